From an optimization exercise on the open Yosys and OpenROAD flow, aimed at small area; shortcuts taken in it are not production practice. Function was checked by simulation only, so behaviour that the tests miss may differ from the original. Runs are listed by start time; runs that overlapped did not see each other's results, and the first one shown may already differ from the original design. Not every run is shown, and edits may drop behaviour that the tests do not exercise. No activity file was given, so power comes from the tool's default toggle rates.

$ cat design/flow/config.mk
export PLATFORM = sky130hd
export DESIGN_NAME = arm
export DESIGN_NICKNAME = arm
export VERILOG_FILES = /design/flow/design.v
export SDC_FILE = /design/flow/constraint.sdc
export NUM_CORES = 4
export LEC_CHECK = 0
export CAP_MARGIN = 20
export CORE_MARGIN = 2
export CORE_UTILIZATION = 40
export PLACE_DENSITY = 0.6
export SLEW_MARGIN = 20
$ cat design/flow/constraint.sdc
create_clock -name core_clock -period 9.0 [get_ports {clk}]
set_input_delay 1.8000 -clock core_clock [delete_from_list [all_inputs] [get_ports {clk}]]
set_output_delay 1.8000 -clock core_clock [all_outputs]
set_load 0.01 [all_outputs]
$ cat design/flow/design.v
module mux_n #(parameter WIDTH = 8)
(	input logic [WIDTH-1:0] d0, d1,
	input logic s,
	output logic [WIDTH-1:0] y
);
	assign y = s ? d1 : d0;
endmodule
module mux3 #(parameter WIDTH = 8)
(
    input  logic [WIDTH-1:0] d0,    
    input  logic [WIDTH-1:0] d1,    
    input  logic [WIDTH-1:0] d2,    
    input  logic [1:0]       s,     
    output logic [WIDTH-1:0] y      
);
    always_comb begin
        case (s)
            2'b00: y = d0;        
            2'b01: y = d1;        
            2'b10: y = d2;        
            default: y = '0;      
        endcase
    end
endmodule
module adder #(parameter int WIDTH = 32) 
(
	input  logic [WIDTH-1:0] A,
	output logic [WIDTH-1:0] Y
);
	assign Y = A + WIDTH'(32'd4);  
endmodule
module flopenr #(parameter WIDTH = 8) 
                (input  logic             clk, reset, en, 
                 input  logic [WIDTH-1:0] d,  
                 output logic [WIDTH-1:0] q); 
  always_ff @(posedge clk, posedge reset) begin 
    if (reset)   q <= 0; 
    else if (en) q <= d; 
	end 
endmodule 
module alu #(parameter N = 32)
(
    input  logic [2:0]    aluControl,
    input  logic [N-1:0]  SrcA,
    input  logic [N-1:0]  SrcB,
    output logic [N-1:0]  aluResult,
    output logic [3:0]    aluFlags
);
    logic [N:0] add_wide;
    logic [N:0] sub_wide;
    always_comb begin
        case (aluControl)
            3'b000:   aluResult = SrcA + SrcB;    
            3'b001:   aluResult = SrcA - SrcB;    
            3'b010:   aluResult = SrcA & SrcB;    
            3'b011:   aluResult = SrcA | SrcB;    
            3'b100:   aluResult = SrcB;           
            default:  aluResult = SrcA + SrcB;    
        endcase
        add_wide = {1'b0, SrcA} + {1'b0, SrcB};
        sub_wide = {1'b0, SrcA} + {1'b0, ~SrcB} + {{N{1'b0}}, 1'b1};  
        aluFlags[3] = aluResult[N-1];              
        aluFlags[2] = (aluResult == '0);           
        case (aluControl)
            3'b000: begin
                aluFlags[1] = add_wide[N];    
                aluFlags[0] = (~(SrcA[N-1] ^ SrcB[N-1])) &
                               (SrcA[N-1] ^ aluResult[N-1]);   
            end
            3'b001: begin
                aluFlags[1] = sub_wide[N];    
                aluFlags[0] = (SrcA[N-1] ^ SrcB[N-1]) &
                               (SrcA[N-1] ^ aluResult[N-1]);   
            end
            default: begin
                aluFlags[1] = 1'b0;
                aluFlags[0] = 1'b0;
            end
        endcase
    end
endmodule
module extimm 
(
    input  logic [23:0]  Instr,
    input  logic [1:0]   ImmSrc,
    output logic [31:0]  ExtImm
);
    always_comb
        case (ImmSrc)
            2'b00: ExtImm = {24'b0, Instr[7:0]};
            2'b01: ExtImm = {20'b0, Instr[11:0]};
            2'b10: ExtImm = {{6{Instr[23]}}, Instr[23:0], 2'b00};
            default: ExtImm = 32'b0;
        endcase
endmodule
module condcheck 
(
    input  logic [3:0]  Cond,
    input  logic [3:0]  Flags,
    output logic        CondEx
);
    logic neg, zero, carry, overflow, ge;
    assign {neg, zero, carry, overflow} = Flags;
    assign ge = (neg == overflow);
    always_comb begin
        case (Cond)
            4'b0000: CondEx = zero;                   
            4'b0001: CondEx = ~zero;                  
            4'b0010: CondEx = carry;                  
            4'b0011: CondEx = ~carry;                 
            4'b0100: CondEx = neg;                    
            4'b0101: CondEx = ~neg;                   
            4'b0110: CondEx = overflow;               
            4'b0111: CondEx = ~overflow;              
            4'b1000: CondEx = carry & ~zero;          
            4'b1001: CondEx = ~(carry & ~zero);       
            4'b1010: CondEx = ge;                     
            4'b1011: CondEx = ~ge;                    
            4'b1100: CondEx = ~zero & ge;             
            4'b1101: CondEx = ~(~zero & ge);          
            4'b1110: CondEx = 1'b1;                   
            default: CondEx = 1'b0;                   
        endcase
    end
endmodule
module control_unit (
	input  logic [3:0] Cond,
	input  logic [1:0] Op,
	input  logic [5:0] Funct,
	input  logic [3:0] Rd,
	output logic MemtoReg,
	output logic MemWrite,
	output logic [2:0] ALUControl,
	output logic ALUSrc,
	output logic [1:0] ImmSrc,
	output logic RegWrite,
	output logic [1:0] RegSrc
);
	always_comb begin
		MemtoReg   = 1'b0;
		MemWrite   = 1'b0;
		RegWrite   = 1'b0;
		ALUSrc     = 1'b0;
		ImmSrc     = 2'b00;
		RegSrc     = 2'b00;
		ALUControl = 3'b000;  
		case (Op)
			2'b00: begin  
				RegWrite = 1'b1;
				MemtoReg = 1'b0;
				MemWrite = 1'b0;
				RegSrc   = 2'b00;
				if (Funct[5] == 1'b0) begin
					ALUSrc = 1'b0;
					ImmSrc = 2'b00;  
				end else begin
					ALUSrc = 1'b1;
					ImmSrc = 2'b00;  
				end
				case (Funct[4:1])
					4'b0010: ALUControl = 3'b001;  
					4'b0000: ALUControl = 3'b010;  
					4'b1100: ALUControl = 3'b011;  
					4'b1101: ALUControl = 3'b100;  
					default: ALUControl = 3'b000;  
				endcase
			end
			2'b01: begin  
				ALUSrc = 1'b1;      
				ImmSrc = 2'b01;     
				RegSrc = 2'b00;
				if (Funct[0] == 1'b0) begin  
					MemWrite = 1'b1;
					RegWrite = 1'b0;
					MemtoReg = 1'b0;  
					RegSrc    = 2'b10;  
				end else begin  
					MemWrite = 1'b0;
					RegWrite = 1'b1;
					MemtoReg = 1'b1;
				end
			end
			default: begin
			end
		endcase
	end
endmodule
module hazardunit
(
    input  logic [3:0]  destRegE,       
    input  logic        loadE,          
    input  logic [3:0]  rsE,            
    input  logic [3:0]  rtE,            
    input  logic [3:0]  rsD,            
    input  logic [3:0]  rtD,            
    input  logic        writeM,         
    input  logic [3:0]  rdM,            
    input  logic        writeW,         
    input  logic [3:0]  rdW,            
    input  logic        branch_M,
    output logic        stall,          
    output logic        flush,          
    output logic [1:0]  forwardA,       
    output logic [1:0]  forwardB        
);
    always_comb begin
        forwardA = 2'b00;
        forwardB = 2'b00;
        if (writeM && (rdM != 4'd15) && (rdM == rsE))
            forwardA = 2'b01;
        else if (writeW && (rdW != 4'd15) && (rdW == rsE))
            forwardA = 2'b10;
        if (writeM && (rdM != 4'd15) && (rdM == rtE))
            forwardB = 2'b01;
        else if (writeW && (rdW != 4'd15) && (rdW == rtE))
            forwardB = 2'b10;
    end
    always_comb begin
    stall = 0;
        flush = 0;
        if (loadE && ((destRegE == rsD) || (destRegE == rtD))) begin
            stall = 1;  
        end
        if (branch_M) begin
            flush = 1;  
        end
    end
endmodule
module reg_file 
(
	input  logic        CLK,
	input  logic        WE3,          
	input  logic [3:0]  RA1,          
	input  logic [3:0]  RA2,          
	input  logic [3:0]  WA3,          
	input  logic [31:0] WD3,          
	input  logic [31:0] R15,          
	output logic [31:0] RD1,          
	output logic [31:0] RD2           
);
	logic [31:0] rf[14:0];
	always_ff @(posedge CLK) begin
		if (WE3 && WA3 != 4'b1111) begin  
			rf[WA3] <= WD3;
		end
	end
	assign RD1 =
		(RA1 == 4'b1111)                           ? R15  :
		(WE3 && (WA3 == RA1) && (WA3 != 4'b1111))  ? WD3  :
		                                             rf[RA1];
	assign RD2 =
		(RA2 == 4'b1111)                           ? R15  :
		(WE3 && (WA3 == RA2) && (WA3 != 4'b1111))  ? WD3  :
		                                             rf[RA2];
endmodule
module IF_register (
	input  logic [31:0] instF,
	input  logic        stall,
	input  logic        flushD,
	input  logic        clk,
	output logic [31:0] instD
);
	always_ff @(posedge clk) begin
		if (flushD) instD <= 32'h0000_0000;  
		else if (!stall) instD <= instF;     
	end
endmodule
module D_register (
    input   logic       clk,
    input   logic       flushE,
    input   logic       stallD,
    input   logic       MemtoRegD,
    input   logic       MemWriteD,
    input   logic       ALUSrcD,
    input   logic       RegWriteD,
    input   logic [2:0] ALUControlD,
    input   logic       BranchD,
    input   logic [1:0] FlagWriteD,
    input   logic       CondTrueD,
    input   logic [3:0] RA1D,
    input   logic [3:0] RA2D,
    input   logic [3:0] WA3D,
    input   logic [31:0] RD1D,
    input   logic [31:0] RD2D,
    input   logic [31:0] ExtImmD,
    output  logic       MemtoRegE,
    output  logic       MemWriteE,
    output  logic       ALUSrcE,
    output  logic       RegWriteE,
    output  logic [2:0] ALUControlE,
    output  logic       BranchE,
    output  logic [1:0] FlagWriteE,
    output  logic       CondTrueE,
    output  logic [3:0] RA1E,
    output  logic [3:0] RA2E,
    output  logic [3:0] WA3E,
    output  logic [31:0] RD1E,
    output  logic [31:0] RD2E,
    output  logic [31:0] ExtImmE
);
    always_ff @(posedge clk) begin
        if (flushE) begin
            MemtoRegE   <= 1'b0;  
            MemWriteE   <= 1'b0;  
            ALUSrcE     <= 1'b0;  
            RegWriteE   <= 1'b0;
            ALUControlE <= 3'b000;  
            BranchE     <= 1'b0;
            FlagWriteE  <= 2'b00;  
            CondTrueE   <= 1'b0;
            RA1E        <= 4'b0;  
            RA2E        <= 4'b0;  
            WA3E        <= 4'b0;  
            RD1E        <= 32'h0;  
            RD2E        <= 32'h0;  
            ExtImmE     <= 32'h0;
        end else if (!stallD) begin
            MemtoRegE   <= MemtoRegD;
            MemWriteE   <= MemWriteD & CondTrueD;  
            ALUSrcE     <= ALUSrcD;  
            RegWriteE   <= RegWriteD & CondTrueD;
            ALUControlE <= ALUControlD;  
            BranchE     <= BranchD;
            FlagWriteE  <= FlagWriteD;  
            CondTrueE   <= CondTrueD;
            RA1E        <= RA1D;  
            RA2E        <= RA2D;  
            WA3E        <= WA3D;
            RD1E        <= RD1D;   
            RD2E        <= RD2D;  
            ExtImmE     <= ExtImmD;  
        end
    end
endmodule
module E_register (
	input  logic        clk,
	input  logic        flushE,    
	input  logic        MemtoRegE,
	input  logic        MemWriteE,
	input  logic        RegWriteE,
	input  logic        PCSrcE,
	input  logic [31:0] ALUResultE,
	input  logic [31:0] WriteDataE,
	input  logic [3:0]  WA3E,
	output logic        MemtoRegM,
	output logic        MemWriteM,
	output logic        RegWriteM,
	output logic        PCSrcM,
	output logic [31:0] ALUResultM,
	output logic [31:0] WriteDataM,
	output logic [3:0]  WA3M
);
	always_ff @(posedge clk) begin
		if (flushE) begin
			MemtoRegM  <= 1'b0;
			MemWriteM  <= 1'b0;
			RegWriteM  <= 1'b0;
			PCSrcM     <= 1'b0;
			ALUResultM <= 32'h0;
			WriteDataM <= 32'h0;
			WA3M       <= 4'h0;
		end else begin
			MemtoRegM  <= MemtoRegE;
			MemWriteM  <= MemWriteE;
			RegWriteM  <= RegWriteE;
			PCSrcM     <= PCSrcE;
			ALUResultM <= ALUResultE;
			WriteDataM <= WriteDataE;
			WA3M       <= WA3E;
		end
	end
endmodule
module WB_register 
(
    input  logic        clk,
    input  logic        PCSrcM,
    input  logic        RegWriteM,
    input  logic        MemtoRegM,
    input  logic [31:0] ReadDataM,
    input  logic [31:0] ALUOutM,
    input  logic [3:0]  WA3M,
    output logic        PCSrcW,
    output logic        RegWriteW,
    output logic        MemtoRegW,
    output logic [31:0] ReadDataW,
    output logic [31:0] ALUOutW,
    output logic [3:0]  WA3W
);
    always_ff @(posedge clk) begin
        PCSrcW     <= PCSrcM;
        RegWriteW  <= RegWriteM;
        MemtoRegW  <= MemtoRegM;
        ReadDataW  <= ReadDataM;
        ALUOutW    <= ALUOutM;
        WA3W       <= WA3M;
    end
endmodule
module datapath( 
	input  logic        clk, 
	input  logic        reset,
	input  logic [1:0]  RegSrc,
	input  logic        RegWrite,
	input  logic        MemWrite,
	input  logic [1:0]  ImmSrc,
	input  logic        ALUSrc,
	input  logic [2:0]  ALUControl,
	input  logic        MemtoReg,
	input  logic        Branch,           
	input  logic [1:0]  FlagWrite,        
	output logic [31:0] PC,
	output logic [3:0]  ALUFlagsE,
	input  logic [31:0] InstrF,           
	output logic [31:0] InstrD,           
	output logic [31:0] ALUResult, 
	output logic [31:0] WriteData,
	input  logic [31:0] ReadData,
	output logic        MemWriteEOut
);
	logic [31:0] PCNext, PCPlus4, PCPlus8;
	logic [31:0] ExtImmD, SrcA, SrcB, Result;
	logic [31:0] WriteDataD;              
	logic [3:0]  RA1, RA2;                
	logic        PCSrcM_clean;
	logic        stallF_clean;
	logic        flushD_clean;
	always_comb begin
		if (reset) begin
			PCSrcM_clean = 1'b0;
			stallF_clean = 1'b0;
			flushD_clean = 1'b1;
		end 
		else begin
			PCSrcM_clean = PCSrcM;
			stallF_clean = stallF;
			flushD_clean = flushD;
		end
	end
	mux_n #(32) pcmux 
	(
		.d0(PCPlus4),
		.d1(ALUResultM),
		.s(PCSrcM_clean),
		.y(PCNext)
	);
	flopenr #(32) pcreg 
	(
		.clk(clk),
		.reset(reset),
		.en(~stallF_clean),
		.d(PCNext),
		.q(PC)
	);
	adder pcadd1
	(
		.A(PC),
		.Y(PCPlus4)
	);
	adder pcadd2(
		.A(PCPlus4),
		.Y(PCPlus8)
	);
	logic [31:0] PCPlus8E;
	assign PCPlus8E = PCPlus4E + 32'd4;
	IF_register u_fetch_dff
	(
		.instF(InstrF),
		.stall(stallF_clean),
		.flushD(flushD_clean),
		.clk(clk),
		.instD(InstrD)
	);
	mux_n #(4) ra1mux 
	(
		.d0(InstrD[19:16]),
		.d1(4'b1111),
		.s(RegSrc[0]),
		.y(RA1)
	);
	mux_n #(4) ra2mux 
	(
		.d0(InstrD[3:0]),
		.d1(InstrD[15:12]),
		.s(RegSrc[1]),
		.y(RA2)
	);
	logic       RegWriteW_clean;
	logic [3:0] WA3W_clean;
	assign RegWriteW_clean = RegWriteW | LinkW;
	assign WA3W_clean      = LinkW ? 4'd14 : WA3W;    
	logic LinkD, LinkE, LinkM, LinkW;
	reg_file rf 
	(
		.CLK(clk),
	    .WE3(RegWriteW_clean),
		.RA1(RA1),
		.RA2(RA2),
	    .WA3(WA3W_clean),
        .WD3(Result),
		.R15(PCPlus8),
		.RD1(SrcA),
		.RD2(WriteDataD)
	);
	extimm Extend
	(
		.Instr(InstrD[23:0]),
		.ImmSrc(ImmSrc),
		.ExtImm(ExtImmD)
	);
    logic        stallF, stallD, flushE, flushM;
    logic [1:0]  forwardA, forwardB;
	logic [31:0] ALUResultE_int;
	logic [31:0] srcA_fwd, srcB_fwd;
	always_comb begin
		srcA_fwd = (forwardA == 2'b01) ? ALUResultM :
		           (forwardA == 2'b10) ? Result     :
		                                 RD1E;
		srcB_fwd = (forwardB == 2'b01) ? ALUResultM :
		           (forwardB == 2'b10) ? Result     :
		                                 RD2E;
	end
	mux_n #(32) srcbmux 
	(
		.d0(srcB_fwd),
		.d1(ExtImmE),
		.s(ALUSrcE),
		.y(SrcB)
	);
	logic [31:0] SrcA_ALU;
	assign SrcA_ALU = BranchE ? PCPlus8E : srcA_fwd;
	alu #(32) alu_inst 
	(
		.aluControl(ALUControlE),
		.SrcA(SrcA_ALU),
		.SrcB(SrcB),
		.aluResult(ALUResultE_int),
		.aluFlags(ALUFlagsE)
	);
	logic        MemtoRegE, MemWriteE, ALUSrcE, RegWriteE;
	logic [2:0]  ALUControlE;
	logic        BranchE;
	logic [1:0]  FlagWriteE;
	logic        CondTrueE;
	logic [31:0] RD1E, RD2E, ExtImmE;
	logic [3:0]  RA1E, RA2E, WA3E;
	logic [3:0] Register_flags;      
	logic [3:0] Cond_flags;          
	logic       CondTrueD;           
	always_comb begin
		Cond_flags = Register_flags;
		if (FlagWriteE) 
			Cond_flags = ALUFlagsE;  
	end
	condcheck u_condcheck
	(
		.Cond(InstrD[31:28]),
		.Flags(Cond_flags),
		.CondEx(CondTrueD)
	);
	D_register u_decode_dff 
	(
		.clk(clk),
		.flushE(flushE),
		.stallD(stallD),
		.MemtoRegD(MemtoReg),
		.MemWriteD(MemWrite),
		.ALUSrcD(ALUSrc),
		.RegWriteD(RegWrite),
		.ALUControlD(ALUControl),
		.BranchD(Branch),
		.FlagWriteD(FlagWrite),
		.CondTrueD(CondTrueD),
		.RA1D(RA1),
		.RA2D(RA2),
		.RD1D(SrcA),
		.RD2D(WriteDataD),
		.ExtImmD(ExtImmD),
		.WA3D(InstrD[15:12]),
		.MemtoRegE(MemtoRegE),
		.MemWriteE(MemWriteE),
		.ALUSrcE(ALUSrcE),
		.RegWriteE(RegWriteE),
		.ALUControlE(ALUControlE),
		.BranchE(BranchE),
		.FlagWriteE(FlagWriteE),
		.CondTrueE(CondTrueE),
		.RA1E(RA1E),
		.RA2E(RA2E),
		.RD1E(RD1E),
		.RD2E(RD2E),
		.ExtImmE(ExtImmE),
		.WA3E(WA3E)
	);
	logic [3:0] WA3W;
	logic        MemtoRegM, MemWriteM, RegWriteM, PCSrcM;
	logic [31:0] ALUResultM, WriteDataM;
	logic [3:0]  WA3M;
	logic        PCSrcW, RegWriteW, MemtoRegW;
	logic [31:0] ReadDataW, ALUOutW;
	always_ff @(posedge clk or posedge reset) begin
		if (reset)
			Register_flags <= 4'h0;
		else if (FlagWriteE)
			Register_flags <= ALUFlagsE;
	end
	logic PCSrcE;
	assign PCSrcE = BranchE & CondTrueE;
	E_register u_execute_dff 
	(
		.clk(clk),
		.flushE(flushM),
	    .MemtoRegE(MemtoRegE),
	    .MemWriteE(MemWriteE),
	    .RegWriteE(RegWriteE),
	    .PCSrcE(PCSrcE),
	    .ALUResultE(ALUResultE_int),
	    .WriteDataE(srcB_fwd),
	    .WA3E(WA3E),
	    .MemtoRegM(MemtoRegM),
	    .MemWriteM(MemWriteM),
	    .RegWriteM(RegWriteM),
	    .PCSrcM(PCSrcM),
	    .ALUResultM(ALUResultM),
	    .WriteDataM(WriteDataM),
	    .WA3M(WA3M)
    );
	logic haz_stall, haz_flush;
	hazardunit hz
	(
		.destRegE(WA3E),
		.loadE(MemtoRegE),
		.rsE(RA1E),
		.rtE(RA2E),
		.rsD(RA1),
		.rtD(RA2),
		.writeM(RegWriteM),
		.rdM(WA3M),
		.writeW(RegWriteW_clean),
		.rdW(WA3W_clean),
		.branch_M(PCSrcM),
		.stall(haz_stall),
		.flush(haz_flush),
		.forwardA(forwardA),
		.forwardB(forwardB)
	);
	assign stallF = haz_stall;
	assign stallD = 1'b0;
	assign flushE = haz_flush | haz_stall | reset;    
	assign flushM = haz_flush | reset;                
	logic  flushD;
	assign flushD = haz_flush;
	assign MemWriteEOut = MemWriteM;
	assign WriteData = WriteDataM;
	assign ALUResult = ALUResultM;
    WB_register u_write_dff 
	(
	    .clk(clk),
	    .PCSrcM(PCSrcM),
	    .RegWriteM(RegWriteM),
	    .MemtoRegM(MemtoRegM),
	    .ReadDataM(ReadData),
	    .ALUOutM(ALUResultM),
	    .WA3M(WA3M),
	    .PCSrcW(PCSrcW),
	    .RegWriteW(RegWriteW),
	    .MemtoRegW(MemtoRegW),
	    .ReadDataW(ReadDataW),
	    .ALUOutW(ALUOutW),
	    .WA3W(WA3W)
    );
	assign LinkD = (InstrD[27:25] == 3'b101) && InstrD[24];
	logic [31:0] PCPlus4D, PCPlus4E, PCPlus4M, PCPlus4W;
	always_ff @(posedge clk or posedge reset) begin
		if (reset) begin
			LinkE    <= 1'b0;
			LinkM    <= 1'b0;
			LinkW    <= 1'b0;
			PCPlus4D <= 32'h0;
			PCPlus4E <= 32'h0;
			PCPlus4M <= 32'h0;
			PCPlus4W <= 32'h0;
		end 
		else begin
			PCPlus4D <= PCPlus4;
			LinkE    <= LinkD;
			PCPlus4E <= PCPlus4D;
			LinkM    <= LinkE;
			PCPlus4M <= PCPlus4E;
			LinkW    <= LinkM;
			PCPlus4W <= PCPlus4M;
		end
	end
	logic [1:0] WB_select;
	always_comb 
		WB_select = LinkW ? 2'b10 : {1'b0, MemtoRegW};
	mux3 #(32) ry_mux 
	(
		.d0(ALUOutW),
		.d1(ReadDataW),
		.d2(PCPlus4W),
		.s(WB_select),
		.y(Result)
	);
endmodule
module arm(
    input  logic        clk,
    input  logic        reset,
    output logic [31:0] PC,
    input  logic [31:0] InstrF,
    output logic        MemWrite,
    output logic [31:0] ALUResult,
    output logic [31:0] WriteData,
    input  logic [31:0] ReadData
);
    logic        RegWrite, ALUSrc, MemtoReg;
    logic [1:0]  RegSrc, ImmSrc;
    logic [2:0]  ALUControl;
    logic        MemWriteD;
    logic        BranchD;
    logic [1:0]  FlagWriteD;
    logic [31:0] InstrD;
    logic [3:0]  ALUFlagsE;
    logic [1:0] Op;          
    logic [5:0] Funct;       
    assign Op    = InstrD[27:26];
    assign Funct = {InstrD[25], InstrD[24:21], InstrD[20]};
    control_unit cu(
        .Cond   (InstrD[31:28]),
        .Op     (Op),
        .Funct  (Funct),
        .Rd     (InstrD[15:12]),
        .MemtoReg(MemtoReg),
        .MemWrite(MemWriteD),
        .ALUControl(ALUControl),
        .ALUSrc (ALUSrc),
        .ImmSrc (ImmSrc),
        .RegWrite(RegWrite),
        .RegSrc (RegSrc)
    );
    always_comb BranchD = (InstrD[27:25] == 3'b101);
    always_comb begin
        FlagWriteD = 2'b00;
        if (Op == 2'b00) begin  
            case (Funct[4:1])
                4'b0010: FlagWriteD = 2'b11;  
                4'b0100: FlagWriteD = 2'b11;  
                default: FlagWriteD = 2'b00;  
            endcase
        end
    end
    logic        ALUSrc_clean;
    logic [1:0]  ImmSrc_clean;
    logic [2:0]  ALUControl_clean;
    always_comb begin
        ALUSrc_clean     = ALUSrc;
        ImmSrc_clean     = ImmSrc;
        ALUControl_clean = ALUControl;
        if (BranchD) begin
            ALUSrc_clean    = 1'b1;      
            ImmSrc_clean    = 2'b10;     
            ALUControl_clean = 3'b000;    
        end
    end
    datapath dp(
        .clk(clk),
        .reset(reset),
        .RegSrc(RegSrc),
        .RegWrite(RegWrite),
        .MemWrite(MemWriteD),
        .ImmSrc(ImmSrc_clean),
        .ALUSrc(ALUSrc_clean),
        .ALUControl(ALUControl_clean),
        .MemtoReg(MemtoReg),
        .Branch(BranchD),
        .FlagWrite(FlagWriteD),
        .PC(PC),
        .InstrF(InstrF),
        .InstrD(InstrD),
        .ALUResult(ALUResult),
        .WriteData(WriteData),
        .ReadData(ReadData),
        .MemWriteEOut(MemWrite),
        .ALUFlagsE(ALUFlagsE)
    );
endmodule
$ cat design/flow/run.sh
#!/bin/bash
# synth_recipe.tcl (not shown) runs the flow's synth.tcl, then flattens the netlist and writes it again
# the make line also repeats each setting of config.mk as NAME=value (left out here)
make -C /OpenROAD-flow-scripts/flow DESIGN_CONFIG=/design/flow/config.mk WORK_HOME=/design/flow/orfs CLKGATE_MAP_FILE= SYNTH_SCRIPT=/design/flow/synth_recipe.tcl finish
==> results.cfg, run 1 <==
[status]
status = timing/DRC/antenna clean

[synthesis]
synth_commonest_cells = nand2_1, edfxtp_1, nor2_1, dfxtp_1, clkbuf_1
yosysSeqAreaShare_pct = 50.83
ys_warn_count = 14
syn_area_um2 = 47840
avgSynthCellArea_um2 = 10.33
synth_edf_count = 480
synthCells = 4630
synth_top_cell_by_area = edfxtp_1
async_flop_share_pct = 17.90
synth_top_area_share_pct = 30.13
synthFlopType = edfxtp_1
synth_area_leaders = edfxtp_1, dfxtp_1, dfrtp_1
yosysMostFrequentCell = nand2_1
synth_cell_type_count = 103
ys_ff_latch = 933

[global_routing]
use_met3_pct = 5.905
gr-usage-met2_pct = 46.23
grt_first_pass_wirelength_mm = 269.1
gr-total-overflow = 0
met1_usage_pct = 41.00
top_usage_layer = met2
grt_usage_pct = 30.54
grt_max_degree = 148
antenna_found_initial = 9
first_global_vias = 36590

[timing]
min_period_ps = 8156
worst_pin_slew_ps = 1175
slew_violations = 0
fin_skew_ps = 60.71
setup_viol = 0
maxSlewHeadroom_pct = 21.06
setup_tns_ps = 0
finalHoldViolCount = 0
fin_ws_ps = 844.1
rsz0062_at_grt = no
period_share_pct = 90.62
clock.fmax_mhz = 122.6

[clocking]
cts_setup_buffers = 0
insertion_delay_ps = 720
h-tree-depth = 3
clk_pin_slew_ps = 60
cts-buffers-inserted = 99
clock-sinks = 933
cts-root-buf = clkbuf_16
clockBufferDepth = 3
tritoncts = yes

[run]
cap_violations = 0

[critical_path]
cp-end-kind = flip-flop
r2r_start = dp.u_write_dff.WA3W[3]
crit_path_start = dp.u_write_dff.WA3W[3]
r2r_cells = 25
crit_path_start_kind = flip-flop
worst-path-max-fanout = 23
critical_path_arrival_ps = 8730
critical_path_required_ps = 9580
r2r_setup_slack_ps = 840
crit_end = dp.u_decode_dff.MemWriteE
path_class = reg2reg
r2r_end = dp.u_decode_dff.MemWriteE

[floorplan]
start_util_pct = 40.41
die_w_um = 349.8
die-area_um2 = 122400
coreArea_um2 = 118400
rows = 126
die_h_um = 349.8
io_pins = 163

[pwr]
power.total_uw = 13130
power_density_nw_per_um2 = 238.2
ir_drop_v = 0.0001471
p_int_uw = 8601
leakage_uw = 0.02106
p_clk_share_pct = 32.4
power_frac_comb_pct = 26.1
power_switching_uw = 4525
p_seq_share_pct = 41.5
switching_share_pct = 34.47

[route]
drtPass1Iterations = 6
via_per_inst = 6.025
wl_per_cell_um = 29.40
vias = 38710
postRouteAntennaNets = 0
drt_iter0_drc = 4732
drt_wl_total_mm = 188.9
drc = 0

[cells_and_area]
fin_cells = 6425
nets = 4934
drive_gt1_share_pct = 11.13
syn_to_final_growth_pct = 15.19

[place]
routabilityCongestion = 1.035
place_inst = 6231
dpl.hpwl_mm = 129.8
place_ws_ps = 1012
port_buffers = 162

[min_path]
hp-class = reg2reg
## flip-flops by register name, summed over array words and instances (netlist names), 3 cells and up
| name | count |
|---|---|
| dp.u_write_dff.ReadDataW | 32 |
| dp.pcreg.q | 32 |
| dp.u_execute_dff.ALUResultM | 32 |
| dp.rf.rf | 480 |
| dp.u_fetch_dff.instD | 32 |
| dp.PCPlus4D | 32 |
| dp.PCPlus4M | 32 |
| dp.u_write_dff.WA3W | 4 |
| dp.u_decode_dff.RA2E | 4 |
| dp.u_decode_dff.ExtImmE | 26 |
| dp.PCPlus4E | 32 |
| dp.u_execute_dff.WriteDataM | 32 |
| dp.u_decode_dff.RA1E | 4 |
| dp.PCPlus4W | 32 |
| dp.u_decode_dff.RD2E | 32 |
| dp.u_decode_dff.WA3E | 4 |
| dp.u_decode_dff.RD1E | 32 |
| dp.u_execute_dff.WA3M | 4 |
| dp.u_write_dff.ALUOutW | 32 |
| dp.u_decode_dff.ALUControlE | 3 |
| dp.Register_flags | 4 |
## worst min path at each step
| stage | start | endpoint | depth (start not counted) |
|---|---|---|---|
| after detailed placement | dp.PCPlus4D[19] | dp.PCPlus4E[19] | 0 |
| after global placement | dp.PCPlus4D[31] | dp.PCPlus4E[31] | 0 |
| final | dp.PCPlus4D[12] | dp.PCPlus4E[12] | 0 |
| after CTS | dp.PCPlus4M[1] | dp.PCPlus4W[1] | 0 |
| after floorplan | dp.u_execute_dff.MemtoRegM | dp.u_write_dff.MemtoRegW | 0 |
| after global routing | dp.PCPlus4M[1] | dp.PCPlus4W[1] | 0 |
## stage by stage
step	hold WS [ps]	cell area [µm²]	util (%)
final	320.4	55110	46.54
after CTS	318.3	55070	46.51
after floorplan	309.6	47840	-
after detailed placement	334.7	51680	43.65
after global placement	331.4	51670	43.64
after global routing	322.1	55090	46.53
## layer usage
metal | vias to the layer above | part of all wire (%)
li1 | 17170 | -
met1 | 19150 | 41
met2 | 1954 | 44
met3 | 433 | 9.0
met4 | 10 | 6.6
met5 | - | 0.028
## critical path, stage by stage, from the launching register on
cell and delay, ps:
dfxtp_1 550, or2_0 340, or4_1 430, nand3_1 490, buf_4 370, a21boi_0 190
o21ai_0 200, o21ai_0 220, mux2i_1 420, inv_1 170, o31ai_1 300, xnor2_1 100
ha_1 430, a21oi_1 290, o21ai_0 250, nor4_1 560, o21ai_0 330, o22ai_1 260
mux2i_1 220, a221oi_1 140, nor4_1 540, a41oi_1 340, a31oi_2 300, o211ai_1 180
nor4_4 320, a21oi_1 100
## repair_timing
item | 4_1_cts | 5_1_grt
setup endpoints to repair | 0 | 3
gates resized for setup | 0 | 1
hold buffers | 0 | 0
## cells by family after synthesis
kind of cell,synth area share (%)
AND/OR/NAND/NOR,15.79
flip-flops,50.83
AO/OA/AOI/OAI,13.16
adder cells (fa/ha/maj),3.573
multiplexers,10.08
buffers and inverters,3.685
XOR/XNOR,2.874
## final cells by class
class / instances / area, µm²
Clock inverter: 59 / 651.9
Sequential cell: 933 / 24340
Tap cell: 1600 / 2002
Inverter: 130 / 493.0
Fill cell: 10960 / 63290
Timing Repair Buffer: 323 / 2843
Multi-Input combinational cell: 3245 / 22020
Clock buffer: 127 / 2738
Antenna cell: 8 / 20.02
## cells in the final DEF (no fill, tap or decap), drive strengths merged, types with 10 or more instances in the layout
master	instances
or2	10
o31ai	18
buf	161
nor3	67
inv	134
o21bai	12
xor2	52
nor2b	21
and3	90
dfxtp	286
a21o	21
a211oi	132
o211ai	27
o22ai	17
ha	135
clkinv	41
nand2	724
nand3	193
a21oi	246
dfrtp	167
mux4	115
nand2b	22
clkbuf	127
a311oi	100
nor4	37
o221ai	15
or4	20
mux2i	209
o21ai	195
nor2	362
o21a	10
nand4	40
and2	34
a31oi	54
edfxtp	480
mux2	12
or3	18
clkdlybuf4s50	162
xnor2	105
## power groups by stage
stage | logic (µW) | clock network, µW | registers [µW]
after CTS | 3320 | 4290 | 5430
after global routing | 3600 | 4470 | 5470
final | 3420 | 4250 | 5450
after floorplan | 1810 | 0 | 5340
after detailed placement | 3300 | 0 | 5520
after global placement | 3310 | 0 | 5510
==> run 2: changes to the inputs <==
==> design/flow/design.v (replaced) <==
module arm(
    input  logic        clk,
    input  logic        reset,
    output logic [31:0] PC,
    input  logic [31:0] InstrF,
    output logic        MemWrite,
    output logic [31:0] ALUResult,
    output logic [31:0] WriteData,
    input  logic [31:0] ReadData
);
    logic [31:2] pc_q;
    logic [31:2] pc_plus4;
    logic        stall;            
    logic        PCSrcM;           
    logic [31:0] ResM;             
    assign pc_plus4 = pc_q + 30'd1;
    always_ff @(posedge clk or posedge reset) begin
        if (reset)       pc_q <= '0;
        else if (!stall) pc_q <= PCSrcM ? ResM[31:2] : pc_plus4;
    end
    assign PC = {pc_q, 2'b00};
    logic [31:0] InstrD;
    always_ff @(posedge clk) begin
        if (!stall) InstrD <= InstrF;
        if (reset | PCSrcM) InstrD[27:26] <= 2'b11;
    end
    logic [31:0] InstrE;
    logic        validE;
    logic       d_store;
    logic [3:0] ra2_d;
    logic       loadE;
    assign d_store = (InstrD[27:26] == 2'b01) & ~InstrD[20];
    assign ra2_d   = d_store ? InstrD[15:12] : InstrD[3:0];
    assign loadE   = validE & (InstrE[27:26] == 2'b01) & InstrE[20];
    assign stall   = loadE & ((InstrE[15:12] == InstrD[19:16]) |
                              (InstrE[15:12] == ra2_d));
    logic        stalled_last;
    logic [31:2] link_d;
    always_ff @(posedge clk) stalled_last <= stall;
    assign link_d = stalled_last ? pc_plus4 : pc_q;
    logic [31:2] link_e;
    always_ff @(posedge clk) begin
        InstrE <= InstrD;
        link_e <= link_d;
        if (reset) InstrE[27:26] <= 2'b11;
    end
    always_ff @(posedge clk or posedge reset) begin
        if (reset) validE <= 1'b0;
        else       validE <= ~(stall | PCSrcM);
    end
    logic [3:0] flags;             
    logic       e_dp, e_mem, e_load, e_store, e_br, e_link;
    logic [3:0] opc;
    assign e_dp    = (InstrE[27:26] == 2'b00);
    assign e_mem   = (InstrE[27:26] == 2'b01);
    assign e_load  = e_mem & InstrE[20];
    assign e_store = e_mem & ~InstrE[20];
    assign e_br    = (InstrE[27:25] == 3'b101);
    assign e_link  = e_br & InstrE[24];
    assign opc     = InstrE[24:21];
    logic n_f, z_f, c_f, v_f, ge, cond_ok;
    assign {n_f, z_f, c_f, v_f} = flags;
    assign ge = (n_f == v_f);
    always_comb begin
        case (InstrE[31:28])
            4'b0000: cond_ok = z_f;
            4'b0001: cond_ok = ~z_f;
            4'b0010: cond_ok = c_f;
            4'b0011: cond_ok = ~c_f;
            4'b0100: cond_ok = n_f;
            4'b0101: cond_ok = ~n_f;
            4'b0110: cond_ok = v_f;
            4'b0111: cond_ok = ~v_f;
            4'b1000: cond_ok = c_f & ~z_f;
            4'b1001: cond_ok = ~(c_f & ~z_f);
            4'b1010: cond_ok = ge;
            4'b1011: cond_ok = ~ge;
            4'b1100: cond_ok = ~z_f & ge;
            4'b1101: cond_ok = ~(~z_f & ge);
            4'b1110: cond_ok = 1'b1;
            default: cond_ok = 1'b0;
        endcase
    end
    logic exec_e;
    assign exec_e = validE & cond_ok;
    logic is_sub, is_and, is_orr, is_mov, flag_we;
    assign is_sub  = e_dp & (opc == 4'b0010);
    assign is_and  = e_dp & (opc == 4'b0000);
    assign is_orr  = e_dp & (opc == 4'b1100);
    assign is_mov  = e_dp & (opc == 4'b1101);
    assign flag_we = validE & e_dp & ((opc == 4'b0010) | (opc == 4'b0100));
    logic        RegWriteM, MemWriteM, LinkM, MemtoRegM;
    logic [3:0]  WA3M;
    logic [31:0] WriteDataM;
    logic        we_m;
    logic [3:0]  wa_m;
    logic [31:0] wd_m;
    assign we_m = (RegWriteM | LinkM) & (wa_m != 4'd15);
    assign wa_m = LinkM ? 4'd14 : WA3M;
    assign wd_m = MemtoRegM ? ReadData : (LinkM ? WriteDataM : ResM);
    logic [31:0] rf [0:14];
    always_ff @(posedge clk) begin
        if (we_m) rf[wa_m] <= wd_m;
    end
    logic [3:0] ra1, ra2;
    assign ra1 = InstrE[19:16];
    assign ra2 = e_store ? InstrE[15:12] : InstrE[3:0];
    logic byp1, byp2;
    assign byp1 = RegWriteM & (WA3M == ra1) & (WA3M != 4'd15);
    assign byp2 = RegWriteM & (WA3M == ra2) & (WA3M != 4'd15);
    logic [31:0] rd1, rd2;
    always_comb begin
        if (e_br)                     rd1 = {link_e, 2'b00};
        else if (ra1 == 4'd15)        rd1 = {pc_plus4, 2'b00};
        else if (byp1)                rd1 = ResM;
        else                          rd1 = rf[ra1];
        if (e_link)                   rd2 = {link_e, 2'b00};
        else if (ra2 == 4'd15)        rd2 = {pc_plus4, 2'b00};
        else if (byp2)                rd2 = ResM;
        else                          rd2 = rf[ra2];
    end
    logic        use_imm;
    logic [31:0] imm, srcb, srcb_x, alu_out;
    logic [32:0] sum;
    logic        cin;
    assign use_imm = e_br | e_mem | (e_dp & InstrE[25]);
    assign imm = e_br  ? {{6{InstrE[23]}}, InstrE[23:0], 2'b11} :
                 e_mem ? {20'b0, InstrE[11:0]} :
                         {24'b0, InstrE[7:0]};
    assign srcb   = use_imm ? imm : rd2;
    assign srcb_x = is_sub ? ~srcb : srcb;
    assign cin    = is_sub | e_br;      
    assign sum    = {1'b0, rd1} + {1'b0, srcb_x} + {32'b0, cin};
    always_comb begin
        if (is_and)      alu_out = rd1 & srcb;
        else if (is_orr) alu_out = rd1 | srcb;
        else if (is_mov) alu_out = srcb;
        else             alu_out = sum[31:0];
    end
    always_ff @(posedge clk or posedge reset) begin
        if (reset)        flags <= 4'b0;
        else if (flag_we) flags <= {sum[31], sum[31:0] == 32'b0, sum[32],
                                    (rd1[31] == srcb_x[31]) & (rd1[31] ^ sum[31])};
    end
    always_ff @(posedge clk or posedge reset) begin
        if (reset) begin
            RegWriteM <= 1'b0;
            MemWriteM <= 1'b0;
            PCSrcM    <= 1'b0;
            LinkM     <= 1'b0;
        end else begin
            RegWriteM <= exec_e & (e_dp | e_load) & ~PCSrcM;
            MemWriteM <= exec_e & e_store & ~PCSrcM;
            PCSrcM    <= exec_e & e_br & ~PCSrcM;
            LinkM     <= e_link;
        end
    end
    always_ff @(posedge clk) begin
        ResM       <= alu_out;
        WriteDataM <= rd2;
        WA3M       <= InstrE[15:12];
        MemtoRegM  <= e_load;
    end
    assign MemWrite  = MemWriteM;
    assign ALUResult = ResM;
    assign WriteData = WriteDataM;
endmodule
==> results.cfg, run 2 <==
[cells_and_area]
syn_to_final_growth_pct = 16.61
fin_cells = 4102
drive_gt1_share_pct = 17.52
mostFrequentLayoutCells = edfxtp_1, nand2_1, mux4_2, o21ai_0, clkdlybuf4s50_1
largest_reg_flops = 480
stdcell_area_um2 = 40680
nets = 2983
top_register = rf
layout_commonest_cell = edfxtp_1
nFillCells = 7512

[critical_path]
cp_cell_sequence = nor3b_4, buf_6, mux2_2, nand2_1, a21oi_2, buf_4, o21ai_0, o22ai_1, a22oi_1, and3_1, a21oi_1, ha_1, o21a_1, a2111oi_2, a21boi_2, or4_1, a21oi_1, a211oi_1, xnor2_1, nor4_1, nand4_1, o41ai_2
critical_path_arrival_ps = 8390
r2r_start = InstrE[26]
r2r_setup_slack_ps = 1160
critPathMaxStageDelay_ps = 650
r2r_end = flags[2]
crit_path_start_kind = flip-flop
critical_path_required_ps = 9550
crit_slowest_cell = dfxtp_1
cp-end-kind = flip-flop
r2r_cells = 22
crit_end = flags[2]
cp_common_cell = a21oi_1
path_class = reg2reg
worst-path-max-fanout = 15
crit_path_start = InstrE[26]

[synthesis]
syn_area_um2 = 34890
avgSynthCellArea_um2 = 12.77
synthCells = 2733
synth_cell_type_count = 87
yosysMostFrequentCell = edfxtp_1
ys_ff_latch = 683
async_flop_share_pct = 5.710
synth_area_leaders = edfxtp_1, mux4_2, dfxtp_1
synth_top_cell_by_area = edfxtp_1
yosysSeqAreaShare_pct = 54.38
synth_commonest_cells = edfxtp_1, nand2_1, mux4_2, o21ai_0, nor2_1
synth_edf_count = 510
synth_top_area_share_pct = 43.90
synthFlopType = edfxtp_1
ys_warn_count = 1

[floorplan]
start_util_pct = 40.28
rows = 108
die-area_um2 = 89600
die_w_um = 299.3
io_pins = 163
coreArea_um2 = 86620
die_h_um = 299.3

[global_routing]
gr-total-overflow = 0
grt_usage_pct = 28.95
first_global_vias = 25480
grt_first_pass_wirelength_mm = 185.8
grt_max_degree = 75
antenna_found_initial = 2

[route]
via_per_inst = 6.346
postRouteAntennaNets = 0
vias = 26030
drt_wl_total_mm = 131.4
drtPass1Iterations = 6
wl_per_cell_um = 32.04
drt_iter0_drc = 3159
drc = 0

[clocking]
cts_resized = 0
cts-root-buf = clkbuf_16
insertion_delay_ps = 660
h-tree-depth = 3
clock-sinks = 683
cts_setup_buffers = 0
tritoncts = yes
clk_pin_slew_ps = 70
cts-buffers-inserted = 75
cts_hold_buf = 0
clockBufferDepth = 3

[timing]
period_share_pct = 87.15
worst_pin_slew_ps = 1195
fin_skew_ps = 42.07
setup_viol = 0
min_period_ps = 7844
slew_violations = 0
setup_tns_ps = 0
rsz0062_at_grt = no
clock.fmax_mhz = 127.5
maxSlewHeadroom_pct = 19.49
finalHoldViolCount = 0

[min_path]
hp-class = reg2reg

[run]
cap_violations = 0

[pwr]
leakage_uw = 0.01390
ir_drop_v = 0.0001307
power_density_nw_per_um2 = 258.1

[place]
dpl_cell_area_um2 = 38030
port_buffers = 160
routabilityCongestion = 1.013
dpl.hpwl_mm = 90.61
place_inst = 3960

[status]
status = timing/DRC/antenna clean
## run 2: cell types whose count changed after synthesis, sizes merged, moves of 104 or more
cell	previous run	this run
dfxtp	286	134
nand3	193	46
nor2	362	161
a21oi	246	121
clkbuf	269	122
dfrtp	167	39
nand2	724	358
a211oi	132	28
mux4	115	221
## run 2: area by class of cell
cell class	count	area (µm²)	area share [%]
diodes	2	5.005	0.01230
clock buffers	91	1957	4.810
clock inverters	48	680.7	1.673
inverters	36	135.1	0.3322
multi-input cells	1818	15000	36.87
flip-flops and latches	683	18990	46.67
well taps	1155	1445	3.552
repair buffers	269	2472	6.077
## run 2: worst min-delay path by stage
stage                     slack, ps       start         end  cells after the start
after floorplan                 320  InstrD[10]  InstrE[10]                      0
final                           340  InstrD[21]  InstrE[21]                      0
after global routing            350  InstrD[21]  InstrE[21]                      0
after global placement          330  InstrD[21]  InstrE[21]                      0
after CTS                       340  InstrD[21]  InstrE[21]                      0
after detailed placement        330  InstrD[21]  InstrE[21]                      0
## run 2: worst max-delay path: cells and delay by family, from the launching register on
family / cells / cell delay, ps
fa+ha+maj: 1 / 330
xor+xnor: 1 / 190
simple gates: 6 / 2060
flops: 1 / 650
mux: 1 / 480
compound gates: 11 / 3350
buf+inv: 2 / 660
## run 2: per-layer routing
metal,vias up,GRT usage (%),wire length (µm)
li1,10850,-,-
met1,13200,38.84,50590
met2,1652,45.75,60740
met3,326,5.008,12660
met4,2,14.14,7432
met5,-,0,11
## run 2: through the flow
step / util (%) / total power (µW) / setup slack [ps] / hold WS [ps]
2_1_floorplan: - / 5716 / 3201 / 323.3
5_1_grt: 46.96 / 10810 / 934.2 / 348.6
6_report: 46.97 / 10500 / 1156 / 340.0
3_5_place_dp: 43.90 / 7172 / 932.9 / 326.9
4_1_cts: 46.94 / 10450 / 947.4 / 341.1
3_3_place_gp: 43.86 / 7136 / 1138 / 326.9
## run 2: report_power, final
| part | leakage, µW | internal (µW) | switching (µW) |
|---|---|---|---|
| registers | 0.00625 | 3960 | 591 |
| logic | 0.00639 | 1070 | 1580 |
| clock network | 0.00126 | 1930 | 1370 |
| total | 0.0139 | 6960 | 3540 |
## run 2: cells by family (layout without fill, tap and decap cells)
logic type               Yosys count  after routing  share of synthesized area, %
AO/OA/AOI/OAI                    599            599                         10.96
buffers and inverters            233            444                         3.073
flip-flops                       683            683                         54.38
multiplexers                     364            364                         18.57
AND/OR/NAND/NOR                  695            695                         8.625
XOR/XNOR                         124            124                         3.113
other                              1              4                       0.01075
adder cells (fa/ha/maj)           34             34                         1.262
==> run 3: changes to the inputs <==
--- a/design/flow/design.v
+++ b/design/flow/design.v
@@ -1,3 +1,16 @@
+module rdport (
+    input  logic [479:0] regs,      
+    input  logic [14:0]  sel,       
+    input  logic         sel_a, sel_b, sel_c,
+    input  logic [31:0]  a, b, c,
+    output logic [31:0]  rd
+);
+    always_comb begin
+        rd = ({32{sel_a}} & a) | ({32{sel_b}} & b) | ({32{sel_c}} & c);
+        for (int i = 0; i < 15; i++)
+            rd = rd | ({32{sel[i]}} & regs[32*i +: 32]);
+    end
+endmodule
 module arm(
     input  logic        clk,
     input  logic        reset,
@@ -108,17 +121,28 @@
     logic byp1, byp2;
     assign byp1 = RegWriteM & (WA3M == ra1) & (WA3M != 4'd15);
     assign byp2 = RegWriteM & (WA3M == ra2) & (WA3M != 4'd15);
+    logic        l1, p1, b1, l2, p2, b2;
+    logic [14:0] s1, s2;
+    assign l1 = e_br;
+    assign p1 = ~e_br & (ra1 == 4'd15);
+    assign b1 = ~e_br & byp1;
+    assign l2 = e_link;
+    assign p2 = ~e_link & (ra2 == 4'd15);
+    assign b2 = ~e_link & byp2;
+    always_comb begin
+        for (int i = 0; i < 15; i++) begin
+            s1[i] = ~e_br & ~byp1 & (ra1 == 4'(i));
+            s2[i] = ~e_link & ~byp2 & (ra2 == 4'(i));
+        end
+    end
+    logic [479:0] regs;
+    always_comb
+        for (int i = 0; i < 15; i++) regs[32*i +: 32] = rf[i];
     logic [31:0] rd1, rd2;
-    always_comb begin
-        if (e_br)                     rd1 = {link_e, 2'b00};
-        else if (ra1 == 4'd15)        rd1 = {pc_plus4, 2'b00};
-        else if (byp1)                rd1 = ResM;
-        else                          rd1 = rf[ra1];
-        if (e_link)                   rd2 = {link_e, 2'b00};
-        else if (ra2 == 4'd15)        rd2 = {pc_plus4, 2'b00};
-        else if (byp2)                rd2 = ResM;
-        else                          rd2 = rf[ra2];
-    end
+    rdport port1 (.regs(regs), .sel(s1), .sel_a(l1), .sel_b(p1), .sel_c(b1),
+                  .a({link_e, 2'b00}), .b({pc_plus4, 2'b00}), .c(ResM), .rd(rd1));
+    rdport port2 (.regs(regs), .sel(s2), .sel_a(l2), .sel_b(p2), .sel_c(b2),
+                  .a({link_e, 2'b00}), .b({pc_plus4, 2'b00}), .c(ResM), .rd(rd2));
     logic        use_imm;
     logic [31:0] imm, srcb, srcb_x, alu_out;
     logic [32:0] sum;
--- a/design/flow/config.mk
+++ b/design/flow/config.mk
@@ -8,5 +8,8 @@
 export CAP_MARGIN = 20
 export CORE_MARGIN = 2
 export CORE_UTILIZATION = 40
+export CTS_BUF_LIST = sky130_fd_sc_hd__clkbuf_4 sky130_fd_sc_hd__clkbuf_8
 export PLACE_DENSITY = 0.6
 export SLEW_MARGIN = 20
+export SYNTH_HIERARCHICAL = 1
+export SYNTH_MINIMUM_KEEP_SIZE = 0
==> results.cfg, run 3 <==
[clocking]
clock-sinks = 683
cts_resized = 0
cts-buffers-inserted = 111
clk_pin_slew_ps = 60
clockBufferDepth = 3
h-tree-depth = 3
insertion_delay_ps = 760
cts_hold_buf = 0
cts-root-buf = clkbuf_8
cts_setup_buffers = 0
tritoncts = yes

[timing]
setup_viol = 0
setup_tns_ps = 0
finalHoldViolCount = 0
clock.fmax_mhz = 122.7
maxSlewHeadroom_pct = 26.30
worst_pin_slew_ps = 1104
hold_slack_ps = 341.5
min_period_ps = 8149
slew_violations = 0
period_share_pct = 90.54
rsz0062_at_grt = no
fin_skew_ps = 68.21

[cells_and_area]
top_register = rf
nFillCells = 7191
syn_to_final_growth_pct = 16.67
layout_commonest_cell = edfxtp_1
mostFrequentLayoutCells = edfxtp_1, a22oi_1, a22o_1, a221oi_1, clkdlybuf4s50_1
drive_gt1_share_pct = 13.81
largest_reg_flops = 480
nets = 2978

[synthesis]
synthFlopType = edfxtp_1
synth_commonest_cells = edfxtp_1, a22oi_1, a22o_1, a221oi_1, o21ai_0
synth_top_area_share_pct = 47.01
avgSynthCellArea_um2 = 12.11
async_flop_share_pct = 5.710
synth_cell_type_count = 79
ys_ff_latch = 683
synth_top_cell_by_area = edfxtp_1
ys_warn_count = 8
synthCells = 2690
syn_area_um2 = 32570
synth_area_leaders = edfxtp_1, dfxtp_1, a22o_1
synth_edf_count = 510
yosysSeqAreaShare_pct = 58.24
yosysMostFrequentCell = edfxtp_1

[min_path]
holdPathStages = 0
hp-class = reg2reg
min-delay-start = InstrD[9]
whs_endpoint = InstrE[9]

[critical_path]
r2r_end = ResM[28]
r2r_start = InstrE[26]
cp-end-kind = flip-flop
crit_path_start_kind = flip-flop
r2r_setup_slack_ps = 850
critical_path_arrival_ps = 8790
critical_path_required_ps = 9640
critPathMaxStageDelay_ps = 700
r2r_cells = 28
crit_slowest_cell = o311ai_0
worst-path-max-fanout = 18
path_class = reg2reg

[place]
dpl.hpwl_mm = 86.67
routabilityCongestion = 0.9581
port_buffers = 160

[pwr]
leakage_uw = 0.01268
power_frac_comb_pct = 25.7
p_seq_share_pct = 45.8
ir_drop_v = 0.0001195
switching_share_pct = 35.18
p_int_uw = 6442
power_density_nw_per_um2 = 261.5
power_switching_uw = 3497
p_clk_share_pct = 28.6

[route]
drt_iter0_drc = 3211
drt_wl_total_mm = 130.0
vias = 26740
drc = 0
postRouteAntennaNets = 0
wl_per_cell_um = 32.18
drtPass1Iterations = 8
via_per_inst = 6.620

[global_routing]
first_global_vias = 25560
grt_first_pass_wirelength_mm = 182.3
grt_usage_pct = 30.28
grt_max_degree = 76
gr-total-overflow = 0
antenna_found_initial = 5

[floorplan]
rows = 104
die_h_um = 289.4
die-area_um2 = 83740
die_w_um = 289.4
coreArea_um2 = 80550
io_pins = 163
start_util_pct = 40.44

[status]
status = timing/DRC/antenna clean

[run]
cap_violations = 0
run 3: cell types whose count changed in the layout (fill, tap and decap cells not counted), sizes merged, moves of 36 or more:
cell,delta
nand4,+75
a22oi,+180
xor2,+39
mux2i,-69
a221oi,+182
clkbuf,+64
and3,+66
nand2,-210
a21oi,-38
mux4,-221
xnor2,-38
a22o,+187
o22ai,-36
run 3: through the flow:
stage / setup slack, ps / instance area, µm² / total power (µW) / cells / util, %
finish: 851.3 / 38000 / 9939 / 4039 / 47.18
global route: 340.6 / 38000 / 10250 / 4037 / 47.18
CTS: 969.1 / 37990 / 9879 / 4035 / 47.16
detailed placement: 973.3 / 35660 / 7055 / 3824 / 44.27
global placement: 1108 / 35650 / 7025 / 3824 / 44.26
floorplan: 2709 / 32610 / 5586 / 2699 / -
run 3: cell type report:
cell class | count | area [µm²] | area share, %
Multi-Input combinational cell | 1784 | 12800 | 33.69
Inverter | 24 | 90.09 | 0.2370
Timing Repair Buffer | 274 | 2474 | 6.509
Clock buffer | 155 | 1908 | 5.021
Antenna cell | 3 | 7.507 | 0.01975
Tap cell | 1060 | 1326 | 3.490
Clock inverter | 56 | 417.9 | 1.100
Sequential cell | 683 | 18980 | 49.93
run 3: critical path, delay by kind of cell (launching register included):
family | cells | cell delay (ps)
compound gates | 10 | 3200
xor+xnor | 1 | 140
fa+ha+maj | 1 | 250
buf+inv | 3 | 660
flops | 1 | 560
mux | 3 | 940
simple gates | 10 | 2310
run 3: cells by family after synthesis:
kind of cell / after synthesis / synth area share [%]
AOI/OAI and AO/OA: 965 / 22.43
other: 1 / 0.01151
and+or+nand+nor: 582 / 8.996
DFF: 683 / 58.24
xor gates and xnor gates: 125 / 3.361
muxes: 68 / 2.116
adders and majority gates: 34 / 1.352
buffers and inverters: 232 / 3.488
run 3: metal layers:
layer | vias to the layer above | track usage (%) | share of wire (%)
li1 | 11250 | - | -
met1 | 13390 | 40.63 | 40
met2 | 1779 | 47.34 | 45
met3 | 313 | 7.780 | 12
met4 | 2 | 11.04 | 3.6
met5 | - | 0 | 0.0092
run 3: worst max path at each step:
stage	cells after the start	slack, ps	to	startpoint
after floorplan	27	2710	flags[2]	InstrE[27]
after global placement	27	1110	ResM[28]	InstrE[26]
after detailed placement	27	970	ResM[28]	InstrE[26]
after CTS	27	970	ResM[28]	InstrE[26]
after global routing	28	340	ResM[28]	InstrE[26]
final	28	850	ResM[28]	InstrE[26]
run 3: per-module statistics from Yosys (local to each module, per instance):
module	area [µm²]	cells inside	flops+latches	copies in the design
arm	26200	1878	683	1
rdport	3189	406	0	2
run 3: power groups by stage:
stage               combinational, µW  clock, µW  sequential, µW
floorplan                        1270          0            4320
global placement                 2450          0            4580
detailed placement               2480          0            4580
CTS                              2490       2870            4520
global route                     2700       3000            4560
finish                           2550       2840            4550
==> run 4: changes to the inputs <==
==> design/flow/config.mk (replaced) <==
export PLATFORM = sky130hd
export DESIGN_NAME = arm
export DESIGN_NICKNAME = arm
export VERILOG_FILES = /design/flow/design.v
export SDC_FILE = /design/flow/constraint.sdc
export NUM_CORES = 4
export LEC_CHECK = 0
export CAP_MARGIN = 20
export CORE_MARGIN = 2
export CORE_UTILIZATION = 60
export CTS_BUF_LIST = sky130_fd_sc_hd__clkbuf_2 sky130_fd_sc_hd__clkbuf_4
export CTS_CLUSTER_SIZE = 30
export PLACE_DENSITY = 0.7
export SLEW_MARGIN = 20
export SYNTH_HIERARCHICAL = 1
export SYNTH_MINIMUM_KEEP_SIZE = 0
==> results.cfg, run 4 <==
[status]
status = timing/DRC/antenna clean

[critical_path]
path_class = reg2reg
cp-end-kind = flip-flop
worst-path-max-fanout = 17
critical_path_required_ps = 9980
cp_common_cell = nand4_1
crit_path_start_kind = flip-flop
critical_path_arrival_ps = 9070
crit_slowest_cell = nor2_2
critPathMaxStageDelay_ps = 980

[clocking]
cts_hold_buf = 0
insertion_delay_ps = 1080
h-tree-depth = 4
clock-sinks = 683
cts_resized = 0
cts-root-buf = clkbuf_4
cts_setup_buffers = 0
clk_pin_slew_ps = 70
tritoncts = yes
clockBufferDepth = 3
cts-buffers-inserted = 172

[cells_and_area]
stdcell_area_um2 = 37640
mostFrequentLayoutCells = edfxtp_1, clkbuf_4, a22oi_1, a22o_1, a221oi_1
largest_reg_flops = 480
drive_gt1_share_pct = 16.74
top_register = rf
nets = 3051
syn_to_final_growth_pct = 15.56
layout_commonest_cell = edfxtp_1
nFillCells = 3917
post-route-util_pct = 70.09

[pwr]
p_int_uw = 6406
ir_drop_v = 0.0001793
leakage_uw = 0.01290
p_clk_share_pct = 28.6
power_switching_uw = 3446
p_seq_share_pct = 46.1
power_density_nw_per_um2 = 261.7
power_frac_comb_pct = 25.3
switching_share_pct = 34.98

[min_path]
hp-class = reg2reg

[route]
drtPass1Iterations = 7
wl_per_cell_um = 32.65
drc = 0
vias = 28160
drt_iter0_drc = 4826
postRouteAntennaNets = 0
drt_wl_total_mm = 124.2
via_per_inst = 7.403

[place]
routabilityCongestion = 1.018
port_buffers = 160
dpl.hpwl_mm = 81.49
dpl_cell_area_um2 = 35230

[synthesis]
synth_edf_count = 510
synth_commonest_cells = edfxtp_1, a22oi_1, a22o_1, a221oi_1, o21ai_0
synth_top_area_share_pct = 47.01
avgSynthCellArea_um2 = 12.11
synth_top_cell_by_area = edfxtp_1
ys_warn_count = 8
synth_cell_type_count = 79
yosysSeqAreaShare_pct = 58.24
yosysMostFrequentCell = edfxtp_1
synthCells = 2690
synthFlopType = edfxtp_1
syn_area_um2 = 32570
ys_ff_latch = 683
async_flop_share_pct = 5.710
synth_area_leaders = edfxtp_1, dfxtp_1, a22o_1

[global_routing]
antenna_found_initial = 4
gr-total-overflow = 0
grt_first_pass_wirelength_mm = 176.0
grt_usage_pct = 43.62
grt_max_degree = 77
first_global_vias = 26680

[timing]
setup_tns_ps = 0
period_share_pct = 89.96
worst_pin_slew_ps = 1267
fin_skew_ps = 70.16
setup_viol = 0
clock.fmax_mhz = 123.5
finalHoldViolCount = 0
min_period_ps = 8096
rsz0062_at_grt = no
slew_violations = 0
maxSlewHeadroom_pct = 15.04

[floorplan]
die_h_um = 237.0
die-area_um2 = 56170
start_util_pct = 60.65
coreArea_um2 = 53710
die_w_um = 237.0
io_pins = 163
rows = 85

[run]
cap_violations = 0
[run 4: worst max-delay path: cells and delay by family (launching register included)]
family,cells,cell delay [ps]
XOR/XNOR,1,230
AO/OA/AOI/OAI,10,2190
buffers and inverters,2,360
multiplexers,2,690
AND/OR/NAND/NOR,12,3620
flip-flops,1,570
adder cells (fa/ha/maj),1,380
[run 4: final timing paths]
path                       slack [ps]        end  cells past startpoint  startpoint
max                               900   flags[2]                     28  InstrE[26]
min                               350  InstrE[4]                      0   InstrD[4]
max reg2reg                       900   flags[2]                     28  InstrE[26]
min reg2reg                       350  InstrE[4]                      0   InstrD[4]
max in group asynchronous        6880   pc_q[28]                      3       reset
min in group asynchronous        1140  MemWriteM                      2       reset
[run 4: cells by family after synthesis]
family / share of synthesized area (%)
simple gates: 8.996
fa+ha+maj: 1.352
other cells: 0.01151
flops: 58.24
xor+xnor: 3.361
compound gates: 22.43
mux: 2.116
buf+inv: 3.488
[run 4: metrics by stage]
step	worst slack, ps	power, µW	hold slack, ps	instances
2_1_floorplan	2709	5586	323.3	2699
3_3_place_gp	1375	6887	329.3	3472
3_5_place_dp	1167	6942	329.7	3472
4_1_cts	1152	9713	347.6	3796
5_1_grt	409.3	10160	349.7	3802
6_report	904.0	9852	345.7	3804
[run 4: power by group through the flow]
stage	clock network (µW)	logic [µW]	registers [µW]
after floorplan	0	1270	4320
after global placement	0	2340	4550
after detailed placement	0	2390	4560
after CTS	2820	2400	4490
after global routing	3000	2620	4540
final	2820	2490	4540
[run 4: Yosys stat by module, one instance, submodules excluded]
module	copies in the design	flip-flops and latches	cell area [µm²]	cells inside
rdport	2	0	3189	406
arm	1	683	26200	1878
[run 4: layout make-up]
class	count	area (µm²)	area share, %
well taps	696	870.8	2.313
diodes	7	17.52	0.04653
flip-flops and latches	683	18980	50.42
clock buffers	264	1982	5.265
inverters	24	90.09	0.2393
clock inverters	60	397.9	1.057
multi-input cells	1784	12760	33.89
repair buffers	286	2551	6.777
[run 4: layer usage]
layer  routed length (µm)  GRT usage (%)
met3                20660          15.35
met2                52860          63.17
met4                 6405          21.63
met5                   12              0
met1                44250          58.54
==> run 5: changes to the inputs <==
--- a/design/flow/design.v
+++ b/design/flow/design.v
@@ -1,12 +1,12 @@
 module rdport (
     input  logic [479:0] regs,      
     input  logic [14:0]  sel,       
-    input  logic         sel_a, sel_b, sel_c,
-    input  logic [31:0]  a, b, c,
+    input  logic         sel_b, sel_c,
+    input  logic [31:0]  b, c,
     output logic [31:0]  rd
 );
     always_comb begin
-        rd = ({32{sel_a}} & a) | ({32{sel_b}} & b) | ({32{sel_c}} & c);
+        rd = ({32{sel_b}} & b) | ({32{sel_c}} & c);
         for (int i = 0; i < 15; i++)
             rd = rd | ({32{sel[i]}} & regs[32*i +: 32]);
     end
@@ -121,32 +121,32 @@
     logic byp1, byp2;
     assign byp1 = RegWriteM & (WA3M == ra1) & (WA3M != 4'd15);
     assign byp2 = RegWriteM & (WA3M == ra2) & (WA3M != 4'd15);
-    logic        l1, p1, b1, l2, p2, b2;
+    logic [31:0] pcv;
+    assign pcv = e_br ? {link_e, 2'b00} : {pc_plus4, 2'b00};
+    logic        p1, b1, p2, b2;
     logic [14:0] s1, s2;
-    assign l1 = e_br;
-    assign p1 = ~e_br & (ra1 == 4'd15);
-    assign b1 = ~e_br & byp1;
-    assign l2 = e_link;
-    assign p2 = ~e_link & (ra2 == 4'd15);
-    assign b2 = ~e_link & byp2;
+    assign p1 = e_br | (~is_mov & (ra1 == 4'd15));
+    assign b1 = ~e_br & ~is_mov & byp1 & (ra1 != 4'd15);
+    assign p2 = e_br | (ra2 == 4'd15);
+    assign b2 = ~e_br & byp2 & (ra2 != 4'd15);
     always_comb begin
         for (int i = 0; i < 15; i++) begin
-            s1[i] = ~e_br & ~byp1 & (ra1 == 4'(i));
-            s2[i] = ~e_link & ~byp2 & (ra2 == 4'(i));
+            s1[i] = ~e_br & ~is_mov & ~byp1 & (ra1 == 4'(i));
+            s2[i] = ~e_br & ~byp2 & (ra2 == 4'(i));
         end
     end
     logic [479:0] regs;
     always_comb
         for (int i = 0; i < 15; i++) regs[32*i +: 32] = rf[i];
     logic [31:0] rd1, rd2;
-    rdport port1 (.regs(regs), .sel(s1), .sel_a(l1), .sel_b(p1), .sel_c(b1),
-                  .a({link_e, 2'b00}), .b({pc_plus4, 2'b00}), .c(ResM), .rd(rd1));
-    rdport port2 (.regs(regs), .sel(s2), .sel_a(l2), .sel_b(p2), .sel_c(b2),
-                  .a({link_e, 2'b00}), .b({pc_plus4, 2'b00}), .c(ResM), .rd(rd2));
+    rdport port1 (.regs(regs), .sel(s1), .sel_b(p1), .sel_c(b1),
+                  .b(pcv), .c(ResM), .rd(rd1));
+    rdport port2 (.regs(regs), .sel(s2), .sel_b(p2), .sel_c(b2),
+                  .b(pcv), .c(ResM), .rd(rd2));
     logic        use_imm;
     logic [31:0] imm, srcb, srcb_x, alu_out;
-    logic [32:0] sum;
-    logic        cin;
+    logic [31:0] g0, p0, gk, pk, cy, sum;
+    logic        cin, cout, logic_op;
     assign use_imm = e_br | e_mem | (e_dp & InstrE[25]);
     assign imm = e_br  ? {{6{InstrE[23]}}, InstrE[23:0], 2'b11} :
                  e_mem ? {20'b0, InstrE[11:0]} :
@@ -154,16 +154,33 @@
     assign srcb   = use_imm ? imm : rd2;
     assign srcb_x = is_sub ? ~srcb : srcb;
     assign cin    = is_sub | e_br;      
-    assign sum    = {1'b0, rd1} + {1'b0, srcb_x} + {32'b0, cin};
-    always_comb begin
-        if (is_and)      alu_out = rd1 & srcb;
-        else if (is_orr) alu_out = rd1 | srcb;
-        else if (is_mov) alu_out = srcb;
-        else             alu_out = sum[31:0];
-    end
+    assign g0 = rd1 & srcb_x;
+    assign p0 = rd1 ^ srcb_x;
+    always_comb begin
+        gk = g0;
+        pk = p0;
+        gk[0] = g0[0] | (p0[0] & cin);
+        for (int l = 0; l < 5; l++)
+            for (int i = 0; i < 32; i++)
+                if ((i + 1) % (2 << l) == 0) begin
+                    gk[i] = gk[i] | (pk[i] & gk[i - (1 << l)]);
+                    pk[i] = pk[i] & pk[i - (1 << l)];
+                end
+        for (int l = 3; l >= 0; l--)
+            for (int i = 0; i < 32; i++)
+                if ((i + 1) % (2 << l) == (1 << l) && i >= (2 << l)) begin
+                    gk[i] = gk[i] | (pk[i] & gk[i - (1 << l)]);
+                    pk[i] = pk[i] & pk[i - (1 << l)];
+                end
+    end
+    assign cy   = {gk[30:0], cin};
+    assign cout = gk[31];
+    assign sum  = p0 ^ cy;
+    assign logic_op = is_and | is_orr;
+    assign alu_out  = logic_op ? (g0 | ({32{is_orr}} & p0)) : sum;
     always_ff @(posedge clk or posedge reset) begin
         if (reset)        flags <= 4'b0;
-        else if (flag_we) flags <= {sum[31], sum[31:0] == 32'b0, sum[32],
+        else if (flag_we) flags <= {sum[31], sum == 32'b0, cout,
                                     (rd1[31] == srcb_x[31]) & (rd1[31] ^ sum[31])};
     end
     always_ff @(posedge clk or posedge reset) begin
==> design/flow/config.mk (replaced) <==
export PLATFORM = sky130hd
export DESIGN_NAME = arm
export DESIGN_NICKNAME = arm
export VERILOG_FILES = /design/flow/design.v
export SDC_FILE = /design/flow/constraint.sdc
export NUM_CORES = 4
export LEC_CHECK = 0
export CAP_MARGIN = 20
export CORE_MARGIN = 2
export CORE_UTILIZATION = 40
export CTS_BUF_LIST = sky130_fd_sc_hd__clkbuf_4 sky130_fd_sc_hd__clkbuf_8
export PLACE_DENSITY = 0.6
export SLEW_MARGIN = 20
export SYNTH_HIERARCHICAL = 1
export SYNTH_MINIMUM_KEEP_SIZE = 0
==> results.cfg, run 5 <==
[route]
drc = 0
postRouteAntennaNets = 0
drtPass1Iterations = 9
via_per_inst = 6.396
drt_iter0_drc = 3425
wl_per_cell_um = 31.18
vias = 25120
drt_wl_total_mm = 122.4

[floorplan]
die-area_um2 = 81360
start_util_pct = 40.25
coreArea_um2 = 78610
rows = 103
io_pins = 163
die_h_um = 285.2
die_w_um = 285.2

[critical_path]
crit_end = flags[2]
crit_path_start_kind = flip-flop
r2r_setup_slack_ps = 880
critical_path_required_ps = 9670
path_class = reg2reg
critPathMaxStageDelay_ps = 810
cp_common_cell = o21ai_0
critical_path_arrival_ps = 8790
r2r_start = InstrE[27]
cp-end-kind = flip-flop
r2r_end = flags[2]
r2r_cells = 34
worst-path-max-fanout = 15
crit_path_start = InstrE[27]
crit_slowest_cell = nor2_2

[clocking]
clock-sinks = 683
cts-buffers-inserted = 111
cts_resized = 0
cts_hold_buf = 0
insertion_delay_ps = 750
cts_setup_buffers = 0
tritoncts = yes
clockBufferDepth = 3
cts-root-buf = clkbuf_8
h-tree-depth = 3
clk_pin_slew_ps = 60

[global_routing]
grt_max_degree = 86
antenna_found_initial = 7
grt_usage_pct = 29.33
grt_first_pass_wirelength_mm = 172.4
gr-total-overflow = 0
gr-usage-met2_pct = 46.07
use_met3_pct = 10.06
first_global_vias = 24910
top_usage_layer = met2
met1_usage_pct = 37.15

[place]
place_ws_ps = 1145
routabilityCongestion = 0.9951
dpl.hpwl_mm = 79.30
port_buffers = 160
place_inst = 3715

[min_path]
hp-class = reg2reg

[cells_and_area]
syn_to_final_growth_pct = 17.63
layout_commonest_cell = edfxtp_1
fin_cells = 3927
nets = 2894
mostFrequentLayoutCells = edfxtp_1, a22oi_1, nand2_1, clkdlybuf4s50_1, dfxtp_1
top_register = rf
nFillCells = 7062
drive_gt1_share_pct = 14.16
largest_reg_flops = 480

[pwr]
ir_drop_v = 0.0001005
leakage_uw = 0.01271
power_density_nw_per_um2 = 262.7

[timing]
min_period_ps = 8117
worst_pin_slew_ps = 1301
rsz0062_at_grt = no
clock.fmax_mhz = 123.2
slew_violations = 0
period_share_pct = 90.19
setup_viol = 0
setup_tns_ps = 0
fin_ws_ps = 882.9
finalHoldViolCount = 0
maxSlewHeadroom_pct = 12.34
fin_skew_ps = 33.93

[synthesis]
yosysMostFrequentCell = edfxtp_1
avgSynthCellArea_um2 = 12.31
yosysSeqAreaShare_pct = 59.97
syn_area_um2 = 31640
async_flop_share_pct = 5.710
synth_top_area_share_pct = 48.40
synth_cell_type_count = 69
synthCells = 2571
synth_area_leaders = edfxtp_1, dfxtp_1, a22oi_1
synth_edf_count = 510
ys_warn_count = 8
synthFlopType = edfxtp_1
synth_commonest_cells = edfxtp_1, a22oi_1, nand2_1, dfxtp_1, o21ai_0
synth_top_cell_by_area = edfxtp_1
ys_ff_latch = 683

[run]
cap_violations = 0

[status]
status = timing/DRC/antenna clean
run 5: cell types whose count changed in the layout (fill, tap and decap cells not counted), sizes merged, moves of 59 or more:
cell / previous run / this run
a221oi: 192 / 133
a222oi: 5 / 64
a22o: 196 / 68
a22oi: 218 / 283
clkbuf: 264 / 166
nand2: 148 / 224
nand3: 26 / 89
nand4: 91 / 13
run 5: critical path: cells and delay by family (launching register included):
kind	cells	cell delay, ps
simple gates	13	3340
mux	2	540
flops	1	340
buf+inv	3	590
compound gates	12	2010
fa+ha+maj	2	940
xor+xnor	2	220
run 5: per-module statistics from Yosys (local to each module, per instance):
module  area [µm²]  flip-flops and latches  times used
rdport        2942                       0           2
arm          25760                     683           1
run 5: how the worst min path moves through the flow:
stage / from / endpoint / slack [ps] / cells after the start
finish: InstrD[7] / InstrE[7] / 340 / 0
floorplan: InstrD[10] / InstrE[10] / 320 / 0
detailed placement: InstrD[30] / InstrE[30] / 330 / 0
CTS: InstrD[7] / InstrE[7] / 340 / 0
global placement: InstrD[24] / InstrE[24] / 330 / 0
global route: InstrD[29] / InstrE[29] / 350 / 0
run 5: kinds of logic after synthesis:
family,share of synthesized area [%]
AO/OA/AOI/OAI,19.80
flip-flops,59.97
AND/OR/NAND/NOR,9.286
buffers and inverters,3.547
XOR/XNOR,3.350
multiplexers,1.653
adder cells (fa/ha/maj),2.381
other,0.01185
run 5: layer usage:
layer,vias to the layer above,routed length [µm]
li1,10650,-
met1,12500,46340
met2,1631,55700
met3,338,15490
met4,6,4848
met5,-,46
run 5: per-stage QoR:
stage	util, %	hold WS (ps)	power, µW	area [µm²]
finish	47.34	338.4	9778	37220
global route	47.34	348.7	10130	37210
CTS	47.33	343.3	9743	37210
detailed placement	44.30	326.9	6870	34830
global placement	44.30	328.8	6821	34820
floorplan	-	323.3	5445	31660
run 5: final cells by class:
type	instances	area [µm²]	share of cell area, %
Sequential cell	683	18980	50.99
Multi-Input combinational cell	1656	11860	31.86
Timing Repair Buffer	283	2522	6.778
Clock buffer	166	2009	5.399
Tap cell	1050	1314	3.530
Clock inverter	44	370.4	0.9952
Inverter	43	161.4	0.4337
Antenna cell	2	5.005	0.01345
run 5: report_power, final:
part | internal [µW] | switching [µW] | total, µW
logic | 955 | 1540 | 2490
registers | 3950 | 441 | 4400
clock network | 1600 | 1290 | 2890
==> run 6: changes to the inputs <==
==> design/flow/flow/run.sh (new file) <==
#!/bin/bash
# Own layout flow: the standard layout (standard.sh, standard synthesis
# included) with two changes: the port buffers are the smallest buffer
# cell, and clock tree synthesis inserts no dummy loads.
set -euo pipefail
export BUFFER_PORTS_ARGS="-buffer_cell sky130_fd_sc_hd__buf_1"
export CTS_ARGS="-sink_clustering_enable -repair_clock_nets -dont_use_dummy_load -buf_list sky130_fd_sc_hd__clkbuf_8"
bash standard.sh finish > standard_flow.log 2>&1
==> design/flow/standard.sh (new file) <==
#!/bin/bash
# synth_recipe.tcl (not shown) runs the flow's synth.tcl, then flattens the netlist and writes it again
# the make line also repeats each setting of config.mk as NAME=value (left out here)
make -C /OpenROAD-flow-scripts/flow DESIGN_CONFIG=/design/flow/config.mk WORK_HOME=/design/flow/orfs CLKGATE_MAP_FILE= SYNTH_SCRIPT=/design/flow/synth_recipe.tcl "${@:-finish}"
removed: design/flow/run.sh
==> results.cfg, run 6 <==
[cells_and_area]
largest_reg_flops = 480
nets = 2889
post-route-util_pct = 45.03
drive_gt1_share_pct = 11.76
layout_commonest_cell = edfxtp_1
syn_to_final_growth_pct = 11.88
mostFrequentLayoutCells = edfxtp_1, a22oi_1, nand2_1, buf_1, dfxtp_1
top_register = rf

[clocking]
tritoncts = yes
cts_resized = 0
cts-buffers-inserted = 112
cts-root-buf = clkbuf_8
h-tree-depth = 3
insertion_delay_ps = 770
cts_hold_buf = 0
clock-sinks = 683
cts_setup_buffers = 0
clk_pin_slew_ps = 60
clockBufferDepth = 3

[critical_path]
crit_slowest_cell = nor2_4
worst-path-max-fanout = 24
critical_path_required_ps = 9620
critPathMaxStageDelay_ps = 880
path_class = reg2reg
critical_path_arrival_ps = 8860
crit_path_start_kind = flip-flop
r2r_cells = 31
cp-end-kind = flip-flop
r2r_end = flags[2]
r2r_setup_slack_ps = 760
r2r_start = InstrE[26]

[global_routing]
grt_max_degree = 88
gr-total-overflow = 0
grt_first_pass_wirelength_mm = 174.8
grt_usage_pct = 29.94
first_global_vias = 24460
antenna_found_initial = 5

[synthesis]
synth_cell_type_count = 69
async_flop_share_pct = 5.710
synthSimpleGateAreaFrac_pct = 9.285
synth-adder-area-share_pct = 2.381
synth_compound_gate_area_share_pct = 19.80
avgSynthCellArea_um2 = 12.31
ys_ff_latch = 683
syn_area_um2 = 31640
synth_top_cell_by_area = edfxtp_1
synthCells = 2571
yosysMostFrequentCell = edfxtp_1
synth_edf_count = 510
synth_top_area_share_pct = 48.40
synthFlopType = edfxtp_1
yosys.area_share.xor_xnor_pct = 3.350
yosysSeqAreaShare_pct = 59.97
synth.area.mux_share_pct = 1.653
synth_area_leaders = edfxtp_1, dfxtp_1, a22oi_1
synth_commonest_cells = edfxtp_1, a22oi_1, nand2_1, dfxtp_1, o21ai_0
ys_warn_count = 8
synth_top_family_by_area = compound AO/OA/AOI/OAI gates

[place]
port_buffers = 160
place_ws_ps = 995.3
dpl.hpwl_mm = 79.65
routabilityCongestion = 0.9909

[timing]
fin_ws_ps = 757.9
fin_skew_ps = 75.49
slew_violations = 0
min_period_ps = 8242
worst_pin_slew_ps = 1230
rsz0062_at_grt = no
setup_viol = 0
clock.fmax_mhz = 121.3
period_share_pct = 91.58
setup_tns_ps = 0
finalHoldViolCount = 0
maxSlewHeadroom_pct = 17.16

[run]
cap_violations = 0

[status]
status = timing/DRC/antenna clean

[pwr]
leakage_uw = 0.01180
ir_drop_v = 0.0001037
power_density_nw_per_um2 = 248.7

[floorplan]
io_pins = 163
die-area_um2 = 81360
die_w_um = 285.2
rows = 103
die_h_um = 285.2
start_util_pct = 40.25
coreArea_um2 = 78610

[min_path]
hp-class = reg2reg
holdPathStages = 0
whs_endpoint = InstrE[22]
min-delay-start = InstrD[22]

[route]
drt_wl_total_mm = 125.4
vias = 25490
drtPass1Iterations = 10
drc = 0
via_per_inst = 6.669
postRouteAntennaNets = 0
drt_iter0_drc = 3984
wl_per_cell_um = 32.82
[run 6: cell types whose count changed in the layout (fill, tap and decap cells not counted), sizes merged, moves of 4 or more]
cell and change:
buf +154, clkinv -33, clkbuf -54, bufinv -6, inv -4, clkdlybuf4s50 -160
[run 6: kinds of logic (layout without fill, tap and decap cells)]
family	after synthesis	after routing
DFF	683	683
adders and majority gates	50	50
muxes	52	52
and+or+nand+nor	606	606
xor gates and xnor gates	121	121
AOI/OAI and AO/OA	821	821
other	1	7
buffers and inverters	237	432
[run 6: worst max-delay path by stage]
stage	slack [ps]	endpoint	cells past startpoint	from
3_5_place_dp	1000	flags[2]	33	InstrE[26]
5_1_grt	220	flags[2]	32	InstrE[26]
4_1_cts	940	flags[2]	33	InstrE[26]
2_1_floorplan	2500	flags[2]	32	InstrE[27]
3_3_place_gp	1180	flags[2]	33	InstrE[26]
6_report	760	flags[2]	31	InstrE[26]
[run 6: stage by stage]
| step | cell area [µm²] | total power [µW] | instances | hold WS [ps] |
|---|---|---|---|---|
| after floorplan | 31660 | 5445 | 2576 | 323.3 |
| after CTS | 35380 | 8739 | 3821 | 335.7 |
| after detailed placement | 33840 | 6550 | 3709 | 326.9 |
| after global placement | 33830 | 6489 | 3709 | 327.7 |
| after global routing | 35400 | 9118 | 3822 | 341.6 |
| final | 35400 | 8802 | 3822 | 337.8 |
[run 6: critical path, delay by kind of cell (launching register included)]
family | cells | cell delay, ps
XOR/XNOR | 2 | 450
adder cells (fa/ha/maj) | 3 | 1180
multiplexers | 1 | 450
AND/OR/NAND/NOR | 10 | 3010
flip-flops | 1 | 310
AO/OA/AOI/OAI | 10 | 1990
buffers and inverters | 5 | 730
[run 6: power by group]
group          switching, µW  total (µW)  internal [µW]  leakage (µW)
Clock                   1130        2220           1090      0.000805
Combinational           1410        2120            715       0.00474
Sequential               503        4460           3960       0.00625
[run 6: layer usage]
metal	up-vias	GRT usage [%]	part of all wire [%]
met5	-	0	0.022
met4	4	13.89	4.5
met2	1990	46.34	45
met1	12610	38.70	37
met3	351	8.840	13
li1	10540	-	-
[run 6: per-module statistics from Yosys, one instance, submodules excluded]
module  times used  cells inside  flops+latches
rdport           2           403              0
arm              1          1765            683
[run 6: final cells by class]
| cell class | instances | area [µm²] |
|---|---|---|
| sequential | 683 | 18980 |
| inverter | 43 | 162.7 |
| multi-input combinational | 1656 | 11920 |
| clock buffer | 112 | 1541 |
| antenna | 1 | 2.502 |
| fill | 7188 | 43220 |
| timing repair buffer | 277 | 1479 |
| tap | 1050 | 1314 |
==> run 7: changes to the inputs <==
==> design/flow/flow/run.sh (replaced) <==
#!/bin/bash
# Own layout flow: the standard layout (standard.sh, standard synthesis
# included) with two changes: the port buffers are the smallest buffer
# cell, and clock tree synthesis inserts no dummy loads.
set -euo pipefail
export BUFFER_PORTS_ARGS="-buffer_cell sky130_fd_sc_hd__buf_1"
export CTS_ARGS="-sink_clustering_enable -repair_clock_nets -dont_use_dummy_load -buf_list sky130_fd_sc_hd__clkbuf_16 -sink_clustering_size 22 -sink_clustering_max_diameter 80"
bash standard.sh finish > standard_flow.log 2>&1
==> results.cfg, run 7 <==
[status]
status = timing/DRC/antenna clean

[timing]
fin_ws_ps = 814.4
clock.fmax_mhz = 122.2
slew_violations = 0
finalHoldViolCount = 0
maxSlewHeadroom_pct = 16.47
hold_slack_ps = 341.5
rsz0062_at_grt = no
worst_pin_slew_ps = 1240
period_share_pct = 90.95
setup_tns_ps = 0
min_period_ps = 8186
setup_viol = 0
fin_skew_ps = 69.76

[route]
via_per_inst = 6.694
postRouteAntennaNets = 0
drt_iter0_drc = 3848
drt_wl_total_mm = 124.2
wl_per_cell_um = 33.12
vias = 25110
drtPass1Iterations = 9
drc = 0

[clocking]
tritoncts = yes
clock-sinks = 683
cts_resized = 0
clk_pin_slew_ps = 90
clockBufferDepth = 3
cts_hold_buf = 0
cts-buffers-inserted = 41
insertion_delay_ps = 620
h-tree-depth = 2
cts-root-buf = clkbuf_16
cts_setup_buffers = 0

[cells_and_area]
nFillCells = 7205
drive_gt1_share_pct = 9.478
stdcell_area_um2 = 34880
insertedDiodeCount = 0
layout_commonest_cell = edfxtp_1
multi_input_area_um2 = 11920
regArea_um2 = 18980
nets = 2819
syn_to_final_growth_pct = 10.25
top_register = rf
largest_reg_flops = 480
mostFrequentLayoutCells = edfxtp_1, a22oi_1, nand2_1, buf_1, dfxtp_1

[synthesis]
avgSynthCellArea_um2 = 12.31
synth_commonest_cells = edfxtp_1, a22oi_1, nand2_1, dfxtp_1, o21ai_0
ys_warn_count = 8
synth_area_leaders = edfxtp_1, dfxtp_1, a22oi_1
async_flop_share_pct = 5.710
syn_area_um2 = 31640
synthFlopType = edfxtp_1
yosysMostFrequentCell = edfxtp_1
synth_compound_gate_area_share_pct = 19.80
synth_edf_count = 510
synth_top_family_by_area = compound AO/OA/AOI/OAI gates
synth-adder-area-share_pct = 2.381
synth_cell_type_count = 69
synth_top_area_share_pct = 48.40
synth_top_cell_by_area = edfxtp_1
yosysSeqAreaShare_pct = 59.97
synth.area.mux_share_pct = 1.653
synthSimpleGateAreaFrac_pct = 9.285
yosys.area_share.xor_xnor_pct = 3.350
ys_ff_latch = 683
synthCells = 2571

[critical_path]
critical_path_arrival_ps = 8710
cp-end-kind = flip-flop
critical_path_required_ps = 9530
worst-path-max-fanout = 24
crit_path_start_kind = flip-flop
crit_slowest_cell = nor2_4
r2r_setup_slack_ps = 810
critPathMaxStageDelay_ps = 890
r2r_start = InstrE[26]
crit_path_start = InstrE[26]
path_class = reg2reg

[floorplan]
die_h_um = 285.2
rows = 103
io_pins = 163
die_w_um = 285.2
start_util_pct = 40.25
die-area_um2 = 81360
coreArea_um2 = 78610

[pwr]
power_density_nw_per_um2 = 240.7
ir_drop_v = 0.0001419
leakage_uw = 0.01151

[place]
dpl.hpwl_mm = 79.65
routabilityCongestion = 0.9909
place_ws_ps = 995.3
port_buffers = 160
dpl_cell_area_um2 = 33840

[global_routing]
grt_max_degree = 88
gr-total-overflow = 0
antenna_found_initial = 4
grt_first_pass_wirelength_mm = 172.8
grt_usage_pct = 29.51
first_global_vias = 23930

[run]
cap_violations = 0

[min_path]
min-delay-start = InstrD[6]
hp-class = reg2reg
==> run 7: cell counts after synthesis <==
Identical to the previous run, type by type.
==> run 7: where the power goes <==
group	total, µW	switching (µW)	leakage, µW	internal [µW]
Clock	1830	1020	0.000505	811
Sequential	4450	500	0.00625	3950
Combinational	2120	1400	0.00475	716
==> run 7: layout make-up <==
class                      count  area share [%]
sequential                   683           54.40
multi-input combinational   1656           34.17
timing repair buffer         278           4.254
tap                         1050           3.766
clock buffer                  41           2.941
inverter                      43          0.4663
==> run 7: per-module statistics from Yosys (local to each module, per instance) <==
module  cell area (µm²)  times used  flops+latches  cells
arm               25760           1            683   1765
rdport             2942           2              0    403
==> run 7: routing by layer <==
| metal | vias to the layer above | track usage, % | part of all wire, % |
|---|---|---|---|
| met5 | - | 0 | 0.011 |
| met4 | 2 | 13.06 | 4.9 |
| met3 | 349 | 7.728 | 13 |
| met2 | 1884 | 45.88 | 45 |
| met1 | 12470 | 38.88 | 38 |
| li1 | 10400 | - | - |
==> run 7: cells by family (layout without fill, tap and decap cells) <==
logic type / after synthesis / in the layout
AOI/OAI and AO/OA: 821 / 821
DFF: 683 / 683
and+or+nand+nor: 606 / 606
buffers and inverters: 237 / 362
xor gates and xnor gates: 121 / 121
muxes: 52 / 52
adders and majority gates: 50 / 50
other: 1 / 6
==> run 7: per-stage QoR <==
step / cells / utilization (%) / total power (µW)
detailed placement: 3709 / 43.05 / 6550
global placement: 3709 / 43.04 / 6489
finish: 3751 / 44.37 / 8398
global route: 3751 / 44.37 / 8682
floorplan: 2576 / - / 5445
CTS: 3750 / 44.35 / 8334
==> run 7: critical path: cells and delay by family, from the launching register on <==
| family | cells | cell delay, ps |
|---|---|---|
| AO/OA/AOI/OAI | 10 | 1980 |
| XOR/XNOR | 2 | 450 |
| adder cells (fa/ha/maj) | 3 | 1190 |
| buffers and inverters | 5 | 720 |
| flip-flops | 1 | 310 |
| multiplexers | 1 | 450 |
| AND/OR/NAND/NOR | 10 | 3020 |
==> run 7: worst paths after layout <==
check,endpoint,cells past startpoint
max,flags[2],31
min,InstrE[6],0
max reg2reg,flags[2],31
min reg2reg,InstrE[6],0
max in group asynchronous,pc_q[27],2
min in group asynchronous,MemWriteM,2
==> run 8: changes to the inputs <==
==> design/flow/flow/run.sh (replaced) <==
#!/bin/bash
# Own layout flow: the standard layout (standard.sh, standard synthesis
# included) with two changes: the port buffers are the smallest buffer
# cell, and clock tree synthesis inserts no dummy loads.
set -euo pipefail
export BUFFER_PORTS_ARGS="-buffer_cell sky130_fd_sc_hd__buf_1"
export CTS_ARGS="-sink_clustering_enable -repair_clock_nets -dont_use_dummy_load -buf_list sky130_fd_sc_hd__clkbuf_16 -sink_clustering_size 30 -sink_clustering_max_diameter 70"
bash standard.sh finish > standard_flow.log 2>&1
==> design/flow/config.mk (replaced) <==
export PLATFORM = sky130hd
export DESIGN_NAME = arm
export DESIGN_NICKNAME = arm
export VERILOG_FILES = /design/flow/design.v
export SDC_FILE = /design/flow/constraint.sdc
export NUM_CORES = 4
export LEC_CHECK = 0
export CAP_MARGIN = 10
export CORE_MARGIN = 2
export CORE_UTILIZATION = 40
export PLACE_DENSITY = 0.6
export SLEW_MARGIN = 10
export SYNTH_HIERARCHICAL = 1
export SYNTH_MINIMUM_KEEP_SIZE = 0
==> results.cfg, run 8 <==
[critical_path]
critPathMaxStageDelay_ps = 900
r2r_cells = 32
critical_path_arrival_ps = 8760
critical_path_required_ps = 9540
crit_path_start_kind = flip-flop
path_class = reg2reg
worst-path-max-fanout = 24
crit_slowest_cell = nor2_4
r2r_start = InstrE[26]
cp-end-kind = flip-flop
r2r_end = flags[2]
r2r_setup_slack_ps = 780

[status]
status = timing/DRC/antenna clean

[floorplan]
die_h_um = 285.2
coreArea_um2 = 78610
die-area_um2 = 81360
die_w_um = 285.2
rows = 103
io_pins = 163
start_util_pct = 40.25

[cells_and_area]
layout_commonest_cell = edfxtp_1
nFillCells = 7271
top_register = rf
insertedDiodeCount = 0
largest_reg_flops = 480
drive_gt1_share_pct = 9.340
stdcell_area_um2 = 34810
syn_to_final_growth_pct = 10.02
nets = 2816
mostFrequentLayoutCells = edfxtp_1, a22oi_1, nand2_1, buf_1, dfxtp_1

[synthesis]
synth_edf_count = 510
synth.area.mux_share_pct = 1.653
synthSimpleGateAreaFrac_pct = 9.285
synth_compound_gate_area_share_pct = 19.80
synthFlopType = edfxtp_1
ys_ff_latch = 683
async_flop_share_pct = 5.710
synth_top_cell_by_area = edfxtp_1
synth_top_family_by_area = compound AO/OA/AOI/OAI gates
synth-adder-area-share_pct = 2.381
synthCells = 2571
ys_warn_count = 8
synth_top_area_share_pct = 48.40
synth_area_leaders = edfxtp_1, dfxtp_1, a22oi_1
yosysMostFrequentCell = edfxtp_1
syn_area_um2 = 31640
avgSynthCellArea_um2 = 12.31
yosysSeqAreaShare_pct = 59.97
synth_cell_type_count = 69
yosys.area_share.xor_xnor_pct = 3.350
synth_commonest_cells = edfxtp_1, a22oi_1, nand2_1, dfxtp_1, o21ai_0

[timing]
setup_viol = 0
maxSlewHeadroom_pct = 6.597
worst_pin_slew_ps = 1386
period_share_pct = 91.34
fin_ws_ps = 779.6
clock.fmax_mhz = 121.6
rsz0062_at_grt = no
slew_violations = 0
setup_tns_ps = 0
hold_slack_ps = 338.0
fin_skew_ps = 60.57
finalHoldViolCount = 0
min_period_ps = 8220

[global_routing]
grt_first_pass_wirelength_mm = 173.1
first_global_vias = 23900
grt_max_degree = 88
gr-total-overflow = 0
grt_usage_pct = 29.51
antenna_found_initial = 4

[clocking]
tritoncts = yes
cts-root-buf = clkbuf_16
cts-buffers-inserted = 39
clk_pin_slew_ps = 90
clock-sinks = 683
cts_resized = 0
cts_setup_buffers = 0
h-tree-depth = 2
insertion_delay_ps = 630
cts_hold_buf = 0
clockBufferDepth = 3

[pwr]
ir_drop_v = 0.0001204
power_density_nw_per_um2 = 239.8
leakage_uw = 0.01147

[place]
port_buffers = 160
dpl_cell_area_um2 = 33830
routabilityCongestion = 0.9909
place_ws_ps = 1012
dpl.hpwl_mm = 79.64

[route]
vias = 24980
drt_iter0_drc = 3805
drc = 0
postRouteAntennaNets = 0
via_per_inst = 6.664
drt_wl_total_mm = 124.1
wl_per_cell_um = 33.11
drtPass1Iterations = 9

[min_path]
holdPathStages = 0
min-delay-start = InstrD[29]
hp-class = reg2reg
whs_endpoint = InstrE[29]

[run]
cap_violations = 0
## run 8: changes by cell type in the layout (fill, tap and decap cells not counted), sizes merged
cell,before,now
inv,42,43
clkinv,1,0
buf,278,277
clkbuf,41,39
## run 8: Yosys stat by module, one instance, submodules excluded
module / area, µm² / cells / flip-flops and latches
rdport: 2942 / 403 / 0
arm: 25760 / 1765 / 683
## run 8: worst max-delay path: cells and delay by family (launching register included)
kind            cells  cell delay, ps
mux                 1             440
compound gates     10            1970
buf+inv             5             710
simple gates       11            3190
xor+xnor            2             340
fa+ha+maj           3            1180
flops               1             310
## run 8: worst max-delay path by stage
stage / start / end / slack [ps] / depth (start not counted)
6_report: InstrE[26] / flags[2] / 780 / 32
5_1_grt: InstrE[26] / flags[2] / 430 / 32
4_1_cts: InstrE[26] / flags[2] / 1010 / 32
3_5_place_dp: InstrE[26] / flags[2] / 1010 / 32
3_3_place_gp: InstrE[26] / flags[2] / 1180 / 33
2_1_floorplan: InstrE[27] / flags[2] / 2500 / 32
## run 8: per-stage QoR
stage | total power, µW | std cells | utilization [%]
final | 8347 | 3748 | 44.28
after global routing | 8622 | 3748 | 44.28
after CTS | 8283 | 3748 | 44.28
after detailed placement | 6548 | 3709 | 43.04
after global placement | 6489 | 3709 | 43.04
after floorplan | 5445 | 2576 | -
## run 8: layout make-up
type                            instances  area, µm²  share of cell area (%)
Multi-Input combinational cell       1656      11900                   34.19
Timing Repair Buffer                  277       1479                   4.249
Inverter                               43      161.4                  0.4637
Clock buffer                           39      975.9                   2.804
Sequential cell                       683      18980                   54.52
Tap cell                             1050       1314                   3.774
## run 8: metal layers
metal / vias up / track usage, % / wire length (µm)
met5: - / 0 / 0
met4: 0 / 12.87 / 6055
met3: 346 / 7.856 / 15310
met2: 1758 / 46.12 / 55520
met1: 12480 / 38.65 / 47230
li1: 10390 / - / -
## run 8: power by group
| part | internal, µW | switching (µW) | total (µW) | leakage [µW] |
|---|---|---|---|---|
| Combinational | 714 | 1400 | 2120 | 0.00474 |
| Clock | 774 | 1010 | 1780 | 0.000481 |
| Sequential | 3950 | 499 | 4450 | 0.00625 |
## run 8: kinds of logic after synthesis
| logic type | Yosys count |
|---|---|
| AO/OA/AOI/OAI | 821 |
| XOR/XNOR | 121 |
| adder cells (fa/ha/maj) | 50 |
| buffers and inverters | 237 |
| flip-flops | 683 |
| multiplexers | 52 |
| other | 1 |
| AND/OR/NAND/NOR | 606 |

==> port drivers added, routing unchanged <==
In the flow no input, the clock included, has a driving cell. The finished layouts below were timed again as built, in two steps.
Step 1, drivers: a clkbuf_16 drives clk and a buf_2 each remaining input, both assumed.
Step 2 adds t to the input delays and takes it off the output delays; t is the mean of the earliest and latest rising clock arrival at the registers after step 1. Input paths then give back, and output paths get back, about the clock's delay inside the block.
Slacks: ideal / step 1 / step 2; pairs: ideal / step 1.
run	t (ns)	setup WS [ns]	hold WS [ns]
run 1	0.760	0.844 / 0.844 / 0.844	0.320 / 0.320 / 0.320
run 2	0.704	1.156 / 1.156 / 1.156	0.340 / 0.340 / 0.340
run 3	0.787	0.851 / 0.851 / 0.851	0.342 / 0.342 / 0.342
run 4	1.104	0.904 / 0.904 / 0.904	0.346 / 0.346 / 0.346
run 5	0.794	0.883 / 0.883 / 0.883	0.338 / 0.338 / 0.338
run 6	0.795	0.758 / 0.758 / 0.758	0.338 / 0.338 / 0.338
run 7	0.652	0.814 / 0.814 / 0.814	0.341 / 0.341 / 0.341
run 8	0.664	0.780 / 0.780 / 0.780	0.338 / 0.338 / 0.338
After both steps every run listed still meets setup and hold.
